From an optimization exercise on the open Yosys and OpenROAD flow, aimed at small area; shortcuts taken in it are not production practice.
Function was checked by simulation only, so behaviour that the tests miss may differ from the original.
Order is by start time. A run may have started before the one above it ended, and the first run may already hold edits.
Not every run is shown, and edits may drop behaviour that the tests do not exercise.
No driver is modelled on the clock port, so clocking that relies on it looks cheaper here than on a real chip.

File: flow/design.v
`timescale 1ns / 1ps
module h_counter(
clk,reset,h_count,trig_v
    );
    input clk;
    input reset;
    output[9:0] h_count;
    output trig_v;
    reg[9:0] h_count;
    reg trig_v;
    always @ (posedge clk)
    begin
        if (reset)
        begin
            h_count <= 0;
            trig_v <= 1'b0;
        end
        else if (h_count < 799)
        begin
            h_count <= h_count + 1;
            trig_v <= 1'b0;       
        end
        else 
        begin
            trig_v <= 1'b1;
            h_count <= 0;        
        end
    end
endmodule
`timescale 1ns / 1ps
module v_counter(clk,reset,enable_v,v_count);
    input clk;
    input reset;
    input enable_v;
    output[9:0] v_count;
    reg[9:0] v_count;
    always @( posedge clk )
    begin
        if (reset)
        begin
            v_count <= 0;
        end
        else if (enable_v & (v_count < 524))
        begin 
                v_count <= v_count + 1;    
        end
        else if (enable_v)
        begin
            v_count <= 0;        
        end
    end
endmodule
`timescale 1ns / 1ps
module vga_sync(
input[9:0] h_count,
input[9:0] v_count,
output[9:0] x_loc,
output [9:0]  y_loc,
output h_sync,v_sync,video_on
    );
    localparam HD = 640;
    localparam HF = 16;
    localparam HB = 48;
    localparam HR = 96;
    localparam VD = 480;
    localparam VF = 10;
    localparam VB = 33;
    localparam VR = 2;
    assign v_sync = (v_count < (VD+VF)) | (v_count >= (VD+VF+VR)); 
    assign h_sync = (h_count < (HD+HF)) | (h_count >= (HD+HF+HR));
    assign video_on = (h_count < HD) & (v_count<VD);
    assign x_loc = h_count;
    assign y_loc = v_count;
endmodule
`timescale 1ns / 1ps
 module pix_gen_game(
    input clk_d, 
    input move_up,
    input move_down,
    input [3:0] vry,
    input [9:0] pixel_x, 
    input [9:0] pixel_y, 
    input video_on, 
    input reset,
    input high_s ,
    input medium_s ,
    input low_s ,
    output reg [3:0] red, 
    output reg [3:0] green, 
    output reg [3:0] blue 
    ); 
    reg[9:0]aeroplane;
always @(posedge clk_d)
begin    
    if(reset)
    begin
    aeroplane <= 1;
    end
    else if(high_s)
    begin
    aeroplane <= 3;
    end 
    else if (medium_s)
    begin
    aeroplane <= 2 ;
    end 
    else if(low_s)
    begin
    aeroplane <= 1;
    end
end
    reg [9:0] counter;
    reg [15:0]collision;
    reg[9:0] block_speed;
        reg[9:0] block_min;
    reg[9:0] block_max;
            reg[9:0] block1_min;
    reg[9:0] block1_max;
            reg[9:0] block2_min;
    reg[9:0] block2_max;
        reg[9:0] block3_min;
    reg[9:0] block3_max;
        reg[9:0] block4_min;
    reg[9:0] block4_max;
        reg[9:0] block5_min;
    reg[9:0] block5_max;
        reg[9:0] block6_min;
    reg[9:0] block6_max;
        reg[9:0] block7_min;
    reg[9:0] block7_max;
        reg[9:0] block8_min;
    reg[9:0] block8_max;
        reg[9:0] block9_min;
    reg[9:0] block9_max;
        reg[9:0] block1_counter;
        reg[9:0] block2_counter;
        reg[9:0] block3_counter;
        reg[9:0] block4_counter;
        reg[9:0] block5_counter;
        reg[9:0] block6_counter;
        reg[9:0] block7_counter;
        reg[9:0] block8_counter;
        reg[9:0] block9_counter;
        reg [9:0]plane_1_max;
    reg [9:0]plane_1_min;
        reg [9:0]plane_2_max;
    reg [9:0]plane_2_min;
        reg [9:0]plane_3_max;
    reg [9:0]plane_3_min;
        reg [9:0]plane_4_max;
    reg [9:0]plane_4_min;
always @(posedge clk_d)
        begin 
if(reset)
begin        
        counter = 1000;
     collision = 0;
     block_speed = 0;
         block_min = 550;
     block_max = 590;
            block1_min = 550;
    block1_max = 590;
             block2_min = 550;
     block2_max = 590;
        block3_min = 550;
    block3_max = 590;
        block4_min = 550;
     block4_max = 590;
         block5_min = 550;
    block5_max = 590;
        block6_min = 550;
     block6_max = 590;
         block7_min = 550;
     block7_max = 590;
        block8_min = 550;
   block8_max = 590;
         block9_min = 550;
     block9_max = 590;
         block1_counter = 1000;
         block2_counter = 1000;
         block3_counter = 800;
         block4_counter = 800;
         block5_counter = 1000;
         block6_counter = 700;
         block7_counter = 900;
         block8_counter = 1000;
         block9_counter = 900;
        plane_1_max = 134;
   plane_1_min = 100;
        plane_2_max = 122;
    plane_2_min = 112 ;
        plane_3_max = 126;
    plane_3_min = 108;
       plane_4_max = 120;
    plane_4_min = 114;         
   if ((pixel_x > 600)|| (pixel_x < 40) || (pixel_y > 440) || (pixel_y <40))
        begin
        red <= 4'hF;    
        green <= 4'h0;    
        blue <= 4'h0;    
        end 
      else if (pixel_x<430 & pixel_x>210 & pixel_y >330 & pixel_y <430)
        begin
        if((pixel_x<260 & pixel_x>220 & ((pixel_y >340 & pixel_y <350) || (pixel_y >370 & pixel_y <380))) || (pixel_x<230 & pixel_x>220 & pixel_y >340 & pixel_y <420) || (pixel_x<260 & pixel_x>250 & pixel_y >340 & pixel_y <380)
        || (pixel_x<280 & pixel_x>270 & pixel_y >340 & pixel_y <420) || (pixel_x<310 & pixel_x>270 & pixel_y >410 & pixel_y <420) || (pixel_x<330 & pixel_x>320 & pixel_y >340 & pixel_y <420) || (pixel_x<360 & pixel_x>320 & pixel_y >340 & pixel_y <350) || (pixel_x<360 & pixel_x>320 & pixel_y >380 & pixel_y <390)
        || (pixel_x<360 & pixel_x>350 & pixel_y >340 & pixel_y <420) || (pixel_x<380 & pixel_x>370 & pixel_y >340 & pixel_y <380) || (pixel_x<420 & pixel_x>370 & pixel_y >370 & pixel_y <380) || (pixel_x<420 & pixel_x>410 & pixel_y >340 & pixel_y <380) || (pixel_x<400 & pixel_x>390 & pixel_y >370 & pixel_y <420) )
            begin
                red <= 4'hF;   
                blue <= 4'hF;  
                green <= 4'hF;
            end
       else if ( 
    (pixel_x>25 && pixel_x<90 && pixel_y>130 && pixel_y<150)
     ||  (pixel_x>25  &&  pixel_x<45  &&  pixel_y>130  &&  pixel_y<230)
     ||  (pixel_x>25  &&  pixel_x<70  &&  pixel_y>170  &&  pixel_y<190 )
     ||  (pixel_x>25  &&  pixel_x<90  &&  pixel_y>210  &&  pixel_y<230 )
     ||  (pixel_x>100  &&  pixel_x<165  &&  pixel_y>130  &&  pixel_y>150)
     ||  (pixel_x>120  &&  pixel_x<145  &&  pixel_y>130  &&  pixel_y>230)
     ||  (pixel_x>175  &&  pixel_x<240  &&  pixel_y>130  &&  pixel_y<150)
     ||  (pixel_x>175  &&  pixel_x<195  &&  pixel_y>130  &&  pixel_y<230)
     ||  (pixel_x>175  &&  pixel_x<220  &&  pixel_y>170  &&  pixel_y<190 )
     ||  (pixel_x>175  &&  pixel_x<240  &&  pixel_y>210  &&  pixel_y<230 )
     ||  (pixel_x>250  &&  pixel_x<270  &&  pixel_y>130  &&  pixel_y>230)
     ||  (pixel_x>250  &&  pixel_x<315  &&  pixel_y>140  &&  pixel_y>160)
     ||  (pixel_x>295  &&  pixel_x<315  &&  pixel_y>140  &&  pixel_y>175)
     ||  (pixel_x>325  &&  pixel_x<345  &&  pixel_y>130  &&  pixel_y>230)
     ||  (pixel_x>325  &&  pixel_x<390  &&  pixel_y>130  &&  pixel_y>150)
     ||  (pixel_x>370  &&  pixel_x<390  &&  pixel_y>130  &&  pixel_y>230)
     ||  (pixel_x>400  &&  pixel_x<465  &&  pixel_y>130  &&  pixel_y>150)
     ||  (pixel_x>400  &&  pixel_x<420  &&  pixel_y>130  &&  pixel_y>230)
     ||  (pixel_x>445  &&  pixel_x<465  &&  pixel_y>130  &&  pixel_y>230)
     ||  (pixel_x>400  &&  pixel_x<465  &&  pixel_y>170  &&  pixel_y>190)
     ||  (pixel_x>475  &&  pixel_x<495  &&  pixel_y>130  &&  pixel_y>230)
     ||  (pixel_x>475  &&  pixel_x<540  &&  pixel_y>210  &&  pixel_y>230)
     ||  (pixel_x>550  &&  pixel_x<615  &&  pixel_y>130  &&  pixel_y>150)	
     ||  (pixel_x>550  &&  pixel_x<615  &&  pixel_y>170  &&  pixel_y>190)
     ||  (pixel_x>550  &&  pixel_x<615  &&  pixel_y>210  &&  pixel_y>230)
     ||  (pixel_x>550  &&  pixel_x<570  &&  pixel_y>130  &&  pixel_y>190)
     ||  (pixel_x>595  &&  pixel_x<615  &&  pixel_y>170  &&  pixel_y>230)
)
begin 
red <= 4'hF;   
 blue <= 4'h0;  
green <= 4'h0;
end 
        else
            begin
                red <= 4'hF;   
                blue <= 4'h0;  
                green <= 4'h0;
            end        
   end
       else
                begin
                    red <= 4'hF; 
                    blue <= 4'hF; 
                    green <= 4'hF; 
                end
end        
else 
     begin              
     if( collision >= 10000)
     begin
      if ((pixel_x > 600)|| (pixel_x < 40) || (pixel_y > 440) || (pixel_y <40))
                begin
                red <= 4'h0;    
                green <= 4'h1;    
                blue <= 4'h0;    
                end
       else if (
           ( pixel_x>=119 && pixel_x<=210 && pixel_y>=130 && pixel_y<=150 ) ||
            ( pixel_x>=119 && pixel_x<=139 && pixel_y>=130 && pixel_y<=230 )||
           ( pixel_x>=119 && pixel_x<=210 && pixel_y>=210 && pixel_y<=230 )||
           ( pixel_x>=190 && pixel_x<=210 && pixel_y>=160 && pixel_y<=230 )||
            ( pixel_x>=169 && pixel_x<=210 && pixel_y>=160 && pixel_y<=180 )|| 
                   ( pixel_x>=219 && pixel_x<=310 && pixel_y>=130 && pixel_y<=150 )||
            ( pixel_x>=219 && pixel_x<=239 && pixel_y>=130 && pixel_y<=230 )||
            ( pixel_x>=290 && pixel_x<=310 && pixel_y>=130 && pixel_y<=230 )||
           ( pixel_x>=219 && pixel_x<=310 && pixel_y>=170 && pixel_y<=190 )||
                   ( pixel_x>=319 && pixel_x<=410 && pixel_y>=130 && pixel_y<=150 )||
            ( pixel_x>=319 && pixel_x<=339 && pixel_y>=130 && pixel_y<=230 )||
           ( pixel_x>=354 && pixel_x<=374 && pixel_y>=130 && pixel_y<=180 )||
           ( pixel_x>=390 && pixel_x<=410 && pixel_y>=130 && pixel_y<=230 )||
                  ( pixel_x>=419 && pixel_x<=510 && pixel_y>=130 && pixel_y<=150 )||
           ( pixel_x>=419 && pixel_x<=439 && pixel_y>=130 && pixel_y<=230 )||
           ( pixel_x>=419 && pixel_x<=469 && pixel_y>=170 && pixel_y<=190 )||
           (pixel_x>=419 && pixel_x<=510 && pixel_y>=210 && pixel_y<=230 )||
                  ( pixel_x>=119 && pixel_x<=210 && pixel_y>=250 && pixel_y<=270 )||
           ( pixel_x>=119 && pixel_x<=139 && pixel_y>=250 && pixel_y<=350 )||
            (pixel_x>=119 && pixel_x<=169 && pixel_y>=290 && pixel_y<=310 )||
           ( pixel_x>=119 && pixel_x<=210 && pixel_y>=330 && pixel_y<=350 )||
                  ( pixel_x>=219 && pixel_x<=310 && pixel_y>=250 && pixel_y<=270 ) ||
           ( pixel_x>=219 && pixel_x<=239 && pixel_y>=250 && pixel_y<=350 ) ||
           ( pixel_x>=290 && pixel_x<=310 && pixel_y>=250 && pixel_y<=350 )||
                   ( pixel_x>=319 && pixel_x<=410 && pixel_y>=250 && pixel_y<=270 ) ||
           ( pixel_x>=319 && pixel_x<=339 && pixel_y>=250 && pixel_y<=350 ) ||
           ( pixel_x>=319 && pixel_x<=410 && pixel_y>=320 && pixel_y<=350 )||
            ( pixel_x>=390 && pixel_x<=410 && pixel_y>=250 && pixel_y<=350 )          
       )
       begin 
        red <= 4'hF;    
        green <= 4'h0;    
        blue <= 4'h3; 
       end
               else
                begin
                    red <= 4'hF; 
                    blue <= 4'hF; 
                    green <= 4'hF; 
                end
     end 
     else
     begin
             if ((( plane_1_max <= 90 && plane_1_max >= 60 ) || ( plane_1_min <= 90 && plane_1_min >= 60 )) 
                        && (( block1_min <= 152 && block1_min >= 100) || ( block1_max <= 152 && block1_max >= 100)))
                begin 
                    collision <= collision + 1;
                end    
            else if ((( plane_1_max <= 190 && plane_1_max >= 160 ) || ( plane_1_min <= 190 && plane_1_min >= 160 )) 
                        && (( block2_min <= 152 && block2_min >= 100) || ( block2_max <= 152 && block2_max >= 100)))
                begin 
                    collision <= collision + 1;
                end   
            else if ((( plane_1_max <= 390 && plane_1_max >= 360 ) || ( plane_1_min <= 390 && plane_1_min >= 360 )) 
                        && (( block3_min <= 152 && block2_min >= 100) || ( block3_max <= 152 && block2_max >= 100)))
                begin 
                    collision <= collision + 1;
                end  
             else if ((( plane_1_max <= 140 && plane_1_max >= 110 ) || ( plane_1_min <= 140 && plane_1_min >= 110 )) 
                        && (( block4_min <= 152 && block4_min >= 100) || ( block4_max <= 152 && block4_max >= 100)))
                begin 
                    collision <= collision + 1;
                end   
             else if ((( plane_1_max <= 230 && plane_1_max >= 200 ) || ( plane_1_min <= 230 && plane_1_min >= 200 )) 
                        && (( block5_min <= 152 && block2_min >= 100) || ( block5_max <= 152 && block5_max >= 100)))
                begin 
                    collision <= collision + 1;
                end   
             else if ((( plane_1_max <= 280 && plane_1_max >= 250 ) || ( plane_1_min <= 280 && plane_1_min >= 250 )) 
                        && (( block6_min <= 152 && block6_min >= 100) || ( block6_max <= 152 && block6_max >= 100)))
                begin 
                    collision <= collision + 1;
                end
             else if ((( plane_1_max <= 320 && plane_1_max >= 290 ) || ( plane_1_min <= 320 && plane_1_min >= 290 )) 
                        && (( block7_min <= 152 && block7_min >= 100) || ( block7_max <= 152 && block7_max >= 100)))
                begin 
                    collision <= collision + 1;
                end   
              else if ((( plane_1_max <= 355 && plane_1_max >= 325 ) || ( plane_1_min <= 355 && plane_1_min >= 325 )) 
                        && (( block8_min <= 152 && block8_min >= 100) || ( block8_max <= 152 && block8_max >= 100)))
                begin 
                    collision <= collision + 1;
                end   
              else if ((( plane_1_max <= 430 && plane_1_max >= 400 ) || ( plane_1_min <= 430 && plane_1_min >= 400 )) 
                        && (( block9_min <= 152 && block9_min >= 100) || ( block9_max <= 152 && block9_max >= 100)))
                begin 
                    collision <= collision + 1;
                end     
               if (block1_min < 40)
                begin
                    block1_min = 550;
                    block1_max = 590;
                end
                else if (block2_min < 40)
                begin
                    block2_min = 550;
                    block2_max = 590;
                end
                else if (block3_min < 40)
                begin
                    block3_min = 550;
                    block3_max = 590;
                end
                else if (block4_min < 40)
                begin
                    block4_min = 550;
                    block4_max = 590;
                end
                else if (block5_min < 40)
                begin
                    block5_min = 550;
                    block5_max = 590;
                end
                else if (block6_min < 40)
                begin
                    block6_min = 550;
                    block6_max = 590;
                end
                else if (block7_min < 40)
                begin
                    block7_min = 550;
                    block7_max = 590;
                end
                else if (block8_min < 40)
                begin
                    block8_min = 550;
                    block8_max = 590;
                end 
                else if (block9_min < 40)
                begin
                    block9_min = 550;
                    block9_max = 590;
                end
            else if ((pixel_x > 600)|| (pixel_x < 40) || (pixel_y > 440) || (pixel_y <40 && pixel_y > 30) || (pixel_y <10)  )
                begin
                red <= 4'h0;    
                green <= 4'h0;    
                blue <= 4'h0;    
                end
            else if ((pixel_x > 600)|| (pixel_x < 40) || (pixel_y >10 && pixel_y < 30)  )
            begin
                if (collision <= 10)
                begin
                    if ((pixel_x > 600)|| (pixel_x < 40) || (pixel_y >10 && pixel_y < 30))
                    begin
                        red <= 4'h0;    
                        green <= 4'hF;    
                        blue <= 4'h0; 
                    end
                end
                else if (collision > 11 )
                begin
                    if ((pixel_x > 600)|| (pixel_x < 240 ) || (pixel_y >10 && pixel_y < 30))
                    begin
                        red <= 4'h0;    
                        green <= 4'hF;    
                        blue <= 4'h0; 
                    end
                end 
            end
             else if ((pixel_x > 132 && pixel_x < 145 && pixel_y > plane_1_min && pixel_y < plane_1_max) || (pixel_x > 107 && pixel_x < 152 && pixel_y > plane_2_min && pixel_y < plane_2_max )|| (pixel_x > 100 && pixel_x < 107 && pixel_y > plane_3_min && pixel_y < plane_3_max)|| (pixel_x > 152 && pixel_x < 154 && pixel_y > plane_4_min && pixel_y < plane_4_max ) )                                                  
                begin
                red <= 4'h0;    
                green <= 4'h0;    
                blue <= 4'hF;    
                if (counter == 1000)
                begin
                    if((pixel_y > 40) && (pixel_y < 440))
                    begin
                    if((vry >= 9 )&& (vry <= 14))
                        begin
                        plane_1_max <= plane_1_max + aeroplane;
                        plane_1_min <= plane_1_min + aeroplane ;
                        plane_2_max <= plane_2_max + aeroplane;
                        plane_2_min <= plane_2_min + aeroplane ;
                        plane_3_max <= plane_3_max + aeroplane;
                        plane_3_min <= plane_3_min + aeroplane ;
                        plane_4_max <= plane_4_max + aeroplane;
                        plane_4_min <= plane_4_min + aeroplane ;
                        counter = 0;
                        end 
                    else if (vry >= 0 && vry <= 3)
                    begin
                        plane_1_max <= plane_1_max - aeroplane;
                        plane_1_min <= plane_1_min - aeroplane ;
                        plane_2_max <= plane_2_max - aeroplane;
                        plane_2_min <= plane_2_min - aeroplane ;
                        plane_3_max <= plane_3_max - aeroplane;
                        plane_3_min <= plane_3_min - aeroplane ;
                        plane_4_max <= plane_4_max - aeroplane;
                        plane_4_min <= plane_4_min - aeroplane ;
                        counter = 0;
                    end
                     end
                     else
                     begin
                        collision <= collision + 1;
                     end
                 end
                 else
                 begin
                    counter = counter +1;
                  end
                end
     else if ((pixel_x > block1_min) && (pixel_x < block1_max) && (pixel_y > 60) && (pixel_y < 90) )
                begin
                    red <= 4'hF; 
                    blue <= 4'h0; 
                    green <= 4'h0; 
                   if (block1_counter == 1000)
                   begin
                        block1_min <= block1_min - 1;
                        block1_max <= block1_max - 1;
                        block1_counter <= 0;
                   end
                   else
                   begin
                        block1_counter <= block1_counter+3;
                   end
                end      
     else if ((pixel_x > block2_min) && (pixel_x < block2_max) && (pixel_y > 160) && (pixel_y < 190) )
                begin
                    red <= 4'hF; 
                    blue <= 4'h0; 
                    green <= 4'h0; 
                   if (block2_counter == 1000)
                   begin
                        block2_min <= block2_min - 1;
                        block2_max <= block2_max - 1;
                        block2_counter <= 0;
                   end
                   else
                   begin
                        block2_counter <= block2_counter+2;
                   end
                end   
     else if ((pixel_x > block3_min) && (pixel_x < block3_max) && (pixel_y > 360) && (pixel_y < 390) )
                begin
                    red <= 4'hF; 
                    blue <= 4'h0; 
                    green <= 4'h0; 
                   if (block3_counter == 1000)
                   begin
                        block3_min <= block3_min - 1;
                        block3_max <= block3_max -1 ;
                        block3_counter <= 0;
                   end
                   else
                   begin
                        block3_counter <= block3_counter+4;
                   end
                end   
     else if ((pixel_x > block4_min) && (pixel_x < block4_max) && (pixel_y > 110) && (pixel_y < 140) )
                begin
                    red <= 4'hF; 
                    blue <= 4'h0; 
                    green <= 4'h0; 
                   if (block4_counter == 1000)
                   begin
                        block4_min <= block4_min - 1;
                        block4_max <= block4_max -1 ;
                        block4_counter <= 0;
                   end
                   else
                   begin
                        block4_counter <= block4_counter+5;
                   end
                end   
      else if ((pixel_x > block5_min) && (pixel_x < block5_max) && (pixel_y > 200) && (pixel_y < 230) )
                begin
                    red <= 4'hF; 
                    blue <= 4'h0; 
                    green <= 4'h0; 
                   if (block5_counter == 1000)
                   begin
                        block5_min <= block5_min - 1;
                        block5_max <= block5_max -1 ;
                        block5_counter <= 0;
                   end
                   else
                   begin
                        block5_counter <= block5_counter+3;
                   end
                end  
        else if ((pixel_x > block6_min) && (pixel_x < block6_max) && (pixel_y > 250) && (pixel_y < 280) )
                begin
                    red <= 4'hF; 
                    blue <= 4'h0; 
                    green <= 4'h0; 
                   if (block6_counter == 1000)
                   begin
                        block6_min <= block6_min - 1;
                        block6_max <= block6_max -1 ;
                        block6_counter <= 0;
                   end
                   else
                   begin
                        block6_counter <= block6_counter+4;
                   end
                end   
       else if ((pixel_x > block7_min) && (pixel_x < block7_max) && (pixel_y > 290) && (pixel_y < 320) )
                begin
                    red <= 4'hF; 
                    blue <= 4'h0; 
                    green <= 4'h0; 
                   if (block7_counter == 1000)
                   begin
                        block7_min <= block7_min - 1;
                        block7_max <= block7_max -1 ;
                        block7_counter <= 0;
                   end
                   else
                   begin
                        block7_counter <= block7_counter+2;
                   end
                end  
         else if ((pixel_x > block8_min) && (pixel_x < block8_max) && (pixel_y > 325) && (pixel_y < 355) )
                begin
                    red <= 4'hF; 
                    blue <= 4'h0; 
                    green <= 4'h0; 
                   if (block8_counter == 1000)
                   begin
                        block8_min <= block8_min - 1;
                        block8_max <= block8_max -1 ;
                        block8_counter <= 0;
                   end
                   else
                   begin
                        block8_counter <= block8_counter+3;
                   end
                end  
         else if ((pixel_x > block9_min) && (pixel_x < block9_max) && (pixel_y > 400) && (pixel_y < 430) )
                begin
                    red <= 4'hF; 
                    blue <= 4'h0; 
                    green <= 4'h0; 
                   if (block9_counter == 1000)
                   begin
                        block9_min <= block9_min - 1;
                        block9_max <= block9_max -1 ;
                        block9_counter <= 0;
                   end
                   else
                   begin
                        block9_counter <= block9_counter+5;
                   end
                end  
            else
                begin
                    red <= 4'hF; 
                    blue <= 4'hF; 
                    green <= 4'hF; 
                end
        end
        end
    end
endmodule
`timescale 1ns / 1ps
module dodge_plane(
  input clk,
  input reset,
  input [3:0] vry,
  input high_s,
  input medium_s,
  input low_s,
  output h_sync,
  output v_sync,
  output [3:0] red,
  output [3:0] green,
  output [3:0] blue
  );
  wire trig_v,video_on;
  wire [9:0] h_count;
  wire [9:0] v_count;
  wire [9:0] x_loc;
  wire [9:0] y_loc;
  h_counter h1(clk, reset, h_count, trig_v);
  v_counter v1(clk, reset, trig_v, v_count);  
  vga_sync s1( h_count, v_count, x_loc, y_loc, h_sync, v_sync, video_on);
  pix_gen_game p1( clk, 1'b0, 1'b0, vry, x_loc, y_loc, video_on, reset, high_s, medium_s, low_s, red, green, blue );
endmodule
File: flow/constraint.sdc
create_clock -name core_clock -period 10.0 [get_ports {clk}]
set_input_delay 2.0000 -clock core_clock [delete_from_list [all_inputs] [get_ports {clk}]]
set_output_delay 2.0000 -clock core_clock [all_outputs]
set_load 0.01 [all_outputs]
File: flow/config.mk
export PLATFORM = sky130hd
export DESIGN_NAME = dodge_plane
export DESIGN_NICKNAME = dodge_plane
export VERILOG_FILES = /design/flow/design.v
export SDC_FILE = /design/flow/constraint.sdc
export NUM_CORES = 4
export LEC_CHECK = 0
export CAP_MARGIN = 20
export CORE_MARGIN = 2
export CORE_UTILIZATION = 40
export SLEW_MARGIN = 20
File: flow/run.sh
#!/bin/bash
# synth_recipe.tcl (not shown) runs the flow's synth.tcl, then flattens the netlist and writes it again
# the make line also repeats each setting of config.mk as NAME=value (left out here)
make -C /OpenROAD-flow-scripts/flow DESIGN_CONFIG=/design/flow/config.mk WORK_HOME=/design/flow/orfs CLKGATE_MAP_FILE= SYNTH_SCRIPT=/design/flow/synth_recipe.tcl finish
==> out/metrics.csv, run 1 <==
stage;metric;value;unit
die;initial core utilization;0.402;
detailed_routing;drt first-iter violations;2932;
critical_path;WS Path Type;primary input to register;
clock_network;CTS Buf Count;49;
min_path;Worst Hold Class;register to register;
min_path;Min-Delay Endpoint;p1.block3_max[8];
synth;Syn Inst Count;4250;
synth;Post-synth EDFFs;4;
cells_and_area;diode count;0;
synth;Synth area leaders;dfxtp_1 (24%), ha_1 (14%), nand2_1 (5.0%);
sta;fin crit period;6.13;ns
clock_network;CTS tree;yes;
global_route;GR Util met3;0.0304;
die;core footprint;0.0817;sq mm
critical_path;r2r setup slk;4.68;ns
critical_path;Slowest-stage cell, CP;inv_2;
sta;final setup violation count;0;
sta;Final Cycle Share;0.613;
cells_and_area;Fill cells;8315;
global_route;first-pass GRT wire length;167000;um
critical_path;CP peak stage delay;0.52;ns
critical_path;crit-path cells;clkdlybuf4s50_1, or3_1, a31o_2, buf_4, inv_2, buf_4, ha_1, a21oi_1, nor2b_1, o21a_1, o41a_1, or4_1, a31oi_1, mux2_2;
critical_path;cell count along the critical path;14;
detailed_routing;# DRC;0;
sta;RSZ-0062 raised after global routing;false;
placement;Post-DP HPWL;72800;um
synth;most common flop cell mapped by yosys;dfxtp_1;
clock_network;hold_buf cts;0;
die;Die Wd;291;um
die;die footprint;0.0844;sq mm
cells_and_area;final cell area excluding filler cells;0.0357;sq mm
critical_path;Top delay family on crit path;buffers and inverters;
critical_path;Crit. End Element;register;
sta;Hold Vio Cnt, Final;0;
cells_and_area;Largest register FFs;16;
critical_path;Reg2Reg Capture Point;p1.block7_counter[1];
min_path;hold depth;2;
clock_network;clk sinks;398;
global_route;pin count of the biggest net entering global routing;113;
detailed_routing;Vias;32097;
detailed_routing;First-pass DRT Iterations;6;
synth;largest area contributor in the netlist;dfxtp_1;
clock_network;clock latency (worst-skew pair);0.62;ns
critical_path;RR Startpoint;v1.v_count[0];
placement;placer congestion estimate;0.960;
die;# rows;105;
clock_network;CTS clock-pin slew for the worst setup and hold paths;0.06;ns
detailed_routing;DRT antenna net count;0;
sta;Worst Max-Slew Pin Slew;1.19;ns
critical_path;Worst Setup Start Kind;primary input;
sta;Max Freq;0.163;GHz
sta;clock skew;0.0288;ns
clock_network;Clock Tree Root;clkbuf_16;
outcome;status;no timing/DRC/antenna violations;
detailed_routing;drt wl/cell;19.9;um
cells_and_area;Largest Register;p1.collision;
synth;syn nets;4639;
synth;top-area cell type share of the netlist area;0.240;
critical_path;CP Data Required Time;10.49;ns
synth;synthesized area;0.0329;sq mm
sta;Final Max Slew Viols;0;
sta;Worst Hold Slack;0.460;ns
die;I/O pin total;23;
global_route;global routing usage on met1;0.323;
critical_path;crit path DAT;6.62;ns
cells_and_area;# nets final;4552;
critical_path;Top cell by count, worst path;buf_4;
die;height of the die;291;um
placement;port bufs;22;
placement;Area after DPL;0.0340;sq mm
run;max-cap violations;0;
cells_and_area;most frequent cells in the layout;nand2_1 (442), dfxtp_1 (385), ha_1 (372), nor2_1 (329), inv_1 (317);
cells_and_area;area grow syn2layout;8.66;%
synth;Cell variety after synth;102;
critical_path;crit path max fanout;49;
clock_network;worst-case clock buffer depth;3;
global_route;global route hottest layer;met2;
detailed_routing;average vias per placed instance;6.09;
min_path;Min-Delay Startpoint;p1.block3_max[8];
critical_path;cells on worst reg2reg path;9;
critical_path;crit path from;vry[2];
synth;mean post-synth cell area;7.73;sq um
cells_and_area;most common cell after layout, fill and taps aside;nand2_1;
clock_network;H-Tree Depth;2;
detailed_routing;WL final;105000;um
synth;YS warnings;3;
global_route;initial antenna violation count;0;
clock_network;PostCTS Resize Cnt;0;
clock_network;total setup buffers inserted after CTS;0;
cells_and_area;share of cells above drive strength 1;0.0619;
global_route;grt ovf;0;
sta;Fin Setup TNS;0;ns
synth;Synth Register Bits;398;
sta;slew margin rel.;0.199;
critical_path;Critical path buffers and inverters;4;
global_route;met2 usage;0.396;
synth;Post-synth ARST share;0;
synth;sequential area share after synthesis;0.244;
global_route;vias in the first global route;30090;
global_route;Overall Global Routing Usage;0.242;
## metal layers
| layer | vias to the layer above | share of wire |
|---|---|---|
| met5 | - | 0 |
| met1 | 15143 | 0.45 |
| met4 | 0 | 0.039 |
| li1 | 15668 | - |
| met3 | 218 | 0.060 |
| met2 | 1068 | 0.45 |
## through the flow
step / utilization / std cells / worst slack, ns
floorplan: - / 4250 / 3.73
global placement: 0.416 / 5182 / 3.33
detailed placement: 0.416 / 5182 / 3.26
CTS: 0.437 / 5272 / 3.90
global route: 0.437 / 5272 / 3.60
finish: 0.437 / 5272 / 3.87
## cells by family (layout without fill, tap and decap cells)
family / after synthesis / in the layout / synth area share
buffers and inverters: 542 / 494 / 0.0660
adders and majority gates: 380 / 380 / 0.147
AOI/OAI and AO/OA: 1109 / 1109 / 0.236
muxes: 109 / 109 / 0.0342
DFF: 398 / 398 / 0.244
xor gates and xnor gates: 76 / 76 / 0.0203
and+or+nand+nor: 1636 / 1636 / 0.253
## synth_stat cells (41+ instances only)
library cell	instances
a211oi_1	52
ha_1	372
inv_1	318
a21oi_1	280
clkbuf_1	140
or4_1	41
nor4_1	66
dfxtp_1	394
mux2i_1	82
and3_1	53
nand4_1	139
o211ai_1	87
nor2b_1	72
xnor2_1	42
nor2_1	331
buf_2	50
a21o_1	47
nand2_1	442
a31oi_1	55
nand3_1	172
nor3_1	111
o21ai_0	165
## final cells by class
| type | instances | area [sq um] | area share |
|---|---|---|---|
| clock inverters | 21 | 314 | 0.00880 |
| clock buffers | 69 | 1390 | 0.0390 |
| inverters | 321 | 1210 | 0.0338 |
| flip-flops and latches | 398 | 8020 | 0.225 |
| well taps | 1070 | 1340 | 0.0375 |
| multi-input cells | 3310 | 22700 | 0.637 |
| repair buffers | 83 | 692 | 0.0194 |
## worst register-to-register path, stage by stage (launching register included)
cell      delay, ns
dfxtp_1        0.80
inv_1          0.45
ha_1           0.42
nand4_1        0.06
o311ai_0       0.60
o221a_2        0.52
buf_4          0.50
nand3_1        0.75
nor3_1         0.72
mux2_2         0.40
## how the worst max path moves through the flow
stage	endpoint	slack, ns
2_1_floorplan	p1.plane_1_min[9]	3.73
3_3_place_gp	p1.plane_1_min[9]	3.33
3_5_place_dp	p1.plane_4_min[9]	3.26
4_1_cts	p1.plane_1_min[9]	3.90
5_1_grt	p1.plane_1_min[9]	3.60
6_report	p1.plane_1_min[9]	3.87
Power of run 1 is not shown: the default activity estimate is doubtful for this run.
==> inputs of run 2 (changes only) <==
==> flow/design.v (replaced) <==
`timescale 1ns / 1ps
module dodge_plane(
  input clk,
  input reset,
  input [3:0] vry,
  input high_s,
  input medium_s,
  input low_s,
  output h_sync,
  output v_sync,
  output [3:0] red,
  output [3:0] green,
  output [3:0] blue
  );
  reg [9:0] x;
  reg [9:0] y;
  reg trig_v;
  wire x_end = x[9] & x[8] & (&x[4:0]);    
  wire y_end = y[9] & y[3] & y[2];         
  always @(posedge clk) begin
    if (reset) begin
      x <= 10'd0;
      trig_v <= 1'b0;
    end else begin
      x <= x_end ? 10'd0 : x + 10'd1;
      trig_v <= x_end;
    end
    if (reset)
      y <= 10'd0;
    else if (trig_v)
      y <= y_end ? 10'd0 : y + 10'd1;
  end
  assign v_sync = (y < 490) | (y >= 492);
  assign h_sync = (x < 656) | (x >= 752);
  reg [1:0] step;            
  reg [8:0] p;               
  reg [9:0] pc;              
  reg [13:0] col;            
  reg [8:0] b1, b2, b3, b4, b5, b6, b7, b8, b9;    
  reg [9:0] k1, k5, k8;      
  reg [8:0] k2, k7;          
  reg [7:0] k3, k6;          
  reg [7:0] k4, k9;          
  reg cr, cg3, cg0, cb3, cb1;   
  assign red   = {4{cr}};
  assign green = {cg3, cg3, cg3, cg0};
  assign blue  = {cb3, cb3, cb1, cb1};
  function [7:0] lf8(input [7:0] s);
    lf8 = {s[6:0], s[7] ^ s[5] ^ s[4] ^ s[3]};
  endfunction
  function [8:0] lf9(input [8:0] s);
    lf9 = {s[7:0], s[8] ^ s[4]};
  endfunction
  function [9:0] lf10(input [9:0] s);
    lf10 = {s[8:0], s[9] ^ s[6]};
  endfunction
  function [13:0] lf14(input [13:0] s);
    lf14 = {s[12:0], s[13] ^ s[4] ^ s[2] ^ s[0]};
  endfunction
  wire xin = (x > 39) & (x < 601);
  wire border_o = ~xin | (y > 440) | (y < 40);                  
  wire border_g = ~xin | (y > 440) | ((y < 40) & (y > 30)) | (y < 10);
  wire health = (y > 10) & (y < 30);
  wire game_over = (col == 14'h0019);
  wire col11 = (col == 14'h3a46);
  wire l1 = (y > 60)  & (y < 90);
  wire l2 = (y > 160) & (y < 190);
  wire l3 = (y > 360) & (y < 390);
  wire l4 = (y > 110) & (y < 140);
  wire l5 = (y > 200) & (y < 230);
  wire l6 = (y > 250) & (y < 280);
  wire l7 = (y > 290) & (y < 320);
  wire l8 = (y > 325) & (y < 355);
  wire l9 = (y > 400) & (y < 430);
  wire lane = l1 | l2 | l3 | l4 | l5 | l6 | l7 | l8 | l9;
  wire [8:0] bsel = ({9{l1}} & b1) | ({9{l2}} & b2) | ({9{l3}} & b3) |
                    ({9{l4}} & b4) | ({9{l5}} & b5) | ({9{l6}} & b6) |
                    ({9{l7}} & b7) | ({9{l8}} & b8) | ({9{l9}} & b9);
  wire rec = lane & (bsel == 9'd0);
  wire [10:0] dx = {1'b0, x} - {2'b0, bsel};
  wire blk = lane & ~dx[10] & (dx[9:0] > 39) & (dx[9:0] < 79);
  wire [10:0] dy = {1'b0, y} - {2'b0, p};
  wire dyp = ~dy[10] & (dy[9:6] == 4'd0);
  wire [5:0] d6 = dy[5:0];
  wire plane_pix = dyp & (
      ((x > 132) & (x < 145) & (d6 > 0)  & (d6 < 34)) |
      ((x > 107) & (x < 152) & (d6 > 12) & (d6 < 22)) |
      ((x > 100) & (x < 107) & (d6 > 8)  & (d6 < 26)) |
      ((x == 153)            & (d6 > 14) & (d6 < 20)));
  function inr(input [8:0] v, input [8:0] lo, input [8:0] hi);
    inr = (v >= lo) & (v <= hi);
  endfunction
  function pin(input [8:0] v, input [8:0] lo, input [8:0] hi);
    pin = inr(v, lo - 9'd34, hi - 9'd34) | inr(v, lo, hi);
  endfunction
  wire hit = (pin(p, 60, 90)   & inr(b1, 21, 113)) |
             (pin(p, 160, 190) & inr(b2, 21, 113)) |
             (pin(p, 360, 390) & (((b3 <= 113) & (b2 >= 61)) | ((b3 <= 73) & (b2 >= 21)))) |
             (pin(p, 110, 140) & inr(b4, 21, 113)) |
             (pin(p, 200, 230) & (((b5 <= 113) & (b2 >= 61)) | inr(b5, 21, 73))) |
             (pin(p, 250, 280) & inr(b6, 21, 113)) |
             (pin(p, 290, 320) & inr(b7, 21, 113)) |
             (pin(p, 325, 355) & inr(b8, 21, 113)) |
             (pin(p, 400, 430) & inr(b9, 21, 113));
  wire run = ~reset & ~game_over;
  wire sel_plane = run & ~rec & ~border_g & ~health & plane_pix;
  wire sel_blk = run & ~rec & ~border_g & ~health & ~plane_pix & blk;
  wire pc_term = (pc == 10'h29b);
  wire yin = (y > 40) & (y < 440);
  wire down = (vry >= 9) & (vry <= 14);
  wire up = (vry <= 3);
  wire move = sel_plane & pc_term & yin & (down | up);
  wire hit2 = sel_plane & pc_term & ~yin;
  wire col_inc = run & (hit | hit2);
  wire t1 = (k1 == 10'h1c7), t5 = (k5 == 10'h1c7), t8 = (k8 == 10'h1c7);
  wire t2 = (k2 == 9'h1bc), t7 = (k7 == 9'h1bc);
  wire t3 = (k3 == 8'h27), t6 = (k6 == 8'h27);
  wire t4 = (k4 == 8'hf4), t9 = (k9 == 8'hf4);
  wire tsel = (l1 & t1) | (l2 & t2) | (l3 & t3) | (l4 & t4) | (l5 & t5) |
              (l6 & t6) | (l7 & t7) | (l8 & t8) | (l9 & t9);
  wire bwr = reset | (run & rec) | (sel_blk & tsel);
  wire [8:0] bnew = (reset | rec) ? 9'h1ff : bsel - 9'd1;
  always @(posedge clk) begin
    if (reset) step <= 2'd1;
    else if (high_s) step <= 2'd3;
    else if (medium_s) step <= 2'd2;
    else if (low_s) step <= 2'd1;
    if (reset) p <= 9'd100;
    else if (move) p <= down ? p + {7'd0, step} : p - {7'd0, step};
    if (reset) pc <= 10'h29b;
    else if (sel_plane)
      pc <= pc_term ? ((yin & (down | up)) ? 10'h3ff : pc) : lf10(pc);
    if (reset) col <= 14'h3fff;
    else if (col_inc) col <= lf14(col);
    if (bwr & (reset | l1)) b1 <= bnew;
    if (bwr & (reset | l2)) b2 <= bnew;
    if (bwr & (reset | l3)) b3 <= bnew;
    if (bwr & (reset | l4)) b4 <= bnew;
    if (bwr & (reset | l5)) b5 <= bnew;
    if (bwr & (reset | l6)) b6 <= bnew;
    if (bwr & (reset | l7)) b7 <= bnew;
    if (bwr & (reset | l8)) b8 <= bnew;
    if (bwr & (reset | l9)) b9 <= bnew;
    if (reset) begin
      k1 <= 10'h1c7; k5 <= 10'h1c7; k8 <= 10'h1c7;
      k2 <= 9'h1bc;  k7 <= 9'h151;
      k3 <= 8'hf4;   k6 <= 8'h53;
      k4 <= 8'ha4;   k9 <= 8'h77;
    end else if (sel_blk) begin
      if (l1) k1 <= t1 ? 10'h3ff : lf10(k1);
      if (l5) k5 <= t5 ? 10'h3ff : lf10(k5);
      if (l8) k8 <= t8 ? 10'h3ff : lf10(k8);
      if (l2) k2 <= t2 ? 9'h1ff : lf9(k2);
      if (l7) k7 <= t7 ? 9'h1ff : lf9(k7);
      if (l3) k3 <= t3 ? 8'hff : lf8(k3);
      if (l6) k6 <= t6 ? 8'hff : lf8(k6);
      if (l4) k4 <= t4 ? 8'hff : lf8(k4);
      if (l9) k9 <= t9 ? 8'hff : lf8(k9);
    end
  end
  wire title_box = (x < 430) & (x > 210) & (y > 330) & (y < 430);
  wire title_txt =
      ((x < 260) & (x > 220) & (((y > 340) & (y < 350)) | ((y > 370) & (y < 380)))) |
      ((x < 230) & (x > 220) & (y > 340) & (y < 420)) |
      ((x < 260) & (x > 250) & (y > 340) & (y < 380)) |
      ((x < 280) & (x > 270) & (y > 340) & (y < 420)) |
      ((x < 310) & (x > 270) & (y > 410) & (y < 420)) |
      ((x < 330) & (x > 320) & (y > 340) & (y < 420)) |
      ((x < 360) & (x > 320) & (y > 340) & (y < 350)) |
      ((x < 360) & (x > 320) & (y > 380) & (y < 390)) |
      ((x < 360) & (x > 350) & (y > 340) & (y < 420)) |
      ((x < 380) & (x > 370) & (y > 340) & (y < 380)) |
      ((x < 420) & (x > 370) & (y > 370) & (y < 380)) |
      ((x < 420) & (x > 410) & (y > 340) & (y < 380)) |
      ((x < 400) & (x > 390) & (y > 370) & (y < 420));
  wire title_red = border_o | (title_box & ~title_txt);
  function rr(input [9:0] a, input [9:0] x0, input [9:0] x1,
              input [9:0] b, input [9:0] y0, input [9:0] y1);
    rr = (a >= x0) & (a <= x1) & (b >= y0) & (b <= y1);
  endfunction
  wire go_txt =
      rr(x,119,210,y,130,150) | rr(x,119,139,y,130,230) | rr(x,119,210,y,210,230) |
      rr(x,190,210,y,160,230) | rr(x,169,210,y,160,180) |
      rr(x,219,310,y,130,150) | rr(x,219,239,y,130,230) | rr(x,290,310,y,130,230) |
      rr(x,219,310,y,170,190) |
      rr(x,319,410,y,130,150) | rr(x,319,339,y,130,230) | rr(x,354,374,y,130,180) |
      rr(x,390,410,y,130,230) |
      rr(x,419,510,y,130,150) | rr(x,419,439,y,130,230) | rr(x,419,469,y,170,190) |
      rr(x,419,510,y,210,230) |
      rr(x,119,210,y,250,270) | rr(x,119,139,y,250,350) | rr(x,119,169,y,290,310) |
      rr(x,119,210,y,330,350) |
      rr(x,219,310,y,250,270) | rr(x,219,239,y,250,350) | rr(x,290,310,y,250,350) |
      rr(x,319,410,y,250,270) | rr(x,319,339,y,250,350) | rr(x,319,410,y,320,350) |
      rr(x,390,410,y,250,350);
  always @(posedge clk) begin
    if (reset) begin
      {cr, cg3, cg0, cb3, cb1} <= title_red ? 5'b10000 : 5'b11111;
    end else if (game_over) begin
      if (border_o)    {cr, cg3, cg0, cb3, cb1} <= 5'b00100;    
      else if (go_txt) {cr, cg3, cg0, cb3, cb1} <= 5'b10001;    
      else             {cr, cg3, cg0, cb3, cb1} <= 5'b11111;
    end else if (rec) begin
    end else if (border_g) begin
      {cr, cg3, cg0, cb3, cb1} <= 5'b00000;
    end else if (health) begin
      if (~col11) {cr, cg3, cg0, cb3, cb1} <= 5'b01100;         
    end else if (plane_pix) begin
      {cr, cg3, cg0, cb3, cb1} <= 5'b00011;                     
    end else if (blk) begin
      {cr, cg3, cg0, cb3, cb1} <= 5'b10000;                     
    end else begin
      {cr, cg3, cg0, cb3, cb1} <= 5'b11111;
    end
  end
endmodule
==> run 2 against run 1 <==
Wire length shrank 58%. First-iteration DRC count shrank 40%. Still clean. Worst setup slack lost 0.53 ns. Critical endpoint is now b4[7]. Core utilization grew 0.42 points.
==> out/metrics.csv, run 2 <==
stage;metric;value;unit;change
placement;port bufs;22;;unchanged
placement;Post-DP HPWL;30800;um;-58%
sta;Worst Max-Slew Pin Slew;1.02;ns;-0.171 ns
clock_network;clk sinks;222;;-44%
detailed_routing;average vias per placed instance;6.29;;+3.3%
global_route;vias in the first global route;11827;;-61%
global_route;first-pass GRT wire length;67600;um;-60%
detailed_routing;# DRC;0;;unchanged
critical_path;crit path DAT;6.90;ns;+0.28 ns
cells_and_area;share of cells above drive strength 1;0.0826;;+0.0207
synth;syn nets;1653;;-64%
critical_path;CP Capture Point;b4[7];;
critical_path;WS Path Type;register to register;;
critical_path;crit path from;y[6];;
critical_path;CP Data Required Time;10.24;ns;-0.25 ns
global_route;initial antenna violation count;0;;unchanged
detailed_routing;WL final;43600;um;-58%
sta;fin crit period;6.66;ns;+0.531 ns
critical_path;Reg2Reg Capture Point;b4[7];;
synth;sequential area share after synthesis;0.371;;+0.127
die;# rows;69;;-34%
cells_and_area;Largest Register;col;;
clock_network;total setup buffers inserted after CTS;0;;unchanged
detailed_routing;DRT antenna net count;0;;unchanged
sta;Final Max Slew Viols;0;;unchanged
critical_path;Crit. End Element;register;;
synth;top-area cell type share of the netlist area;0.190;;-0.0498
cells_and_area;# nets final;1612;;-65%
clock_network;CTS clock-pin slew for the worst setup and hold paths;0.06;ns;about the same
synth;Post-synth ARST share;0;;unchanged
synth;largest area contributor in the netlist;dfxtp_1;;
global_route;grt ovf;0;;unchanged
cells_and_area;fin cells;2047;;-61%
cells_and_area;most common cell after layout, fill and taps aside;nor2_1;;
sta;Max Freq;0.150;GHz;-8.0%
critical_path;Worst Setup Start Kind;register;;
die;height of the die;193;um;-34%
synth;Synth area leaders;dfxtp_1 (19%), edfxtp_1 (18%), mux2i_1 (4.7%);;
critical_path;cells on worst reg2reg path;19;;+10
global_route;Overall Global Routing Usage;0.230;;-0.0118
clock_network;worst-case clock buffer depth;3;;unchanged
critical_path;r2r setup slk;3.34;ns;-1.34 ns
critical_path;RR Startpoint;y[6];;
clock_network;PostCTS Resize Cnt;0;;unchanged
clock_network;CTS tree;yes;;
placement;placed cell count;1996;;-61%
sta;Hold Vio Cnt, Final;0;;unchanged
sta;final setup violation count;0;;unchanged
sta;slew margin rel.;0.310;;+0.111
synth;top-count cell post-synth;nor2_1;;
outcome;status;no timing/DRC/antenna violations;;
placement;placer congestion estimate;0.981;;+2.2%
sta;Fin Setup TNS;0;ns;unchanged
die;initial core utilization;0.404;;+0.00212
synth;mean post-synth cell area;8.91;sq um;+15%
detailed_routing;Vias;12873;;-60%
clock_network;clock latency (worst-skew pair);0.56;ns;-0.06 ns
synth;Synth Register Bits;222;;-44%
synth;synthesized area;0.0143;sq mm;-56%
synth;YS warnings;1;;-2
cells_and_area;Fill cells;3451;;-58%
cells_and_area;diode count;0;;unchanged
clock_network;H-Tree Depth;1;;-1
sta;clock skew;0.0153;ns;-0.0135 ns
run;max-cap violations;0;;unchanged
synth;Post-synth EDFFs;86;;+82
die;die footprint;0.0373;sq mm;-56%
clock_network;hold_buf cts;0;;unchanged
die;Die Wd;193;um;-34%
global_route;pin count of the biggest net entering global routing;65;;-42%
die;I/O pin total;23;;unchanged
sta;Final Cycle Share;0.666;;+0.0531
clock_network;Clock Tree Root;clkbuf_16;;
placement;Area after DPL;0.0147;sq mm;-57%
min_path;Worst Hold Class;register to register;;
cells_and_area;Largest register FFs;14;;-2
critical_path;crit path max fanout;38;;-22%
cells_and_area;area grow syn2layout;9.13;%;
detailed_routing;drt first-iter violations;1771;;-40%
detailed_routing;First-pass DRT Iterations;9;;+3
die;core footprint;0.0354;sq mm;-57%
synth;Syn Inst Count;1606;;-62%
synth;commonest cells in the netlist;nor2_1 (175), dfxtp_1 (136), nand2_1 (101);;
cells_and_area;most frequent cells in the layout;nor2_1 (175), dfxtp_1 (136), nand2_1 (101), a21oi_1 (88), edfxtp_1 (86);;
synth;most common flop cell mapped by yosys;dfxtp_1;;
cells_and_area;final cell area excluding filler cells;0.0156;sq mm;-56%
clock_network;CTS Buf Count;27;;-45%
sta;RSZ-0062 raised after global routing;false;;
detailed_routing;drt wl/cell;21.3;um;+7.2%
synth;Cell variety after synth;114;;+12%
## run 2: cell count changes in the layout (fill, tap and decap cells not counted), sizes merged, moves of 106 or more
cell   change
nor2     -153
nand3    -126
ha       -337
nand2    -339
nand4    -106
dfxtp    -258
a21oi    -192
inv      -264
## run 2: area by class of cell
class | count | area, sq um | share of cell area
multi-input combinational | 1208 | 8150 | 0.522
sequential | 222 | 5310 | 0.340
tap | 461 | 577 | 0.0369
inverter | 55 | 206 | 0.0132
timing repair buffer | 51 | 439 | 0.0281
clock inverter | 9 | 116 | 0.00745
clock buffer | 41 | 821 | 0.0526
## run 2: per-stage QoR
step	setup slack (ns)	util	hold slack [ns]
after floorplan	5.10	-	0.442
after global routing	2.99	0.441	0.491
after global placement	3.30	0.414	0.456
final	3.34	0.441	0.467
after CTS	3.14	0.441	0.473
after detailed placement	3.17	0.414	0.464
## run 2: worst min path at each step
stage / endpoint / depth (start not counted) / from
2_1_floorplan: col[11] / 2 / col[10]
3_3_place_gp: k5[4] / 2 / k5[4]
3_5_place_dp: col[9] / 2 / col[8]
4_1_cts: col[9] / 2 / col[8]
5_1_grt: col[9] / 2 / col[8]
6_report: col[9] / 2 / col[8]
## run 2: logic make-up after synthesis
kind of cell / Yosys count / synth area share
and+or+nand+nor: 603 / 0.226
DFF: 222 / 0.371
muxes: 68 / 0.0477
buffers and inverters: 176 / 0.0601
xor gates and xnor gates: 54 / 0.0331
adders and majority gates: 39 / 0.0355
AOI/OAI and AO/OA: 444 / 0.227
## run 2: worst max-delay path, stage by stage (launching register included)
cell and delay [ns]:
dfxtp_1 1.00, nand2_2 0.26, o31a_1 0.38, a2111oi_4 0.68
buf_6 0.24, a222oi_1 0.10, nand3_1 0.16, ha_1 0.19
inv_1 0.05, fa_1 0.41, a211oi_1 0.42, o21ai_0 0.17
a211oi_1 0.34, o211ai_1 0.14, mux2i_1 0.17, o2111a_1 0.32
o21a_1 0.15, buf_4 0.38, a31o_2 0.41, a31o_2 0.36
## run 2: per-layer routing
metal / vias to the layer above / wire length [um] / track usage
met3: 112 / 3880 / 0.0414
met2: 644 / 18800 / 0.352
met1: 6100 / 19300 / 0.324
met4: 0 / 1650 / 0.0822
li1: 6017 / - / -
met5: - / 0 / 0
Power of run 2 is not shown: the default activity estimate is doubtful for this run.
==> inputs of run 3 (changes only) <==
==> flow/design.v (replaced) <==
`timescale 1ns / 1ps
module dodge_plane(
  input clk,
  input reset,
  input [3:0] vry,
  input high_s,
  input medium_s,
  input low_s,
  output h_sync,
  output v_sync,
  output [3:0] red,
  output [3:0] green,
  output [3:0] blue
  );
  function lt(input [9:0] a, input [9:0] c);
    integer i; reg r;
    begin
      r = 1'b0;
      for (i = 0; i < 10; i = i + 1) r = c[i] ? (~a[i] | r) : (~a[i] & r);
      lt = r;
    end
  endfunction
  function gt(input [9:0] a, input [9:0] c);
    gt = ~lt(a, c + 10'd1);
  endfunction
  function [10:0] add10(input [9:0] a, input [9:0] b, input ci);
    integer i; reg c; reg [9:0] s;
    begin
      c = ci;
      for (i = 0; i < 10; i = i + 1) begin
        s[i] = a[i] ^ b[i] ^ c;
        c = (a[i] & b[i]) | (c & (a[i] ^ b[i]));
      end
      add10 = {c, s};
    end
  endfunction
  function [9:0] inc10(input [9:0] a);
    integer i; reg c;
    begin
      c = 1'b1;
      for (i = 0; i < 10; i = i + 1) begin
        inc10[i] = a[i] ^ c;
        c = c & a[i];
      end
    end
  endfunction
  function [8:0] dec9(input [8:0] a);
    integer i; reg c;
    begin
      c = 1'b1;
      for (i = 0; i < 9; i = i + 1) begin
        dec9[i] = a[i] ^ c;
        c = c & ~a[i];
      end
    end
  endfunction
  reg [9:0] x;
  reg [9:0] y;
  reg trig_v;
  wire x_end = x[9] & x[8] & (&x[4:0]);    
  wire y_end = y[9] & y[3] & y[2];         
  always @(posedge clk) begin
    if (reset) begin
      x <= 10'd0;
      trig_v <= 1'b0;
    end else begin
      x <= x_end ? 10'd0 : inc10(x);
      trig_v <= x_end;
    end
    if (reset)
      y <= 10'd0;
    else if (trig_v)
      y <= y_end ? 10'd0 : inc10(y);
  end
  assign v_sync = lt(y, 490) | ~lt(y, 492);
  assign h_sync = lt(x, 656) | ~lt(x, 752);
  reg [1:0] step;            
  reg [8:0] p;               
  reg [9:0] pc;              
  reg [13:0] col;            
  reg [8:0] b1, b2, b3, b4, b5, b6, b7, b8, b9;    
  reg [9:0] k1, k5, k8;      
  reg [8:0] k2, k7;          
  reg [7:0] k3, k6;          
  reg [7:0] k4, k9;          
  reg cr, cg3, cg0, cb3, cb1;   
  assign red   = {4{cr}};
  assign green = {cg3, cg3, cg3, cg0};
  assign blue  = {cb3, cb3, cb1, cb1};
  function [7:0] lf8(input [7:0] s, input t);
    lf8 = {s[6:0], s[7] ^ s[5] ^ s[4] ^ s[3] ^ t};
  endfunction
  function [8:0] lf9(input [8:0] s, input t);
    lf9 = {s[7:0], s[8] ^ s[4] ^ t};
  endfunction
  function [9:0] lf10(input [9:0] s, input t);
    lf10 = {s[8:0], s[9] ^ s[6] ^ t};
  endfunction
  function [13:0] lf14(input [13:0] s);
    lf14 = {s[12:0], s[13] ^ s[4] ^ s[2] ^ s[0]};
  endfunction
  wire xin = gt(x, 39) & lt(x, 601);
  wire border_o = ~xin | gt(y, 440) | lt(y, 40);                  
  wire border_g = ~xin | gt(y, 440) | (lt(y, 40) & gt(y, 30)) | lt(y, 10);
  wire health = gt(y, 10) & lt(y, 30);
  wire game_over = (col == 14'h0019);
  wire col11 = (col == 14'h3a46);
  wire l1 = gt(y, 60)  & lt(y, 90);
  wire l2 = gt(y, 160) & lt(y, 190);
  wire l3 = gt(y, 360) & lt(y, 390);
  wire l4 = gt(y, 110) & lt(y, 140);
  wire l5 = gt(y, 200) & lt(y, 230);
  wire l6 = gt(y, 250) & lt(y, 280);
  wire l7 = gt(y, 290) & lt(y, 320);
  wire l8 = gt(y, 325) & lt(y, 355);
  wire l9 = gt(y, 400) & lt(y, 430);
  wire lane = l1 | l2 | l3 | l4 | l5 | l6 | l7 | l8 | l9;
  wire [8:0] bsel = ({9{l1}} & b1) | ({9{l2}} & b2) | ({9{l3}} & b3) |
                    ({9{l4}} & b4) | ({9{l5}} & b5) | ({9{l6}} & b6) |
                    ({9{l7}} & b7) | ({9{l8}} & b8) | ({9{l9}} & b9);
  wire rec = lane & (bsel == 9'd0);
  wire [10:0] dx = add10(x, {1'b1, ~bsel}, 1'b0);
  wire blk = lane & dx[10] & ~lt(dx[9:0], 39) & lt(dx[9:0], 78);
  wire [10:0] dy = add10(y, {1'b1, ~p}, 1'b0);
  wire dyp = dy[10] & (dy[9:6] == 4'd0);
  wire [9:0] d6 = {4'd0, dy[5:0]};
  wire plane_pix = dyp & (
      (gt(x, 132) & lt(x, 145) & lt(d6, 33)) |
      (gt(x, 107) & lt(x, 152) & gt(d6, 11) & lt(d6, 21)) |
      (gt(x, 100) & lt(x, 107) & gt(d6, 7)  & lt(d6, 25)) |
      ((x == 153)              & gt(d6, 13) & lt(d6, 19)));
  function inr(input [8:0] v, input [8:0] lo, input [8:0] hi);
    inr = ~lt({1'b0, v}, {1'b0, lo}) & lt({1'b0, v}, {1'b0, hi} + 10'd1);
  endfunction
  function le(input [8:0] v, input [8:0] c);
    le = lt({1'b0, v}, {1'b0, c} + 10'd1);
  endfunction
  function ge(input [8:0] v, input [8:0] c);
    ge = ~lt({1'b0, v}, {1'b0, c});
  endfunction
  function pin(input [8:0] v, input [8:0] lo, input [8:0] hi);
    pin = inr(v, lo - 9'd34, hi - 9'd34) | inr(v, lo, hi);
  endfunction
  wire hit = (pin(p, 60, 90)   & inr(b1, 21, 113)) |
             (pin(p, 160, 190) & inr(b2, 21, 113)) |
             (pin(p, 360, 390) & ((le(b3, 113) & ge(b2, 61)) | (le(b3, 73) & ge(b2, 21)))) |
             (pin(p, 110, 140) & inr(b4, 21, 113)) |
             (pin(p, 200, 230) & ((le(b5, 113) & ge(b2, 61)) | inr(b5, 21, 73))) |
             (pin(p, 250, 280) & inr(b6, 21, 113)) |
             (pin(p, 290, 320) & inr(b7, 21, 113)) |
             (pin(p, 325, 355) & inr(b8, 21, 113)) |
             (pin(p, 400, 430) & inr(b9, 21, 113));
  wire run = ~reset & ~game_over;
  wire sel_plane = run & ~rec & ~border_g & ~health & plane_pix;
  wire sel_blk = run & ~rec & ~border_g & ~health & ~plane_pix & blk;
  wire pc_term = (pc == 10'h0d1);
  wire yin = gt(y, 40) & lt(y, 440);
  wire down = vry[3] & ~(vry[2] & vry[1] & vry[0]) & (vry[2] | vry[1] | vry[0]);
  wire up = ~vry[3] & ~vry[2];
  wire move = sel_plane & pc_term & yin & (down | up);
  wire hit2 = sel_plane & pc_term & ~yin;
  wire col_inc = run & (hit | hit2);
  wire t1 = (k1 == 10'h2b2), t5 = (k5 == 10'h2b2), t8 = (k8 == 10'h2b2);
  wire t2 = (k2 == 9'h084), t7 = (k7 == 9'h084);
  wire t3 = (k3 == 8'h3b), t6 = (k6 == 8'h3b);
  wire t4 = (k4 == 8'h90), t9 = (k9 == 8'h90);
  wire tsel = (l1 & t1) | (l2 & t2) | (l3 & t3) | (l4 & t4) | (l5 & t5) |
              (l6 & t6) | (l7 & t7) | (l8 & t8) | (l9 & t9);
  wire bwr = reset | (run & rec) | (sel_blk & tsel);
  wire [8:0] bnew = (reset | rec) ? 9'h1ff : dec9(bsel);
  wire [10:0] padd = add10({1'b0, p}, {{8{~down}}, step ^ {2{~down}}}, ~down);
  wire [8:0] pnew = padd[8:0];
  always @(posedge clk) begin
    if (reset) step <= 2'd1;
    else if (high_s) step <= 2'd3;
    else if (medium_s) step <= 2'd2;
    else if (low_s) step <= 2'd1;
    if (reset) p <= 9'd100;
    else if (move) p <= pnew;
    if (reset) pc <= 10'h0d1;
    else if (sel_plane & (~pc_term | (yin & (down | up))))
      pc <= lf10(pc, pc_term);
    if (reset) col <= 14'h3fff;
    else if (col_inc) col <= lf14(col);
    if (bwr & (reset | l1)) b1 <= bnew;
    if (bwr & (reset | l2)) b2 <= bnew;
    if (bwr & (reset | l3)) b3 <= bnew;
    if (bwr & (reset | l4)) b4 <= bnew;
    if (bwr & (reset | l5)) b5 <= bnew;
    if (bwr & (reset | l6)) b6 <= bnew;
    if (bwr & (reset | l7)) b7 <= bnew;
    if (bwr & (reset | l8)) b8 <= bnew;
    if (bwr & (reset | l9)) b9 <= bnew;
    if (reset) begin
      k1 <= 10'h2b2; k5 <= 10'h2b2; k8 <= 10'h2b2;
      k2 <= 9'h084;  k7 <= 9'h091;
      k3 <= 8'h0d;   k6 <= 8'hfb;
      k4 <= 8'h47;   k9 <= 8'h06;
    end else if (sel_blk) begin
      if (l1) k1 <= lf10(k1, t1);
      if (l5) k5 <= lf10(k5, t5);
      if (l8) k8 <= lf10(k8, t8);
      if (l2) k2 <= lf9(k2, t2);
      if (l7) k7 <= lf9(k7, t7);
      if (l3) k3 <= lf8(k3, t3);
      if (l6) k6 <= lf8(k6, t6);
      if (l4) k4 <= lf8(k4, t4);
      if (l9) k9 <= lf8(k9, t9);
    end
  end
  wire title_box = lt(x, 430) & gt(x, 210) & gt(y, 330) & lt(y, 430);
  wire title_txt =
      (lt(x, 260) & gt(x, 220) & ((gt(y, 340) & lt(y, 350)) | (gt(y, 370) & lt(y, 380)))) |
      (lt(x, 230) & gt(x, 220) & gt(y, 340) & lt(y, 420)) |
      (lt(x, 260) & gt(x, 250) & gt(y, 340) & lt(y, 380)) |
      (lt(x, 280) & gt(x, 270) & gt(y, 340) & lt(y, 420)) |
      (lt(x, 310) & gt(x, 270) & gt(y, 410) & lt(y, 420)) |
      (lt(x, 330) & gt(x, 320) & gt(y, 340) & lt(y, 420)) |
      (lt(x, 360) & gt(x, 320) & gt(y, 340) & lt(y, 350)) |
      (lt(x, 360) & gt(x, 320) & gt(y, 380) & lt(y, 390)) |
      (lt(x, 360) & gt(x, 350) & gt(y, 340) & lt(y, 420)) |
      (lt(x, 380) & gt(x, 370) & gt(y, 340) & lt(y, 380)) |
      (lt(x, 420) & gt(x, 370) & gt(y, 370) & lt(y, 380)) |
      (lt(x, 420) & gt(x, 410) & gt(y, 340) & lt(y, 380)) |
      (lt(x, 400) & gt(x, 390) & gt(y, 370) & lt(y, 420));
  wire title_red = border_o | (title_box & ~title_txt);
  function rr(input [9:0] a, input [9:0] x0, input [9:0] x1,
              input [9:0] b, input [9:0] y0, input [9:0] y1);
    rr = ~lt(a, x0) & lt(a, x1 + 10'd1) & ~lt(b, y0) & lt(b, y1 + 10'd1);
  endfunction
  wire go_txt =
      rr(x,119,210,y,130,150) | rr(x,119,139,y,130,230) | rr(x,119,210,y,210,230) |
      rr(x,190,210,y,160,230) | rr(x,169,210,y,160,180) |
      rr(x,219,310,y,130,150) | rr(x,219,239,y,130,230) | rr(x,290,310,y,130,230) |
      rr(x,219,310,y,170,190) |
      rr(x,319,410,y,130,150) | rr(x,319,339,y,130,230) | rr(x,354,374,y,130,180) |
      rr(x,390,410,y,130,230) |
      rr(x,419,510,y,130,150) | rr(x,419,439,y,130,230) | rr(x,419,469,y,170,190) |
      rr(x,419,510,y,210,230) |
      rr(x,119,210,y,250,270) | rr(x,119,139,y,250,350) | rr(x,119,169,y,290,310) |
      rr(x,119,210,y,330,350) |
      rr(x,219,310,y,250,270) | rr(x,219,239,y,250,350) | rr(x,290,310,y,250,350) |
      rr(x,319,410,y,250,270) | rr(x,319,339,y,250,350) | rr(x,319,410,y,320,350) |
      rr(x,390,410,y,250,350);
  always @(posedge clk) begin
    if (reset) begin
      {cr, cg3, cg0, cb3, cb1} <= title_red ? 5'b10000 : 5'b11111;
    end else if (game_over) begin
      if (border_o)    {cr, cg3, cg0, cb3, cb1} <= 5'b00100;    
      else if (go_txt) {cr, cg3, cg0, cb3, cb1} <= 5'b10001;    
      else             {cr, cg3, cg0, cb3, cb1} <= 5'b11111;
    end else if (rec) begin
    end else if (border_g) begin
      {cr, cg3, cg0, cb3, cb1} <= 5'b00000;
    end else if (health) begin
      if (~col11) {cr, cg3, cg0, cb3, cb1} <= 5'b01100;         
    end else if (plane_pix) begin
      {cr, cg3, cg0, cb3, cb1} <= 5'b00011;                     
    end else if (blk) begin
      {cr, cg3, cg0, cb3, cb1} <= 5'b10000;                     
    end else begin
      {cr, cg3, cg0, cb3, cb1} <= 5'b11111;
    end
  end
endmodule
==> run 3 against run 2 <==
Fmax decreased by 20%. Synthesized cell count decreased by 12%. Highest routed layer unchanged. Wire length decreased by 14%. Worst setup slack got worse by 1.7 ns. Cell count decreased by 10%. Core utilization increased by 0.30 points.
==> out/metrics.csv, run 3 <==
stage;metric;value;unit;change
clock_network;Clock Tree Root;clkbuf_16;;
global_route;initial antenna violation count;0;;unchanged
cells_and_area;Largest register FFs;14;;unchanged
synth;Syn Inst Count;1415;;-12%
clock_network;H-Tree Depth;1;;unchanged
global_route;first-pass GRT wire length;59100;um;-13%
critical_path;crit path DAT;8.81;ns;+1.91 ns
clock_network;CTS Buf Count;26;;-3.7%
global_route;vias in the first global route;10517;;-11%
synth;YS warnings;1;;unchanged
placement;placer congestion estimate;0.984;;+0.31%
clock_network;hold_buf cts;0;;unchanged
clock_network;PostCTS Resize Cnt;0;;unchanged
synth;largest area contributor in the netlist;dfxtp_1;;
critical_path;CP peak stage delay;0.77;ns;-0.23 ns
die;# rows;66;;-4.3%
critical_path;Slowest-stage cell, CP;o21a_1;;
critical_path;crit path max fanout;21;;-45%
sta;Hold Vio Cnt, Final;0;;unchanged
critical_path;Crit. End Element;register;;
global_route;pin count of the biggest net entering global routing;79;;+22%
clock_network;worst-case clock buffer depth;3;;unchanged
detailed_routing;average vias per placed instance;6.06;;-3.7%
sta;Final Cycle Share;0.835;;+0.169
die;core footprint;0.0325;sq mm;-8.3%
synth;top-area cell type share of the netlist area;0.207;;+0.0172
sta;slew margin rel.;0.260;;-0.0496
cells_and_area;most frequent cells in the layout;dfxtp_1 (136), nor2_1 (133), nand2_1 (98), edfxtp_1 (86), a21oi_1 (76);;
synth;top-count cell post-synth;dfxtp_1;;
detailed_routing;First-pass DRT Iterations;8;;-1
critical_path;CP Data Required Time;10.46;ns;+0.22 ns
sta;fin crit period;8.35;ns;+1.69 ns
detailed_routing;drt wl/cell;20.3;um;-4.6%
cells_and_area;share of cells above drive strength 1;0.0757;;-0.00694
cells_and_area;Fill cells;3122;;-9.5%
cells_and_area;area grow syn2layout;9.84;%;
clock_network;CTS clock-pin slew for the worst setup and hold paths;0.06;ns;about the same
min_path;Worst Hold Class;register to register;;
clock_network;total setup buffers inserted after CTS;0;;unchanged
synth;Cell variety after synth;95;;-17%
sta;Worst Max-Slew Pin Slew;1.10;ns;+0.0749 ns
cells_and_area;most common cell after layout, fill and taps aside;dfxtp_1;;
sta;Max Freq;0.120;GHz;-20%
die;die footprint;0.0343;sq mm;-8.1%
outcome;status;no timing/DRC/antenna violations;;
detailed_routing;drt first-iter violations;1273;;-28%
clock_network;clk sinks;222;;unchanged
detailed_routing;Vias;11164;;-13%
sta;RSZ-0062 raised after global routing;false;;
synth;sequential area share after synthesis;0.404;;+0.0335
placement;Post-DP HPWL;26700;um;-13%
cells_and_area;diode count;0;;unchanged
cells_and_area;Util after Layout;0.444;;+0.00302
sta;Final Max Slew Viols;0;;unchanged
synth;Post-synth ARST share;0;;unchanged
critical_path;Worst Setup Start Kind;register;;
placement;port bufs;22;;unchanged
cells_and_area;register area;0.00531;sq mm;unchanged
global_route;Overall Global Routing Usage;0.218;;-0.0118
detailed_routing;WL final;37500;um;-14%
synth;Post-synth EDFFs;86;;unchanged
clock_network;clock latency (worst-skew pair);0.55;ns;about the same
detailed_routing;DRT antenna net count;0;;unchanged
die;I/O pin total;23;;unchanged
critical_path;WS Path Type;register to register;;
cells_and_area;Largest Register;col;;
sta;clock skew;0.0126;ns;-0.00266 ns
critical_path;Top delay family on crit path;adder cells;;
sta;final setup violation count;0;;unchanged
die;height of the die;185;um;-4.1%
synth;mean post-synth cell area;9.27;sq um;+4.1%
global_route;grt ovf;0;;unchanged
synth;commonest cells in the netlist;dfxtp_1 (136), nor2_1 (133), nand2_1 (98);;
synth;most common flop cell mapped by yosys;dfxtp_1;;
sta;Fin Setup TNS;0;ns;unchanged
synth;Synth Register Bits;222;;unchanged
cells_and_area;multi-input logic area;0.00708;sq mm;-13%
synth;Synth area leaders;dfxtp_1 (21%), edfxtp_1 (20%), mux2i_1 (5.0%);;
clock_network;CTS tree;yes;;
critical_path;Top cell by count, worst path;fa_1;;
cells_and_area;# nets final;1455;;-9.7%
run;max-cap violations;0;;unchanged
critical_path;Critical path buffers and inverters;7;;+4
detailed_routing;# DRC;0;;unchanged
die;Die Wd;185;um;-4.1%
die;initial core utilization;0.404;;about the same
synth;synthesized area;0.0131;sq mm;-8.3%
synth;syn nets;1488;;-10%
==> run 3: worst min-delay path: stages (launching register included) <==
cell and delay, ns:
dfxtp_1 0.32, nand2_1 0.06, mux2i_1 0.05
==> run 3: logic make-up (layout without fill, tap and decap cells) <==
family,Yosys count,in the layout,share of synthesized area
adder cells (fa/ha/maj),65,65,0.0749
multiplexers,66,66,0.0503
flip-flops,222,222,0.404
AO/OA/AOI/OAI,351,351,0.189
XOR/XNOR,16,16,0.0107
buffers and inverters,162,148,0.0566
AND/OR/NAND/NOR,533,533,0.214
==> run 3: final timing paths <==
| check | from | to | cells after the start | slack (ns) |
|---|---|---|---|---|
| setup / recovery | y[1] | k5[6] | 30 | 1.65 |
| hold / removal | k2[0] | k2[0] | 2 | 0.48 |
| setup reg to reg | y[1] | k5[6] | 30 | 1.65 |
| hold reg to reg | k2[0] | k2[0] | 2 | 0.48 |
==> run 3: metal layers <==
layer	global-route usage	part of all wire	vias up
li1	-	-	5200
met3	0.0409	0.082	101
met5	0	0	-
met2	0.341	0.44	523
met4	0.0803	0.037	0
met1	0.300	0.44	5340
==> run 3: layout make-up <==
class | count | area share
Timing Repair Buffer | 36 | 0.0224
Multi-Input combinational cell | 1031 | 0.491
Sequential cell | 222 | 0.368
Inverter | 65 | 0.0169
Tap cell | 442 | 0.0384
Clock inverter | 13 | 0.0116
Clock buffer | 34 | 0.0514
==> run 3: stage by stage <==
step | area, sq um | hold WS (ns) | cells | worst slack [ns]
after global routing | 14400 | 0.508 | 1843 | 1.11
final | 14400 | 0.478 | 1843 | 1.65
after detailed placement | 13500 | 0.474 | 1795 | 1.76
after global placement | 13500 | 0.459 | 1795 | 1.89
after CTS | 14400 | 0.484 | 1842 | 1.70
after floorplan | 13100 | 0.443 | 1415 | 3.21
Power of run 3 is not shown: the default activity estimate is doubtful for this run.
==> inputs of run 4 (changes only) <==
--- a/flow/design.v
+++ b/flow/design.v
@@ -56,20 +56,17 @@
   endfunction
   reg [9:0] x;
   reg [9:0] y;
-  reg trig_v;
   wire x_end = x[9] & x[8] & (&x[4:0]);    
   wire y_end = y[9] & y[3] & y[2];         
+  wire x_zero = (x == 10'd0);
   always @(posedge clk) begin
-    if (reset) begin
+    if (reset)
       x <= 10'd0;
-      trig_v <= 1'b0;
-    end else begin
+    else
       x <= x_end ? 10'd0 : inc10(x);
-      trig_v <= x_end;
-    end
     if (reset)
-      y <= 10'd0;
-    else if (trig_v)
+      y <= 10'd1023;
+    else if (x_zero)
       y <= y_end ? 10'd0 : inc10(y);
   end
   assign v_sync = lt(y, 490) | ~lt(y, 492);
--- a/flow/config.mk
+++ b/flow/config.mk
@@ -7,5 +7,8 @@
 export LEC_CHECK = 0
 export CAP_MARGIN = 20
 export CORE_MARGIN = 2
-export CORE_UTILIZATION = 40
+export CORE_UTILIZATION = 75
+export CTS_BUF_LIST = sky130_fd_sc_hd__clkbuf_16
+export CTS_CLUSTER_DIAMETER = 80
+export CTS_CLUSTER_SIZE = 30
 export SLEW_MARGIN = 20
==> run 4 against run 3 <==
Worst hold slack got worse by 0.0053 ns. Count of clock-buffer cells in the layout decreased by 21. Sequential share of layout area rose by 2.0 points. Highest routed layer unchanged. Wire length fell by 4.8%. Sequential cell count is 1 lower. Area after synthesis is 0.23% lower. Critical endpoint is now k9[0]. Synthesized cell count grew 2.6%. Die area down 46%.
==> out/metrics.csv, run 4 <==
stage;metric;value;unit;change
outcome;status;no timing/DRC/antenna violations;;
sta;Max Freq;0.119;GHz;-0.96%
cells_and_area;area grow syn2layout;4.05;%;
clock_network;Clock Tree Root;clkbuf_16;;
global_route;pin count of the biggest net entering global routing;60;;-24%
detailed_routing;average vias per placed instance;7.16;;+18%
global_route;initial antenna violation count;1;;+1
clock_network;hold_buf cts;0;;unchanged
sta;Final Max Slew Viols;0;;unchanged
cells_and_area;Util after Layout;0.793;;+0.349
run;max-cap violations;0;;unchanged
detailed_routing;WL final;35700;um;-4.8%
synth;top-count cell post-synth;dfxtp_1;;
synth;synthesized area;0.0131;sq mm;-0.23%
detailed_routing;drt first-iter violations;2103;;+65%
global_route;Overall Global Routing Usage;0.387;;+0.169
cells_and_area;most common cell after layout, fill and taps aside;dfxtp_1;;
placement;placed cell count;1615;;-10%
critical_path;Crit. End Element;register;;
critical_path;r2r setup slk;1.57;ns;-0.08 ns
global_route;grt ovf;0;;unchanged
synth;area share of and/or/nand/nor cells after synthesis;0.220;;+0.00651
synth;largest area contributor in the netlist;dfxtp_1;;
synth;commonest cells in the netlist;dfxtp_1 (135), nand2_1 (132), nor2_1 (110);;
cells_and_area;share of cells above drive strength 1;0.0539;;-0.0218
critical_path;crit path from;y[2];;
cells_and_area;Fill cells;1213;;-61%
clock_network;CTS Buf Count;12;;-54%
critical_path;WS Path Type;register to register;;
sta;Worst Max-Slew Pin Slew;1.03;ns;-0.0690 ns
synth;Cell variety after synth;95;;unchanged
die;height of the die;136;um;-26%
detailed_routing;First-pass DRT Iterations;12;;+4
synth;XOR/XNOR Fraction of Synth Area;0.0127;;+0.00203
critical_path;CP peak stage delay;0.86;ns;+0.09 ns
cells_and_area;# nets final;1477;;+1.5%
cells_and_area;Largest Register;col;;
synth;Synth Register Bits;221;;-0.45%
synth;largest family of logic cells by synthesized area;simple AND/OR/NAND/NOR gates;;
synth;sequential area share after synthesis;0.404;;-0.000602
min_path;Worst Hold Class;register to register;;
placement;placer congestion estimate;1.06;;+8.0%
sta;final setup violation count;0;;unchanged
die;die footprint;0.0185;sq mm;-46%
clock_network;total setup buffers inserted after CTS;0;;unchanged
die;# rows;48;;-27%
clock_network;clock latency (worst-skew pair);0.49;ns;-0.06 ns
detailed_routing;Vias;11706;;+4.9%
sta;RSZ-0062 raised after global routing;false;;
sta;fin crit period;8.43;ns;+0.0812 ns
synth;Compound-Gate Fraction of Synth Area;0.196;;+0.00626
critical_path;Top cell by count, worst path;fa_1;;
min_path;Min-Delay Endpoint;k5[3];;
die;core footprint;0.0172;sq mm;-47%
cells_and_area;fin cells;1636;;-11%
sta;Final Cycle Share;0.843;;+0.00812
critical_path;Slowest-stage cell, CP;dfxtp_1;;
cells_and_area;Largest register FFs;14;;unchanged
clock_network;CTS tree;yes;;
sta;Worst Hold Slack;0.473;ns;-0.00534 ns
synth;syn nets;1525;;+2.5%
synth;Syn Inst Count;1452;;+2.6%
critical_path;crit path max fanout;35;;+67%
clock_network;worst-case clock buffer depth;3;;unchanged
sta;clock skew;0.0305;ns;+0.0179 ns
critical_path;CP Data Required Time;10.39;ns;-0.07 ns
synth;Synth area leaders;dfxtp_1 (21%), edfxtp_1 (20%), ha_1 (3.9%);;
synth;Synth Area in Adders;0.0751;;+0.000172
global_route;first-pass GRT wire length;56600;um;-4.2%
synth;mux cell area share after synthesis;0.0329;;-0.0175
cells_and_area;most frequent cells in the layout;dfxtp_1 (135), nand2_1 (132), nor2_1 (110), nand3_1 (93), a21oi_1 (93);;
cells_and_area;register area;0.00529;sq mm;-0.38%
synth;top-area cell type share of the netlist area;0.206;;-0.00105
sta;slew margin rel.;0.309;;+0.0489
synth;mean post-synth cell area;9.02;sq um;-2.8%
placement;Post-DP HPWL;25100;um;-6.2%
clock_network;PostCTS Resize Cnt;0;;unchanged
critical_path;cells on worst reg2reg path;30;;unchanged
detailed_routing;# DRC;0;;unchanged
critical_path;Reg2Reg Capture Point;k9[0];;
sta;Fin Setup TNS;0;ns;unchanged
global_route;vias in the first global route;10637;;+1.1%
sta;Hold Vio Cnt, Final;0;;unchanged
min_path;hold depth;2;;unchanged
critical_path;Worst Setup Start Kind;register;;
min_path;Min-Delay Startpoint;k5[3];;
synth;most common flop cell mapped by yosys;dfxtp_1;;
die;initial core utilization;0.762;;+0.358
clock_network;H-Tree Depth;1;;unchanged
synth;Post-synth EDFFs;86;;unchanged
die;I/O pin total;23;;unchanged
detailed_routing;DRT antenna net count;0;;unchanged
cells_and_area;multi-input logic area;0.00702;sq mm;-0.78%
clock_network;CTS clock-pin slew for the worst setup and hold paths;0.11;ns;+0.05 ns
synth;YS warnings;1;;unchanged
die;Die Wd;136;um;-26%
synth;Post-synth ARST share;0;;unchanged
critical_path;crit path DAT;8.82;ns;about the same
placement;port bufs;22;;unchanged
clock_network;clk sinks;221;;-0.45%
detailed_routing;drt wl/cell;21.8;um;+7.3%
critical_path;RR Startpoint;y[2];;
==> run 4: changes by cell type after synthesis, sizes merged, moves of 10 or more <==
| cell | before | now |
|---|---|---|
| mux2i | 66 | 43 |
| a21oi | 82 | 94 |
| nand2 | 102 | 132 |
| nor2 | 134 | 111 |
| o21ai | 74 | 84 |
| nand4 | 28 | 14 |
| o2111ai | 2 | 14 |
| nand3 | 58 | 93 |
==> run 4: how the worst max path moves through the flow <==
stage / end / slack, ns / cells after the start
6_report: k9[0] / 1.57 / 30
5_1_grt: k9[0] / 1.09 / 30
4_1_cts: k9[0] / 1.76 / 30
3_5_place_dp: k9[0] / 1.91 / 30
3_3_place_gp: k9[0] / 2.13 / 30
2_1_floorplan: b2[0] / 2.79 / 32
==> run 4: per-stage QoR <==
step | cell area (sq um) | worst slack, ns
after CTS | 13600 | 1.76
after global routing | 13600 | 1.09
after detailed placement | 13200 | 1.91
after floorplan | 13100 | 2.79
after global placement | 13200 | 2.13
final | 13600 | 1.57
==> run 4: cell type report <==
cell class / count / area share
well taps: 225 / 0.0207
inverters: 76 / 0.0209
clock inverters: 7 / 0.00551
diodes: 1 / 0.000184
clock buffers: 13 / 0.0239
flip-flops and latches: 221 / 0.388
repair buffers: 39 / 0.0252
multi-input cells: 1054 / 0.516
==> run 4: routing by layer <==
metal  up-vias  share of wire  GRT usage
met1      5440           0.38      0.526
li1       5272              -          -
met5         -              0          0
met3       177           0.12     0.0861
met4         0          0.048      0.152
met2       817           0.45      0.604
==> run 4: cells by family (layout without fill, tap and decap cells) <==
family,Yosys count,after routing
AO/OA/AOI/OAI,377,377
XOR/XNOR,19,19
adder cells (fa/ha/maj),65,65
buffers and inverters,177,135
flip-flops,221,221
multiplexers,43,43
other,0,1
AND/OR/NAND/NOR,550,550
==> run 4: worst max-delay path, delay by kind of cell (launching register included) <==
family,cells,cell delay (ns)
AOI/OAI and AO/OA,6,1.72
adders and majority gates,11,2.98
buffers and inverters,8,1.24
DFF,1,0.86
and+or+nand+nor,5,1.51
Power of run 4 is not shown: the default activity estimate is doubtful for this run.
==> inputs of run 5 (changes only) <==
--- a/flow/design.v
+++ b/flow/design.v
@@ -54,23 +54,23 @@
       end
     end
   endfunction
-  reg [9:0] x;
+  reg [9:0] xo;
   reg [9:0] y;
-  wire x_end = x[9] & x[8] & (&x[4:0]);    
+  wire x_end = xo[9] & ~xo[8] & (&xo[7:4]) & (&xo[2:0]);    
   wire y_end = y[9] & y[3] & y[2];         
-  wire x_zero = (x == 10'd0);
+  wire x_zero = (xo == 10'd984);           
   always @(posedge clk) begin
     if (reset)
-      x <= 10'd0;
+      xo <= 10'd984;
     else
-      x <= x_end ? 10'd0 : inc10(x);
+      xo <= x_end ? 10'd984 : inc10(xo);
     if (reset)
       y <= 10'd1023;
     else if (x_zero)
       y <= y_end ? 10'd0 : inc10(y);
   end
   assign v_sync = lt(y, 490) | ~lt(y, 492);
-  assign h_sync = lt(x, 656) | ~lt(x, 752);
+  assign h_sync = lt(xo, 616) | ~lt(xo, 712);    
   reg [1:0] step;            
   reg [8:0] p;               
   reg [9:0] pc;              
@@ -80,7 +80,12 @@
   reg [8:0] k2, k7;          
   reg [7:0] k3, k6;          
   reg [7:0] k4, k9;          
-  reg cr, cg3, cg0, cb3, cb1;   
+  reg [2:0] c;
+  wire cr  = c[2];
+  wire cg3 = c[1] & (c[2] | ~c[0]);
+  wire cg0 = c[1];
+  wire cb3 = c[2] ? c[1] : (~c[1] & c[0]);
+  wire cb1 = c[2] ? c[0] : (~c[1] & c[0]);
   assign red   = {4{cr}};
   assign green = {cg3, cg3, cg3, cg0};
   assign blue  = {cb3, cb3, cb1, cb1};
@@ -96,7 +101,7 @@
   function [13:0] lf14(input [13:0] s);
     lf14 = {s[12:0], s[13] ^ s[4] ^ s[2] ^ s[0]};
   endfunction
-  wire xin = gt(x, 39) & lt(x, 601);
+  wire xin = lt(xo, 561);                        
   wire border_o = ~xin | gt(y, 440) | lt(y, 40);                  
   wire border_g = ~xin | gt(y, 440) | (lt(y, 40) & gt(y, 30)) | lt(y, 10);
   wire health = gt(y, 10) & lt(y, 30);
@@ -116,16 +121,16 @@
                     ({9{l4}} & b4) | ({9{l5}} & b5) | ({9{l6}} & b6) |
                     ({9{l7}} & b7) | ({9{l8}} & b8) | ({9{l9}} & b9);
   wire rec = lane & (bsel == 9'd0);
-  wire [10:0] dx = add10(x, {1'b1, ~bsel}, 1'b0);
-  wire blk = lane & dx[10] & ~lt(dx[9:0], 39) & lt(dx[9:0], 78);
+  wire [10:0] dx = add10(xo, {1'b1, ~bsel}, 1'b1);
+  wire blk = lane & dx[10] & lt(dx[9:0], 39);
   wire [10:0] dy = add10(y, {1'b1, ~p}, 1'b0);
   wire dyp = dy[10] & (dy[9:6] == 4'd0);
   wire [9:0] d6 = {4'd0, dy[5:0]};
   wire plane_pix = dyp & (
-      (gt(x, 132) & lt(x, 145) & lt(d6, 33)) |
-      (gt(x, 107) & lt(x, 152) & gt(d6, 11) & lt(d6, 21)) |
-      (gt(x, 100) & lt(x, 107) & gt(d6, 7)  & lt(d6, 25)) |
-      ((x == 153)              & gt(d6, 13) & lt(d6, 19)));
+      (gt(xo, 92) & lt(xo, 105) & lt(d6, 33)) |
+      (gt(xo, 67) & lt(xo, 112) & gt(d6, 11) & lt(d6, 21)) |
+      (gt(xo, 60) & lt(xo, 67) & gt(d6, 7)  & lt(d6, 25)) |
+      ((xo == 113)             & gt(d6, 13) & lt(d6, 19)));
   function inr(input [8:0] v, input [8:0] lo, input [8:0] hi);
     inr = ~lt({1'b0, v}, {1'b0, lo}) & lt({1'b0, v}, {1'b0, hi} + 10'd1);
   endfunction
@@ -148,8 +153,9 @@
              (pin(p, 325, 355) & inr(b8, 21, 113)) |
              (pin(p, 400, 430) & inr(b9, 21, 113));
   wire run = ~reset & ~game_over;
-  wire sel_plane = run & ~rec & ~border_g & ~health & plane_pix;
-  wire sel_blk = run & ~rec & ~border_g & ~health & ~plane_pix & blk;
+  wire plane_vis = ~border_g & ~health & plane_pix;
+  wire sel_plane = run & ~rec & plane_vis;
+  wire sel_blk = run & ~rec & ~plane_vis & blk;
   wire pc_term = (pc == 10'h0d1);
   wire yin = gt(y, 40) & lt(y, 440);
   wire down = vry[3] & ~(vry[2] & vry[1] & vry[0]) & (vry[2] | vry[1] | vry[0]);
@@ -205,58 +211,58 @@
       if (l9) k9 <= lf8(k9, t9);
     end
   end
-  wire title_box = lt(x, 430) & gt(x, 210) & gt(y, 330) & lt(y, 430);
+  wire title_box = lt(xo, 390) & gt(xo, 170) & gt(y, 330) & lt(y, 430);
   wire title_txt =
-      (lt(x, 260) & gt(x, 220) & ((gt(y, 340) & lt(y, 350)) | (gt(y, 370) & lt(y, 380)))) |
-      (lt(x, 230) & gt(x, 220) & gt(y, 340) & lt(y, 420)) |
-      (lt(x, 260) & gt(x, 250) & gt(y, 340) & lt(y, 380)) |
-      (lt(x, 280) & gt(x, 270) & gt(y, 340) & lt(y, 420)) |
-      (lt(x, 310) & gt(x, 270) & gt(y, 410) & lt(y, 420)) |
-      (lt(x, 330) & gt(x, 320) & gt(y, 340) & lt(y, 420)) |
-      (lt(x, 360) & gt(x, 320) & gt(y, 340) & lt(y, 350)) |
-      (lt(x, 360) & gt(x, 320) & gt(y, 380) & lt(y, 390)) |
-      (lt(x, 360) & gt(x, 350) & gt(y, 340) & lt(y, 420)) |
-      (lt(x, 380) & gt(x, 370) & gt(y, 340) & lt(y, 380)) |
-      (lt(x, 420) & gt(x, 370) & gt(y, 370) & lt(y, 380)) |
-      (lt(x, 420) & gt(x, 410) & gt(y, 340) & lt(y, 380)) |
-      (lt(x, 400) & gt(x, 390) & gt(y, 370) & lt(y, 420));
+      (lt(xo, 220) & gt(xo, 180) & ((gt(y, 340) & lt(y, 350)) | (gt(y, 370) & lt(y, 380)))) |
+      (lt(xo, 190) & gt(xo, 180) & gt(y, 340) & lt(y, 420)) |
+      (lt(xo, 220) & gt(xo, 210) & gt(y, 340) & lt(y, 380)) |
+      (lt(xo, 240) & gt(xo, 230) & gt(y, 340) & lt(y, 420)) |
+      (lt(xo, 270) & gt(xo, 230) & gt(y, 410) & lt(y, 420)) |
+      (lt(xo, 290) & gt(xo, 280) & gt(y, 340) & lt(y, 420)) |
+      (lt(xo, 320) & gt(xo, 280) & gt(y, 340) & lt(y, 350)) |
+      (lt(xo, 320) & gt(xo, 280) & gt(y, 380) & lt(y, 390)) |
+      (lt(xo, 320) & gt(xo, 310) & gt(y, 340) & lt(y, 420)) |
+      (lt(xo, 340) & gt(xo, 330) & gt(y, 340) & lt(y, 380)) |
+      (lt(xo, 380) & gt(xo, 330) & gt(y, 370) & lt(y, 380)) |
+      (lt(xo, 380) & gt(xo, 370) & gt(y, 340) & lt(y, 380)) |
+      (lt(xo, 360) & gt(xo, 350) & gt(y, 370) & lt(y, 420));
   wire title_red = border_o | (title_box & ~title_txt);
   function rr(input [9:0] a, input [9:0] x0, input [9:0] x1,
               input [9:0] b, input [9:0] y0, input [9:0] y1);
     rr = ~lt(a, x0) & lt(a, x1 + 10'd1) & ~lt(b, y0) & lt(b, y1 + 10'd1);
   endfunction
   wire go_txt =
-      rr(x,119,210,y,130,150) | rr(x,119,139,y,130,230) | rr(x,119,210,y,210,230) |
-      rr(x,190,210,y,160,230) | rr(x,169,210,y,160,180) |
-      rr(x,219,310,y,130,150) | rr(x,219,239,y,130,230) | rr(x,290,310,y,130,230) |
-      rr(x,219,310,y,170,190) |
-      rr(x,319,410,y,130,150) | rr(x,319,339,y,130,230) | rr(x,354,374,y,130,180) |
-      rr(x,390,410,y,130,230) |
-      rr(x,419,510,y,130,150) | rr(x,419,439,y,130,230) | rr(x,419,469,y,170,190) |
-      rr(x,419,510,y,210,230) |
-      rr(x,119,210,y,250,270) | rr(x,119,139,y,250,350) | rr(x,119,169,y,290,310) |
-      rr(x,119,210,y,330,350) |
-      rr(x,219,310,y,250,270) | rr(x,219,239,y,250,350) | rr(x,290,310,y,250,350) |
-      rr(x,319,410,y,250,270) | rr(x,319,339,y,250,350) | rr(x,319,410,y,320,350) |
-      rr(x,390,410,y,250,350);
+      rr(xo,79,170,y,130,150) | rr(xo,79,99,y,130,230) | rr(xo,79,170,y,210,230) |
+      rr(xo,150,170,y,160,230) | rr(xo,129,170,y,160,180) |
+      rr(xo,179,270,y,130,150) | rr(xo,179,199,y,130,230) | rr(xo,250,270,y,130,230) |
+      rr(xo,179,270,y,170,190) |
+      rr(xo,279,370,y,130,150) | rr(xo,279,299,y,130,230) | rr(xo,314,334,y,130,180) |
+      rr(xo,350,370,y,130,230) |
+      rr(xo,379,470,y,130,150) | rr(xo,379,399,y,130,230) | rr(xo,379,429,y,170,190) |
+      rr(xo,379,470,y,210,230) |
+      rr(xo,79,170,y,250,270) | rr(xo,79,99,y,250,350) | rr(xo,79,129,y,290,310) |
+      rr(xo,79,170,y,330,350) |
+      rr(xo,179,270,y,250,270) | rr(xo,179,199,y,250,350) | rr(xo,250,270,y,250,350) |
+      rr(xo,279,370,y,250,270) | rr(xo,279,299,y,250,350) | rr(xo,279,370,y,320,350) |
+      rr(xo,350,370,y,250,350);
   always @(posedge clk) begin
     if (reset) begin
-      {cr, cg3, cg0, cb3, cb1} <= title_red ? 5'b10000 : 5'b11111;
+      c <= title_red ? 3'b100 : 3'b111;
     end else if (game_over) begin
-      if (border_o)    {cr, cg3, cg0, cb3, cb1} <= 5'b00100;    
-      else if (go_txt) {cr, cg3, cg0, cb3, cb1} <= 5'b10001;    
-      else             {cr, cg3, cg0, cb3, cb1} <= 5'b11111;
+      if (border_o)    c <= 3'b011;
+      else if (go_txt) c <= 3'b101;
+      else             c <= 3'b111;
     end else if (rec) begin
+    end else if (plane_vis) begin
+      c <= 3'b001;                                   
+    end else if (blk) begin
+      c <= 3'b100;                                   
     end else if (border_g) begin
-      {cr, cg3, cg0, cb3, cb1} <= 5'b00000;
+      c <= 3'b000;                                   
     end else if (health) begin
-      if (~col11) {cr, cg3, cg0, cb3, cb1} <= 5'b01100;         
-    end else if (plane_pix) begin
-      {cr, cg3, cg0, cb3, cb1} <= 5'b00011;                     
-    end else if (blk) begin
-      {cr, cg3, cg0, cb3, cb1} <= 5'b10000;                     
+      if (~col11) c <= 3'b010;                       
     end else begin
-      {cr, cg3, cg0, cb3, cb1} <= 5'b11111;
+      c <= 3'b111;                                   
     end
   end
 endmodule
--- a/flow/config.mk
+++ b/flow/config.mk
@@ -7,7 +7,7 @@
 export LEC_CHECK = 0
 export CAP_MARGIN = 20
 export CORE_MARGIN = 2
-export CORE_UTILIZATION = 75
+export CORE_UTILIZATION = 65
 export CTS_BUF_LIST = sky130_fd_sc_hd__clkbuf_16
 export CTS_CLUSTER_DIAMETER = 80
 export CTS_CLUSTER_SIZE = 30
==> run 5 against run 4 <==
Wire length rose by 4.0%. Critical path depth down 1. Still clean. Via count fell by 4.2%. Area after synthesis shrank 1.1%. Fmax shrank 1.2%. Design area is essentially flat. Clock skew rose by 0.0029 ns. Sequential cell count fell by 2. Non-clock buffer count increased by 1. Cell count grew 0.79%. Register-to-register slack got worse by 0.10 ns. Global-route usage decreased by 3.8 points.
==> out/metrics.csv, run 5 <==
stage;metric;value;unit;change
outcome;status;no timing/DRC/antenna violations;;
detailed_routing;drt first-iter violations;1649;;-22%
clock_network;total setup buffers inserted after CTS;0;;unchanged
global_route;grt ovf;0;;unchanged
synth;Post-synth EDFFs;84;;-2.3%
synth;largest area contributor in the netlist;dfxtp_1;;
die;Die Wd;145;um;+6.6%
cells_and_area;Largest register FFs;14;;unchanged
placement;worst slack at placement;1.37;ns;-0.534 ns
clock_network;CTS tree;yes;;
synth;sequential area share after synthesis;0.404;;about the same
critical_path;Crit. End Element;register;;
synth;most common flop cell mapped by yosys;dfxtp_1;;
detailed_routing;WL final;37100;um;+4.0%
die;height of the die;145;um;+6.6%
die;die footprint;0.0211;sq mm;+14%
synth;commonest cells in the netlist;nand2_1 (158), dfxtp_1 (135), nor2_1 (134);;
clock_network;CTS clock-pin slew for the worst setup and hold paths;0.11;ns;about the same
sta;Final Max Slew Viols;0;;unchanged
synth;mean post-synth cell area;9.19;sq um;+1.9%
clock_network;H-Tree Depth;1;;unchanged
sta;final worst slack;1.47;ns;-0.100 ns
clock_network;clk sinks;219;;-0.90%
global_route;pin count of the biggest net entering global routing;82;;+37%
critical_path;WS Path Type;register to register;;
die;initial core utilization;0.663;;-0.0992
min_path;Worst Hold Class;register to register;;
cells_and_area;multi-input logic area;0.00697;sq mm;-0.80%
detailed_routing;# DRC;0;;unchanged
detailed_routing;average vias per placed instance;6.80;;-4.9%
synth;synthesized area;0.0129;sq mm;-1.1%
sta;slew margin rel.;0.309;;-0.000437
clock_network;Clock Tree Root;clkbuf_16;;
critical_path;Slowest-stage cell, CP;dfxtp_1;;
detailed_routing;drt wl/cell;22.5;um;+3.2%
cells_and_area;# nets final;1447;;-2.0%
sta;RSZ-0062 raised after global routing;false;;
sta;Final Cycle Share;0.853;;+0.0100
placement;placer congestion estimate;0.984;;-7.4%
sta;Worst Max-Slew Pin Slew;1.04;ns;+0.00871 ns
sta;final setup violation count;0;;unchanged
sta;Worst Hold Slack;0.481;ns;+0.00817 ns
detailed_routing;First-pass DRT Iterations;7;;-5
clock_network;CTS Buf Count;13;;+1
cells_and_area;register area;0.00523;sq mm;-1.1%
detailed_routing;DRT antenna net count;0;;unchanged
synth;Synth Register Bits;219;;-0.90%
cells_and_area;final cell area excluding filler cells;0.0136;sq mm;about the same
die;# rows;51;;+6.3%
global_route;vias in the first global route;10623;;-0.13%
critical_path;CP Data Required Time;10.16;ns;-0.23 ns
global_route;Overall Global Routing Usage;0.348;;-0.0384
synth;Cell variety after synth;91;;-4.2%
die;core footprint;0.0195;sq mm;+14%
synth;YS warnings;1;;unchanged
sta;Fin Setup TNS;0;ns;unchanged
global_route;first-pass GRT wire length;58600;um;+3.5%
placement;port bufs;22;;unchanged
synth;Post-synth ARST share;0;;unchanged
synth;syn nets;1480;;-3.0%
clock_network;PostCTS Resize Cnt;0;;unchanged
sta;clock skew;0.0334;ns;+0.00294 ns
cells_and_area;most frequent cells in the layout;nand2_1 (158), dfxtp_1 (135), nor2_1 (134), mux2i_1 (93), edfxtp_1 (84);;
clock_network;hold_buf cts;0;;unchanged
cells_and_area;share of cells above drive strength 1;0.0542;;+0.000329
clock_network;clock latency (worst-skew pair);0.52;ns;+0.03 ns
critical_path;Top cell by count, worst path;fa_1;;
global_route;initial antenna violation count;0;;-1
synth;Synth area leaders;dfxtp_1 (21%), edfxtp_1 (19%), mux2i_1 (7.2%);;
placement;Area after DPL;0.0132;sq mm;-0.28%
cells_and_area;most common cell after layout, fill and taps aside;nand2_1;;
cells_and_area;area grow syn2layout;5.32;%;
detailed_routing;Vias;11218;;-4.2%
run;max-cap violations;0;;unchanged
sta;Max Freq;0.117;GHz;-1.2%
sta;fin crit period;8.53;ns;+0.100 ns
critical_path;CP peak stage delay;1.02;ns;+0.16 ns
critical_path;crit path DAT;8.69;ns;-0.13 ns
cells_and_area;Largest Register;col;;
cells_and_area;Fill cells;1518;;+25%
synth;Syn Inst Count;1409;;-3.0%
synth;top-count cell post-synth;nand2_1;;
die;I/O pin total;23;;unchanged
clock_network;worst-case clock buffer depth;3;;unchanged
critical_path;crit path max fanout;27;;-23%
sta;Hold Vio Cnt, Final;0;;unchanged
synth;top-area cell type share of the netlist area;0.209;;+0.00231
critical_path;Worst Setup Start Kind;register;;
placement;Post-DP HPWL;27400;um;+9.3%
run 5: logic make-up (layout without fill, tap and decap cells):
group,Yosys count,in the layout,synth area share
buf+inv,169,143,0.0591
flops,219,219,0.404
other cells,0,1,0
fa+ha+maj,63,63,0.0740
compound gates,315,315,0.171
xor+xnor,15,15,0.0101
mux,96,96,0.0745
simple gates,532,532,0.207
run 5: critical path: cells and delay by family (launching register included):
kind	cells	cell delay, ns
simple gates	7	1.37
buf+inv	5	0.32
flops	1	1.02
fa+ha+maj	10	3.06
compound gates	7	2.40
run 5: path summary, 6_finish.rpt:
kind                            endpoint  slack, ns  depth (start not counted)  start
worst max-delay path               b6[7]       1.47                         29   y[3]
worst min-delay path               k6[2]       0.48                          2  k6[1]
worst max register to register     b6[7]       1.47                         29   y[3]
worst min register to register     k6[2]       0.48                          2  k6[1]
run 5: cell type report:
class                      instances  share of cell area
sequential                       219               0.383
multi-input combinational       1021               0.511
clock inverter                     9             0.00918
inverter                          81              0.0223
tap                              265              0.0243
timing repair buffer              40              0.0259
clock buffer                      13              0.0239
antenna                            1            0.000184
run 5: metal layers:
metal	wire (um)	part of all wire	vias to the layer above	track usage
li1	-	-	5092	-
met5	0	0	-	0
met3	3170	0.085	180	0.0538
met2	17200	0.46	637	0.562
met4	2670	0.072	0	0.207
met1	14100	0.38	5309	0.446
run 5: through the flow:
step,utilization,std cells
floorplan,-,1409
global route,0.698,1648
detailed placement,0.675,1626
global placement,0.675,1626
finish,0.698,1649
CTS,0.698,1648
Power of run 5 is not shown: the default activity estimate is doubtful for this run.
==> inputs of run 6 (changes only) <==
==> flow/flow/run.sh (new file) <==
#!/bin/bash
# The standard layout (standard.sh, unchanged synthesis and steps), with
# three changes to how the layout is made:
#  - port buffers are sky130_fd_sc_hd__buf_1 (every port still gets one);
#  - clock tree synthesis without dummy loads (clustering as in config.mk);
#  - after CTS, logic cells are downsized to drive 1 where timing, slew and
#    capacitance allow (flow/downsize.tcl), then placement is re-legalized.
# make's full output goes to standard.log; ORFS's per-step logs are under orfs/logs.
set -euo pipefail
HERE=$(pwd)
export BUFFER_PORTS_ARGS="-buffer_cell sky130_fd_sc_hd__buf_1"
export CTS_ARGS="-sink_clustering_enable -repair_clock_nets -sink_clustering_size 30 -sink_clustering_max_diameter 80 -buf_list sky130_fd_sc_hd__clkbuf_16 -dont_use_dummy_load"
export POST_CTS_TCL="$HERE/flow/post_cts.tcl"
bash standard.sh > standard.log 2>&1
==> flow/flow/downsize.tcl (new file) <==
# Try each multi-drive cell at drive 1 (same function); keep the change if setup/hold slack stay >= margin and no slew/cap violations.
proc core_area {} { set a 0; foreach i [[ord::get_db_block] getInsts] { set m [$i getMaster]; if {[$m getType] eq "CORE"} { set a [expr {$a + [$m getWidth]*[$m getHeight]}] } }; return [expr {$a/1e6}] }
proc try_downsize {margin} {
  set db [ord::get_db]
  set changed 0
  set sv0 [sta::max_slew_violation_count]; set cv0 [sta::max_capacitance_violation_count]
  foreach inst [[ord::get_db_block] getInsts] {
    set m [$inst getMaster]; set n [$m getName]
    if {[$m getType] ne "CORE"} continue
    if {[string match *clkbuf* $n] || [string match *clkinv* $n] || [string match *df* $n]} continue
    if {![regexp {^(.*)_(\d+)$} $n -> base d] || $d <= 1} continue
    set cand ""
    foreach s {1 0} { set c [$db findMaster ${base}_$s]; if {$c ne "NULL"} { set cand $c; break } }
    if {$cand eq ""} continue
    set iname [$inst getName]
    if {[catch {replace_cell [get_cells $iname] [$cand getName]}]} continue
    estimate_parasitics -placement
    set ok [expr {[sta::worst_slack_cmd max] >= $margin && [sta::worst_slack_cmd min] >= 0.05e-9 && [sta::max_slew_violation_count] <= $sv0 && [sta::max_capacitance_violation_count] <= $cv0}]
    if {!$ok} { replace_cell [get_cells $iname] $n; estimate_parasitics -placement } else { incr changed }
  }
  return $changed
}
==> flow/flow/post_cts.tcl (new file) <==
# After CTS: give each multi-drive logic cell its drive-1 variant when setup
# slack stays >= 0.5 ns, hold slack >= 0.05 ns and no max-slew or
# max-capacitance violation is added; then re-legalize the placement.
source [file join [file dirname [info script]] downsize.tcl]
set n [try_downsize 0.5e-9]
puts "post_cts: downsized $n cells"
detailed_placement
check_placement -verbose
==> flow/standard.sh (new file) <==
#!/bin/bash
# synth_recipe.tcl (not shown) runs the flow's synth.tcl, then flattens the netlist and writes it again
# the make line also repeats each setting of config.mk as NAME=value (left out here)
make -C /OpenROAD-flow-scripts/flow DESIGN_CONFIG=/design/flow/config.mk WORK_HOME=/design/flow/orfs CLKGATE_MAP_FILE= SYNTH_SCRIPT=/design/flow/synth_recipe.tcl "${@:-finish}"
removed: flow/run.sh
==> run 6 against run 5 <==
Still clean on timing, DRC and antenna. Non-clock buffer count grew 1. Sequential cell count stayed put. Fmax is 4.0% lower. Critical path type unchanged.
==> out/metrics.csv, run 6 <==
stage;metric;value;unit;change
cells_and_area;Largest Register;col;;
synth;largest family of logic cells by synthesized area;simple AND/OR/NAND/NOR gates;;
critical_path;cells on worst reg2reg path;29;;unchanged
sta;fin crit period;8.89;ns;+0.360 ns
sta;Fin Setup TNS;0;ns;unchanged
run;max-cap violations;0;;unchanged
sta;RSZ-0062 raised after global routing;false;;
critical_path;Worst Setup Start Kind;register;;
cells_and_area;diode count;0;;-1
die;# rows;51;;unchanged
sta;Hold Vio Cnt, Final;0;;unchanged
cells_and_area;area grow syn2layout;1.66;%;
cells_and_area;# nets final;1447;;unchanged
critical_path;Slowest-stage cell, CP;o21ai_1;;
synth;Compound-Gate Fraction of Synth Area;0.171;;unchanged
critical_path;crit path from;y[7];;
clock_network;CTS clock-pin slew for the worst setup and hold paths;0.11;ns;about the same
outcome;status;no timing/DRC/antenna violations;;
synth;Synth Register Bits;219;;unchanged
detailed_routing;average vias per placed instance;6.65;;-2.2%
synth;mean post-synth cell area;9.19;sq um;unchanged
critical_path;crit path DAT;9.03;ns;+0.34 ns
detailed_routing;WL final;35300;um;-4.9%
sta;Max Freq;0.112;GHz;-4.0%
sta;Worst Max-Slew Pin Slew;1.11;ns;+0.0716 ns
synth;largest area contributor in the netlist;dfxtp_1;;
die;Die Wd;145;um;unchanged
die;initial core utilization;0.663;;unchanged
synth;Synth area leaders;dfxtp_1 (21%), edfxtp_1 (19%), mux2i_1 (7.2%);;
synth;Post-synth ARST share;0;;unchanged
detailed_routing;First-pass DRT Iterations;6;;-1
detailed_routing;# DRC;0;;unchanged
placement;Post-DP HPWL;26300;um;-4.1%
die;I/O pin total;23;;unchanged
synth;Syn Inst Count;1409;;unchanged
die;die footprint;0.0211;sq mm;unchanged
die;height of the die;145;um;unchanged
synth;mux cell area share after synthesis;0.0745;;unchanged
min_path;Min-Delay Startpoint;col[10];;
synth;area share of and/or/nand/nor cells after synthesis;0.207;;unchanged
cells_and_area;most common cell after layout, fill and taps aside;nand2_1;;
critical_path;Reg2Reg Capture Point;b8[3];;
synth;sequential area share after synthesis;0.404;;unchanged
detailed_routing;DRT antenna net count;0;;unchanged
critical_path;CP Data Required Time;10.13;ns;-0.03 ns
critical_path;WS Path Type;register to register;;
synth;XOR/XNOR Fraction of Synth Area;0.0101;;unchanged
global_route;Overall Global Routing Usage;0.328;;-0.0197
min_path;hold depth;2;;unchanged
cells_and_area;Largest register FFs;14;;unchanged
synth;synthesized area;0.0129;sq mm;unchanged
synth;Post-synth EDFFs;84;;unchanged
sta;clock skew;0.0889;ns;+0.0555 ns
clock_network;CTS tree;yes;;
min_path;Worst Hold Class;register to register;;
cells_and_area;most frequent cells in the layout;nand2_1 (158), nor2_1 (141), dfxtp_1 (135), mux2i_1 (93), edfxtp_1 (84);;
synth;Cell variety after synth;91;;unchanged
cells_and_area;share of cells above drive strength 1;0.0167;;-0.0375
detailed_routing;drt wl/cell;21.5;um;-4.3%
clock_network;clk sinks;219;;unchanged
sta;slew margin rel.;0.259;;-0.0495
global_route;grt ovf;0;;unchanged
critical_path;r2r setup slk;1.11;ns;-0.36 ns
synth;YS warnings;1;;unchanged
clock_network;clock latency (worst-skew pair);0.50;ns;-0.02 ns
sta;final setup violation count;0;;unchanged
global_route;initial antenna violation count;0;;unchanged
critical_path;crit path max fanout;18;;-33%
global_route;pin count of the biggest net entering global routing;67;;-18%
critical_path;RR Startpoint;y[7];;
placement;port bufs;22;;unchanged
detailed_routing;Vias;10906;;-2.8%
synth;syn nets;1480;;unchanged
synth;top-area cell type share of the netlist area;0.209;;unchanged
critical_path;Crit. End Element;register;;
synth;Synth Area in Adders;0.0740;;unchanged
synth;top-count cell post-synth;nand2_1;;
synth;most common flop cell mapped by yosys;dfxtp_1;;
placement;placer congestion estimate;1.07;;+9.1%
sta;Final Max Slew Viols;0;;unchanged
critical_path;Top cell by count, worst path;fa_1;;
sta;Final Cycle Share;0.889;;+0.0360
global_route;first-pass GRT wire length;55400;um;-5.4%
global_route;vias in the first global route;10265;;-3.4%
die;core footprint;0.0195;sq mm;unchanged
min_path;Min-Delay Endpoint;col[11];;
synth;commonest cells in the netlist;nand2_1 (158), dfxtp_1 (135), nor2_1 (134);;
critical_path;CP peak stage delay;0.78;ns;-0.24 ns
detailed_routing;drt first-iter violations;1166;;-29%
sta;Worst Hold Slack;0.471;ns;-0.0101 ns
[run 6: final cells by class]
cell class | instances | area (sq um)
Multi-Input combinational cell | 1021 | 6830
Fill cell | 1668 | 6360
Sequential cell | 219 | 5230
Tap cell | 265 | 332
Inverter | 81 | 304
Clock buffer | 12 | 300
Timing Repair Buffer | 41 | 175
[run 6: through the flow]
step | cell area (sq um) | utilization | setup slack (ns) | instances
final | 13200 | 0.674 | 1.11 | 1639
after global routing | 13200 | 0.674 | 0.538 | 1639
after detailed placement | 13100 | 0.669 | 1.40 | 1627
after global placement | 13100 | 0.668 | 1.85 | 1626
after floorplan | 12900 | - | 2.64 | 1409
[run 6: worst max-delay path by stage]
| stage | to | depth (start not counted) | slack (ns) |
|---|---|---|---|
| final | b8[3] | 29 | 1.11 |
| after global routing | b8[1] | 29 | 0.54 |
| after detailed placement | b3[1] | 30 | 1.40 |
| after global placement | b1[7] | 33 | 1.85 |
| after floorplan | b1[0] | 33 | 2.64 |
[run 6: per-layer routing]
| metal | vias to the layer above | wire (um) | global-route usage |
|---|---|---|---|
| met5 | - | 0 | 0 |
| met3 | 133 | 2880 | 0.0418 |
| met2 | 569 | 16300 | 0.535 |
| met1 | 5127 | 14000 | 0.432 |
| met4 | 0 | 2070 | 0.169 |
| li1 | 5077 | - | - |
[run 6: cells by family (layout without fill, tap and decap cells)]
family,count (synthesis),in the layout
AOI/OAI and AO/OA,315,315
xor gates and xnor gates,15,15
adders and majority gates,63,63
buffers and inverters,169,134
DFF,219,219
muxes,96,96
and+or+nand+nor,532,532
[run 6: critical path: cells and delay by family, from the launching register on]
family	cells	cell delay, ns
flops	1	0.32
simple gates	6	1.60
fa+ha+maj	10	2.99
buf+inv	7	1.43
compound gates	6	2.22
Power of run 6 is not shown: the default activity estimate is doubtful for this run.

## afterwards: timing with drivers on the ports
The results above use ideal ports. As a check the final layouts listed here were re-extracted and re-timed, cells and wires unchanged. Step 1 assumes that a clkbuf_16 drives the clock port and a buf_2 every other input. Step 2 adds t to the input delays and takes it off the output delays; t is the mean of the earliest and latest rising clock arrival at the registers after step 1. Input paths then give back, and output paths get back, about the clock's delay inside the block. Slacks: ideal / step 1 / step 2; pairs: ideal / step 1.
run	shift t [ns]	setup slack, ns	hold slack, ns	worst setup path at the end	pins driven straight from the clock port
run 1	0.673	3.869 / 3.915 / 3.241	0.460 / 0.460 / 0.460	input to register	1
run 2	0.601	3.338 / 3.338 / 3.338	0.467 / 0.467 / 0.467	register to register	1
run 3	0.597	1.648 / 1.648 / 1.648	0.478 / 0.478 / 0.478	register to register	1
run 4	0.527	1.567 / 1.567 / 1.567	0.473 / 0.473 / 0.473	register to register	1
run 5	0.550	1.466 / 1.466 / 1.466	0.481 / 0.481 / 0.481	register to register	1
run 6	0.508	1.107 / 1.107 / 1.107	0.471 / 0.471 / 0.471	register to register	1
After both steps every run listed still meets setup and hold. For run 1, which loses most, drivers alone change the setup slack by +0.046 ns; drivers and shift together by -0.628 ns.
